Background: an optimization exercise with open tools, aiming at small area, a short achievable clock period and few clock cycles. Do not read the settings as production practice. RTL that was checked went through simulation tests only; none was proved equivalent to the original. Order is by start time. A run may have started before the one above it ended, and the first run may already hold edits. Not every run is shown, and edits may drop behaviour that the tests do not exercise. No functional check of the RTL was part of runs 2 and 3. Power is estimated from default activity; no workload was simulated.

<file path="config.mk">
export PLATFORM = sky130hd
export DESIGN_NAME = Two_D_Conv_with_S_and_P
export DESIGN_NICKNAME = Two_D_Conv_with_S_and_P
export VERILOG_FILES = /design/flow/design.v
export SDC_FILE = /design/flow/constraint.sdc
export NUM_CORES = 8
export LEC_CHECK = 0
export CAP_MARGIN = 20
export CORE_MARGIN = 2
export CORE_UTILIZATION = 40
export SLEW_MARGIN = 20
</file>
<file path="constraint.sdc">
create_clock -name core_clock -period 15.0 [get_ports {CLK}]
set_input_delay 3.0000 -clock core_clock [delete_from_list [all_inputs] [get_ports {CLK}]]
set_output_delay 3.0000 -clock core_clock [all_outputs]
set_load 0.01 [all_outputs]
</file>
<file path="design.v">
module Two_D_Conv_with_S_and_P #(parameter Width = 16 )(
 input[Width-1:0] A_in,
 input[Width-1:0] B_in,
 input RST,CLK,
 input[5:0] N1, M1, S1, P1, O1,
   output reg [Width-1:0] FINAL_OUT,
   output  reg Done
    );
 reg signed [Width-1:0] A[63:0];
 reg signed [Width-1:0] B[63:0];
 reg signed [Width-1:0] OUT[63:0];
 reg [3:0] State , nxt_State ;
 reg [Width-1:0] ACC;
 reg [5:0] Out_size ;
 reg [5:0] Count_1, Count_2, Count_3,Count_4,Count_5; 
 reg [5:0] N, M ,S,P,N_padded;
 localparam s0 = 4'b0000,
            s1 = 4'b0001,
            s2 = 4'b0010,
            s3 = 4'b0011,
            s4 = 4'b0100,
            s5 = 4'b0101;
 integer i;
 always@(posedge CLK or posedge RST) begin
 if (RST == 1)
 begin
 State <= s0;
  for (i = 0; i < 64 ; i = i+1)
   begin
    A[i] <= 0;
    B[i] <= 0;
    OUT[i] <= 0;
   end
 end
 else
 begin
 State <= nxt_State;
 case (State)
  s0    : begin              
            Count_1  <= 0;
            Count_2 <= 0;
            Count_3 <=0;
            Count_4 <= 0;
            Count_5 <= 0;
            Done <= 0;
            FINAL_OUT <= 0;
            ACC <= 0;
            Out_size <= (O1)   *  (O1) ;
             N <= N1;
              M <= M1;
              S <= S1;
              P <= P1;
              N_padded <= 2*P1 + N1; 
          end
   s1    : begin       
              Count_1 <= Count_1 + 1'b1;
              if(Count_1 < N*N )
              A[Count_1 + P*(N + 2*P + 1) + Count_3] <= A_in;
              if(Count_1 < M*M )
              B[Count_1] <= B_in;
              if(Count_1 == N*N)
               begin
                Count_1 <= 0;
                Count_2 <= 0;
                Count_3 <= 0;
               end
             else if(Count_2 == N-1 )
               begin
               Count_3 <= Count_3 + 2*P;
               Count_2 <= 0;
               end
             else
                Count_2 <= Count_2 + 1'b1;
          end
   s2   : begin  
             ACC <= (ACC + A[Count_1 + N_padded *Count_2 + Count_3 + N_padded *Count_4 ]*B[Count_1 + M*Count_2 ]);
                   if (Count_1 == M-1)
                         begin 
                         Count_1 <=0;
                         Count_2 <= Count_2 + 1;
                        end
                      else
                        Count_1 <= Count_1 + 1'b1; 
             end 
   s3 :   OUT[ Count_5 ]  <= ACC;
   s4 :  begin
                ACC <= 0;
                Count_1 <= 0; 
                Count_2 <= 0;
                Count_5 <= Count_5 + 1;
                Count_3 <= Count_3 + S;
                             if ( Count_3 == N_padded -M)
                             begin
                             Count_4 <= Count_4 + S;
                             Count_3 <= 0;
                             end
           end
   s5 :    begin
                if (Count_5 > 0) 
                 begin
                FINAL_OUT <= OUT[Out_size- (Count_5 )];
                Count_5 <= Count_5 - 1;
                Done <= 1;
                 end
                else 
                  begin
                   Done <= 0;
                   FINAL_OUT <= 0;
                  end
                end
  endcase 
  end 
 end
 always@(*) begin
 case(State)
 4'b0000 :  begin 
         nxt_State =  4'b0001;
         end
4'b0001 : begin
         if(Count_1 == N*N)
                 nxt_State =  4'b0010;
                 else
                 begin
                 nxt_State =  4'b0001;
                 end
         end
  4'b0010 : begin  
            if (Count_2 == M-1 && Count_1 == M-1)
             nxt_State =  4'b0011;
            else
            nxt_State =  4'b0010; 
          end        
  4'b0011 : nxt_State =   4'b0100;        
  4'b0100: begin
           if (Count_4 == N_padded-M && Count_3 == N_padded-M)
           nxt_State = 4'b0101; 
           else
           nxt_State = 4'b0010;
           end   
  4'b0101 : nxt_State =   4'b0101;
  default : nxt_State =   State;
 endcase
 end
endmodule
</file>
<file path="run.sh">
#!/bin/bash
# synth_recipe.tcl (not shown) runs the flow's synth.tcl, then flattens the netlist and writes it again
# the make line also repeats each setting of config.mk as NAME=value (left out here)
make -C /OpenROAD-flow-scripts/flow DESIGN_CONFIG=/design/flow/config.mk WORK_HOME=/design/flow/orfs CLKGATE_MAP_FILE= SYNTH_SCRIPT=/design/flow/synth_recipe.tcl finish
</file>
==> impl_metrics.tcl, run 1 <==
set metrics [dict create \
    place_hpwl_mm 350 \
    path_class "register to register" \
    row_count 222 \
    synth_area_mm2 0.147 \
    route.top_layer_used "met5" \
    grt_pass1_vias 109373 \
    critPathMaxFanout 37 \
    rsz0062_at_grt "false" \
    syn_to_final_growth_pct 13.6 \
    yosys.area.top_type "dfrtp_1" \
    synthTopCellsByCount "dfrtp_1, mux2_2, nand2_1" \
    antenna_found_initial 26 \
    min_period_ns 13.21 \
    slowest_stage "or4_1" \
    cts_tree "yes" \
    yosys_register_bits 3172 \
    min_path_type "register to register" \
    avgSynthCellArea_um2 12.4 \
    fin_nets 12230 \
    synth_sequential_area_ratio_pct 54.2 \
    drt_iter0_markers 13561 \
    grt_overflow_total 0 \
    die-height_um 611 \
    fmax_mhz 75.7 \
    ys.flop_type "dfrtp_1" \
    max_stage_delay_ns 0.64 \
    ant_nets 0 \
    track_usage_pct 30.3 \
    root_buffer "clkbuf_16" \
    async_reset_ff_share_pct 96.9 \
    met3_length_mm 62.5 \
    cap_violations 0 \
    first_pass_iters 6 \
    coreArea_mm2 0.366 \
    synthTopCellsByArea "dfrtp_1, mux2_2, a22oi_1" \
    wl_per_cell_um 33.9 \
    cts_buffers 352 \
    port_buffers 79 \
    cts_sinks 3172 \
    synth-edff-count 97 \
    place_congestion 0.936 \
    final.setup.tns_ns 0 \
    grt_pass1_wl_mm 818 \
    dieArea_mm2 0.374 \
    yosys.area.top_type_share_pct 52.2 \
    syn-num-nets 12285 \
    cp.arrival_ns 14.06 \
    via_per_inst 6.39 \
    syn_inst 11901 \
    grt_max_degree 195 \
    ctsHoldBuffers 0 \
    h-tree-depth 5 \
    drt-met1-wl_mm 220 \
    start_kind "register" \
    min_period_over_period_pct 88.1 \
    die_width_um 611 \
    clk_pin_slew_worst_paths_ns 0.06 \
    status "timing/DRC/antenna clean" \
    crit_required_ns 15.85 \
    crit_path_frequent_cell "fa_1" \
    wl_mm 574 \
    clkLatencyLatePin_ns 1.01 \
    tightest_slew_ns 1.30 \
    hold_violations 0 \
    post_cts_buffers 0 \
    clock_skew_ns 0.107 \
    maxSlewHeadroom_pct 12.8 \
    wl_met2_mm 252 \
    io_pins 81 \
    initial_core_util_pct 40.3 \
    yosysWarnings 4 \
    synth_most_common_cell "dfrtp_1" \
    slew_violations 0 \
    clockBufferDepth 4 \
    end_kind "register" \
    drive_above_1_share_pct 32.8 \
    vias 108451 \
    ys_types 81 \
    remaining_drc_errors 0 \
    setup-violations-final 0 \
    cts_resized 0 \
]
## worst max-delay path: cells and delay by family (launching register included)
family	cells	cell delay, ns
and+or+nand+nor	9	2.29
DFF	1	0.58
xor gates and xnor gates	3	0.60
AOI/OAI and AO/OA	8	2.72
buffers and inverters	6	0.65
adders and majority gates	14	6.17
## flip-flops by register name (all words and copies together) (netlist names), 16 cells and up
signal and flops:
A 1024, B 1024, ACC 16, FINAL_OUT 16
OUT 1024
## worst paths after layout
| path | endpoint | depth (start not counted) | start | slack [ns] |
|---|---|---|---|---|
| setup / recovery | ACC[15] | 40 | Count_4[0] | 1.79 |
| hold / removal | OUT[53][5] | 2 | OUT[53][5] | 0.48 |
| setup reg to reg | ACC[15] | 40 | Count_4[0] | 1.79 |
| hold reg to reg | OUT[53][5] | 2 | OUT[53][5] | 0.48 |
| max in group asynchronous | B[46][9] | 5 | RST | 8.80 |
| min in group asynchronous | State[1] | 2 | RST | 2.99 |
## cell families after synthesis
| kind of cell | count (synthesis) | synth area share (%) |
|---|---|---|
| AOI/OAI and AO/OA | 2132 | 10.5 |
| xor gates and xnor gates | 181 | 1.19 |
| adders and majority gates | 320 | 3.45 |
| buffers and inverters | 1269 | 3.27 |
| DFF | 3172 | 54.2 |
| muxes | 2756 | 21.0 |
| and+or+nand+nor | 2071 | 6.41 |
## per-layer routing
| layer | track usage [%] | up-vias |
|---|---|---|
| met5 | 0 | - |
| met4 | 16.9 | 20 |
| met3 | 7.57 | 1831 |
| met2 | 46.1 | 6478 |
| met1 | 39.6 | 56705 |
| li1 | - | 43417 |
## area by class of cell
cell class | instances | area, µm²
Antenna cell | 14 | 35.0
Clock buffer | 524 | 10400
Clock inverter | 115 | 1590
Fill cell | 32802 | 199000
Inverter | 283 | 1070
Multi-Input combinational cell | 7460 | 63800
Sequential cell | 3172 | 79900
Tap cell | 4816 | 6030
Timing Repair Buffer | 577 | 4770
## cell usage in the layout, fill, tap and decap left out, types with 171 or more instances in the layout
cell / instances
a22oi_1: 620
dfrtp_1: 3075
o21ai_0: 470
inv_1: 279
buf_4: 460
clkbuf_16: 354
mux2_2: 2703
ha_1: 171
nand2_1: 943
nor2_1: 181
nand3_1: 256
a22o_1: 190
a221oi_1: 210
## metrics by stage
step | setup WS, ns | cell area [µm²] | std cells | hold WS, ns | utilization (%)
floorplan | -36.84 | 147000 | 11901 | 0.450 | -
CTS | 1.94 | 167000 | 16942 | 0.483 | 45.7
global placement | 1.57 | 155000 | 16298 | 0.461 | 42.4
global route | 1.25 | 167000 | 16949 | 0.495 | 45.7
detailed placement | 2.04 | 155000 | 16303 | 0.470 | 42.4
finish | 1.79 | 168000 | 16961 | 0.480 | 45.7
Testbench counts, summed over its fixed seeds: cycles 193,814.
Power of run 1 is left out: the tool's default activity adds up to more than one toggle a clock period on the data nets, which glitch-free logic cannot reach.
==> run 2: changes to the inputs <==
==> design.v (replaced) <==
module Two_D_Conv_with_S_and_P #(parameter Width = 16 )(
  input  [Width-1:0] A_in,
  input  [Width-1:0] B_in,
  input  RST, CLK,
  input  [5:0] N1, M1, S1, P1, O1,
  output reg [Width-1:0] FINAL_OUT,
  output reg Done
);
  localparam L = 5;
  function [2:0] add7;
    input [2:0] a, b;
    reg [3:0] s;
    begin
      s = a + b;
      add7 = (s >= 4'd7) ? s - 4'd7 : s[2:0];
    end
  endfunction
  function [2:0] sub7;
    input [2:0] a, b;
    begin
      sub7 = (a >= b) ? a - b : a + 3'd7 - b;
    end
  endfunction
  function [2:0] mul7;
    input [2:0] a, b;
    reg [5:0] p;
    begin
      p = a * b;
      mul7 = p % 7;
    end
  endfunction
  function [6:0] onehot7;
    input [2:0] a;
    begin
      onehot7 = 7'd1 << a;
    end
  endfunction
  reg [2:0] cN, cM, cS, cO;
  reg [1:0] cP;
  always @(posedge CLK) begin
    cN <= N1[2:0];
    cM <= M1[2:0];
    cS <= S1[2:0];
    cP <= P1[1:0];
    cO <= O1[2:0];
  end
  wire m6 = (cM == 3'd6);
  wire m7 = (cM == 3'd7);
  wire [2:0] N7 = (cN == 3'd7) ? 3'd0 : cN;    
  wire [2:0] S7 = (cS == 3'd7) ? 3'd0 : cS;    
  wire [2:0] M7 = m7 ? 3'd0 : cM;              
  reg [2:0] tm7;
  wire [2:0] tm7_n = (tm7 == 3'd6) ? 3'd0 : tm7 + 3'd1;
  always @(posedge CLK or posedge RST)
    if (RST) tm7 <= 3'd6; else tm7 <= tm7_n;
  reg        go;                
  reg [2:0]  ar, ac;            
  reg        adone;             
  reg [2:0]  kr, kc;            
  reg        kdone;
  wire       awr = go & ~adone;
  wire       kwr = go & ~kdone;
  always @(posedge CLK or posedge RST) begin
    if (RST) begin
      go <= 1'b0;
      ar <= 3'd0; ac <= 3'd0; adone <= 1'b0;
      kr <= 3'd0; kc <= 3'd0; kdone <= 1'b0;
    end else begin
      go <= 1'b1;
      if (awr) begin
        if (ac == cN - 3'd1) begin
          ac <= 3'd0;
          ar <= ar + 3'd1;
          if (ar == cN - 3'd1) adone <= 1'b1;
        end else
          ac <= ac + 3'd1;
      end
      if (kwr) begin
        if (kc == cM - 3'd1) begin
          kc <= 3'd0;
          kr <= kr + 3'd1;
          if (kr == cM - 3'd1) kdone <= 1'b1;
        end else
          kc <= kc + 3'd1;
      end
    end
  end
  reg [Width-1:0] aring [0:6][0:6];
  reg [Width-1:0] kring [0:5][0:6];
  integer ri, si;
  always @(posedge CLK) begin
    for (ri = 0; ri < 7; ri = ri + 1) begin
      for (si = 1; si < 7; si = si + 1)
        aring[ri][si] <= aring[ri][si-1];
      aring[ri][0] <= (awr && ar == ri) ? A_in : aring[ri][6];
    end
    for (ri = 0; ri < 6; ri = ri + 1) begin
      for (si = 1; si < 7; si = si + 1)
        kring[ri][si] <= kring[ri][si-1];
      kring[ri][0] <= (kwr && kc == ri) ? B_in : kring[ri][6];
    end
  end
  wire signed [4:0] sN = $signed({2'b00, cN});
  wire signed [4:0] sM = $signed({2'b00, cM});
  wire signed [4:0] sS = $signed({2'b00, cS});
  function [4:0] lanemask;
    input signed [4:0] x;
    input [2:0] m, n;
    integer q;
    reg signed [5:0] c;
    begin
      for (q = 0; q < 5; q = q + 1) begin
        c = x + q;
        lanemask[q] = (q < m) && (c >= 0) && (c < $signed({3'b000, n}));
      end
    end
  endfunction
  function [2:0] lastcol;
    input signed [4:0] x;
    input [2:0] m, n;
    reg signed [5:0] c;
    begin
      c = x + $signed({3'b000, m}) - 6'sd1;
      if (c >= $signed({3'b000, n})) lastcol = n - 3'd1;
      else if (c < 0) lastcol = 3'd0;
      else lastcol = c[2:0];
    end
  endfunction
  reg [2:0] kN7, kS7, kM7, kSN7, kSM7, kP1;
  reg signed [4:0] k_top0;        
  reg [2:0] k_tN0, k_tM0;         
  reg [2:0] k_last0;              
  reg [4:0] k_lm0;                
  reg [2:0] kOm1, kNm1;           
  reg k_m6, k_m7;
  always @(posedge CLK) begin
    kN7   <= (cN == 3'd7) ? 3'd0 : cN;
    kS7   <= (cS == 3'd7) ? 3'd0 : cS;
    kM7   <= (cM == 3'd7) ? 3'd0 : cM;
    kSN7  <= mul7((cS == 3'd7) ? 3'd0 : cS, (cN == 3'd7) ? 3'd0 : cN);
    kSM7  <= mul7((cS == 3'd7) ? 3'd0 : cS, (cM == 3'd7) ? 3'd0 : cM);
    kP1   <= sub7({1'b0, cP}, 3'd1);
    k_top0 <= -$signed({3'b000, cP});
    k_tN0 <= sub7(3'd0, mul7({1'b0, cP}, (cN == 3'd7) ? 3'd0 : cN));
    k_tM0 <= sub7(3'd0, mul7({1'b0, cP}, (cM == 3'd7) ? 3'd0 : cM));
    k_last0 <= lastcol(-$signed({3'b000, cP}), cM, cN);
    k_lm0 <= lanemask(-$signed({3'b000, cP}), cM, cN);
    kOm1  <= cO - 3'd1;
    kNm1  <= cN - 3'd1;
    k_m6  <= (cM == 3'd6);
    k_m7  <= (cM == 3'd7);
  end
  function [26:0] rowdesc;        
    input signed [4:0] t;
    input [2:0] tn, tm;
    input [2:0] n, m, p1;
    reg signed [5:0] bot;
    reg [2:0] ra_, rb_, ua_, ba_, ka_;
    reg e;
    begin
      bot = t + $signed({3'b000, m}) - 6'sd1;
      ra_ = t[4] ? 3'd0 : t[2:0];
      ua_ = t[4] ? -t[2:0] : 3'd0;
      rb_ = (bot >= $signed({3'b000, n})) ? n - 3'd1 : bot[2:0];
      e   = (t >= $signed({2'b00, n})) || bot[5];
      ba_ = t[4] ? p1 : sub7(p1, tn);         
      ka_ = t[4] ? add7(3'd6, tm) : 3'd6;      
      rowdesc = {e, ka_, ba_, ua_, rb_, ra_, tm, tn, t};
    end
  endfunction
  function [12:0] coldesc;
    input signed [4:0] x;
    input [2:0] m, n;
    begin
      coldesc = {lanemask(x, m, n), lastcol(x, m, n), x};
    end
  endfunction
  reg        go1;               
  reg        run;               
  reg [2:0]  oi, oj;            
  reg [2:0]  ra, rb, ua;        
  reg        empty;             
  reg [2:0]  ba, ka;            
  reg [10:0] nrow;              
  reg [2:0]  n_ra, n_rb, n_ua, n_ba, n_ka;
  reg        n_empty;
  reg signed [4:0] c0;          
  reg [2:0]  cend;              
  reg [4:0]  lmo;               
  reg signed [4:0] n_c0;        
  reg [2:0]  n_cend;
  reg [4:0]  n_lmo;
  reg [2:0]  r, u;              
  reg        sub;               
  reg [2:0]  bb, kb;            
  reg [6:0]  rsel;              
  reg [6:0]  bsel, ksel;        
  reg [4:0]  lmask;             
  wire a_ok  = adone || (r < ar) || (r == ar && cend < ac);
  wire k_ok  = kdone || (u < kr);
  wire avail = empty || (a_ok && k_ok);
  wire last_row  = empty || (r == rb);
  wire more_sub  = k_m6 && !sub && !empty;
  wire step_last = last_row && !more_sub;
  wire issue     = run && !k_m7 && avail;
  wire col_adv   = issue && !more_sub && last_row && (oj != kOm1);
  wire row_adv   = issue && !more_sub && last_row && (oj == kOm1) && (oi != kOm1);
  wire [10:0] rbase = go1 ? nrow : {k_tM0, k_tN0, k_top0};
  wire [26:0] rd_0  = rowdesc(k_top0, k_tN0, k_tM0, cN, cM, kP1);
  wire signed [4:0] t2 = $signed(rbase[4:0]) + sS;
  wire [26:0] rd_2  = rowdesc(t2, add7(rbase[7:5], kSN7), add7(rbase[10:8], kSM7), cN, cM, kP1);
  wire signed [4:0] cbase = col_adv ? n_c0 : k_top0;
  wire [12:0] cd_2  = coldesc(cbase + sS, cM, cN);
  reg        run_x, sub_x, empty_x;
  reg [2:0]  r_x, u_x, bb_x, kb_x, bsub, ksub;
  reg [4:0]  lmask_x;
  always @(*) begin
    run_x = run; sub_x = sub; empty_x = empty;
    r_x = r; u_x = u; bb_x = bb; kb_x = kb;
    lmask_x = lmask;
    if (!go1) begin
      run_x = go; sub_x = 1'b0;
      empty_x = rd_0[26];
      r_x = rd_0[13:11]; u_x = rd_0[19:17];
      bb_x = rd_0[22:20]; kb_x = rd_0[25:23];
      lmask_x = rd_0[26] ? 5'd0 : k_lm0;
    end else if (issue) begin
      if (more_sub) begin
        sub_x = 1'b1;
        lmask_x = {4'd0, (c0 + 5'sd5 < sN)};
      end else begin
        sub_x = 1'b0;
        if (!last_row) begin
          r_x = r + 3'd1; u_x = u + 3'd1;
          bb_x = sub7(bb, kN7); kb_x = sub7(kb, kM7);
          lmask_x = lmo;
        end else if (oj != kOm1) begin
          r_x = ra; u_x = ua;
          bb_x = sub7(ba, kS7); kb_x = ka;
          lmask_x = empty ? 5'd0 : n_lmo;
        end else if (oi != kOm1) begin
          empty_x = n_empty;
          r_x = n_ra; u_x = n_ua;
          bb_x = n_ba; kb_x = n_ka;
          lmask_x = n_empty ? 5'd0 : k_lm0;
        end else
          run_x = 1'b0;
      end
    end
    bsub = sub_x ? sub7(bb_x, 3'd5) : bb_x;
    ksub = sub_x ? sub7(kb_x, 3'd5) : kb_x;
  end
  always @(posedge CLK or posedge RST) begin
    if (RST) begin
      go1 <= 1'b0;
      run <= 1'b0; sub <= 1'b0; empty <= 1'b0;
      oi <= 3'd0; oj <= 3'd0; r <= 3'd0; u <= 3'd0;
      ra <= 3'd0; rb <= 3'd0; ua <= 3'd0; ba <= 3'd0; ka <= 3'd0;
      nrow <= 11'd0; n_ra <= 3'd0; n_rb <= 3'd0; n_ua <= 3'd0; n_ba <= 3'd0; n_ka <= 3'd0;
      n_empty <= 1'b0;
      c0 <= 5'sd0; cend <= 3'd0; lmo <= 5'd0;
      n_c0 <= 5'sd0; n_cend <= 3'd0; n_lmo <= 5'd0;
      bb <= 3'd0; kb <= 3'd0; lmask <= 5'd0;
      rsel <= 7'd0; bsel <= 7'd0; ksel <= 7'd0;
    end else begin
      go1 <= go;
      run <= run_x; sub <= sub_x; empty <= empty_x;
      r <= r_x; u <= u_x; bb <= bb_x; kb <= kb_x; lmask <= lmask_x;
      rsel <= onehot7(r_x);
      bsel <= onehot7(add7(tm7_n, bsub));
      ksel <= onehot7(add7(tm7_n, ksub));
      if (go && !go1) begin
        oi <= 3'd0; oj <= 3'd0;
        {empty, ka, ba, ua, rb, ra} <= rd_0[26:11];
        c0 <= k_top0; cend <= k_last0; lmo <= k_lm0;
        {n_empty, n_ka, n_ba, n_ua, n_rb, n_ra, nrow} <= rd_2;
        {n_lmo, n_cend, n_c0} <= cd_2;
      end else if (col_adv) begin
        oj <= oj + 3'd1;
        c0 <= n_c0; cend <= n_cend; lmo <= n_lmo;
        ba <= sub7(ba, kS7);
        {n_lmo, n_cend, n_c0} <= cd_2;
      end else if (row_adv) begin
        oi <= oi + 3'd1; oj <= 3'd0;
        {empty, ka, ba, ua, rb, ra} <= {n_empty, n_ka, n_ba, n_ua, n_rb, n_ra};
        c0 <= k_top0; cend <= k_last0; lmo <= k_lm0;
        {n_empty, n_ka, n_ba, n_ua, n_rb, n_ra, nrow} <= rd_2;
        {n_lmo, n_cend, n_c0} <= cd_2;
      end
    end
  end
  reg [Width-1:0] rowv [0:6];
  integer rs, rr;
  always @(*) begin
    for (rs = 0; rs < 7; rs = rs + 1) begin
      rowv[rs] = {Width{1'b0}};
      for (rr = 0; rr < 7; rr = rr + 1)
        rowv[rs] = rowv[rs] | ({Width{rsel[rr]}} & aring[rr][rs]);
    end
  end
  function [23:0] booth_enc;
    input [Width-1:0] y;
    integer k;
    reg ym1;
    begin
      for (k = 0; k < 8; k = k + 1) begin
        ym1 = (k == 0) ? 1'b0 : y[2*k-1];
        booth_enc[3*k]   = y[2*k+1];
        booth_enc[3*k+1] = y[2*k] ^ ym1;
        booth_enc[3*k+2] = (y[2*k+1] & ~y[2*k] & ~ym1) | (~y[2*k+1] & y[2*k] & ym1);
      end
    end
  endfunction
  reg [Width-1:0] la [0:L-1];
  reg [23:0]      lk [0:L-1];
  reg v_valid, v_first, v_last;
  reg first_pend;               
  integer l, ss;
  reg [Width-1:0] av, kv;
  always @(posedge CLK) begin
    for (l = 0; l < L; l = l + 1) begin
      av = {Width{1'b0}};
      kv = {Width{1'b0}};
      for (ss = 0; ss < 7; ss = ss + 1) begin
        av = av | ({Width{bsel[(ss + l) % 7]}} & rowv[ss]);
        if (l == 0)
          kv = kv | ({Width{ksel[ss]}} & (sub ? kring[5][ss] : kring[0][ss]));
        else
          kv = kv | ({Width{ksel[(ss + l) % 7]}} & kring[l][ss]);
      end
      if (k_m7) begin
        la[l] <= (l == 0) ? A_in : {Width{1'b0}};
        lk[l] <= booth_enc((l == 0) ? B_in : {Width{1'b0}});
      end else begin
        la[l] <= lmask[l] ? av : {Width{1'b0}};
        lk[l] <= booth_enc(kv);
      end
    end
  end
  always @(posedge CLK or posedge RST) begin
    if (RST) begin
      v_valid <= 1'b0; v_first <= 1'b0; v_last <= 1'b0; first_pend <= 1'b1;
    end else begin
      if (k_m7) begin
        v_valid <= awr;
        v_first <= awr && ar == 3'd0 && ac == 3'd0;
        v_last  <= awr && ar == 3'd6 && ac == 3'd6;
      end else begin
        v_valid <= issue;
        v_first <= issue && first_pend;
        v_last  <= issue && step_last;
        if (issue) first_pend <= step_last;
      end
    end
  end
  function [2*Width-1:0] csa;         
    input [Width-1:0] a, b, c;
    reg [Width-1:0] cy;
    begin
      cy = (a & b) | (a & c) | (b & c);
      csa = {cy[Width-2:0], 1'b0, a ^ b ^ c};
    end
  endfunction
  function [2*Width-1:0] lane_mul;
    input [Width-1:0] x;
    input [23:0] yd;
    reg [Width-1:0] pp [0:8];
    reg [Width-1:0] mag, x2;
    reg neg, one, two;
    reg [2*Width-1:0] t1, t2, t3, t4, t5, t6, t7;
    integer k;
    begin
      x2 = {x[Width-2:0], 1'b0};
      pp[8] = {Width{1'b0}};
      for (k = 0; k < 8; k = k + 1) begin
        neg = yd[3*k];
        one = yd[3*k+1];
        two = yd[3*k+2];
        mag = ({Width{one}} & x) | ({Width{two}} & x2);
        pp[k] = ({Width{neg}} ^ mag) << (2*k);
        pp[8][2*k] = neg;
      end
      t1 = csa(pp[0], pp[1], pp[2]);
      t2 = csa(pp[3], pp[4], pp[5]);
      t3 = csa(pp[6], pp[7], pp[8]);
      t4 = csa(t1[Width-1:0], t1[2*Width-1:Width], t2[Width-1:0]);
      t5 = csa(t2[2*Width-1:Width], t3[Width-1:0], t3[2*Width-1:Width]);
      t6 = csa(t4[Width-1:0], t4[2*Width-1:Width], t5[Width-1:0]);
      t7 = csa(t6[Width-1:0], t6[2*Width-1:Width], t5[2*Width-1:Width]);
      lane_mul = t7;
    end
  endfunction
  reg [2*Width-1:0] pm [0:L-1];
  reg p_valid, p_first, p_last;
  integer lp;
  always @(posedge CLK) begin
    for (lp = 0; lp < L; lp = lp + 1)
      pm[lp] <= lane_mul(la[lp], lk[lp]);
  end
  reg [Width-1:0] acs, acc_c;
  wire [Width-1:0] qs = p_first ? {Width{1'b0}} : acs;
  wire [Width-1:0] qc = p_first ? {Width{1'b0}} : acc_c;
  wire [2*Width-1:0] q1 = csa(pm[0][Width-1:0], pm[0][2*Width-1:Width], pm[1][Width-1:0]);
  wire [2*Width-1:0] q2 = csa(pm[1][2*Width-1:Width], pm[2][Width-1:0], pm[2][2*Width-1:Width]);
  wire [2*Width-1:0] q3 = csa(pm[3][Width-1:0], pm[3][2*Width-1:Width], pm[4][Width-1:0]);
  wire [2*Width-1:0] q4 = csa(pm[4][2*Width-1:Width], qs, qc);
  wire [2*Width-1:0] q5 = csa(q1[Width-1:0], q1[2*Width-1:Width], q2[Width-1:0]);
  wire [2*Width-1:0] q6 = csa(q2[2*Width-1:Width], q3[Width-1:0], q3[2*Width-1:Width]);
  wire [2*Width-1:0] q7 = csa(q4[Width-1:0], q4[2*Width-1:Width], q5[Width-1:0]);
  wire [2*Width-1:0] q8 = csa(q5[2*Width-1:Width], q6[Width-1:0], q6[2*Width-1:Width]);
  wire [2*Width-1:0] q9 = csa(q7[Width-1:0], q7[2*Width-1:Width], q8[Width-1:0]);
  wire [2*Width-1:0] q10 = csa(q9[Width-1:0], q9[2*Width-1:Width], q8[2*Width-1:Width]);
  reg q_last;
  always @(posedge CLK) begin
    if (p_valid) begin
      acs   <= q10[Width-1:0];
      acc_c <= q10[2*Width-1:Width];
    end
  end
  always @(posedge CLK) begin
    if (q_last) FINAL_OUT <= acs + acc_c;
  end
  always @(posedge CLK or posedge RST) begin
    if (RST) begin
      p_valid <= 1'b0; p_first <= 1'b0; p_last <= 1'b0; q_last <= 1'b0;
      Done <= 1'b0;
    end else begin
      p_valid <= v_valid;
      p_first <= v_first;
      p_last  <= v_valid && v_last;
      q_last  <= p_valid && p_last;
      Done    <= q_last;
    end
  end
endmodule
==> impl_metrics.tcl, run 2 <==
set metrics [dict create \
    status "timing/DRC/antenna clean" \
    clkLatencyLatePin_ns 0.87 \
    synth_compound_area_share_pct 15.7 \
    largestRegisters "aring x784, kring x672, pm x140" \
    track_usage_pct 21.0 \
    fin_nets 7964 \
    post_cts_buffers 0 \
    end_kind "register" \
    syn_to_final_growth_pct 12.0 \
    min_period_over_period_pct 41.0 \
    critPathMaxFanout 23 \
    rr_worst_depth 20 \
    path_class "register to register" \
    synth_sequential_area_ratio_pct 50.2 \
    vias 56960 \
    avgSynthCellArea_um2 11.4 \
    remaining_drc_errors 0 \
    ys.flop_type "dfxtp_1" \
    antenna_found_initial 19 \
    synthSimpleGateAreaFrac_pct 5.69 \
    slowest_stage "o41ai_1" \
    crit_path_end "n_cend[1]" \
    yosysWarnings 12 \
    crit_required_ns 15.77 \
    final_cell_mix "dfxtp_1, a22oi_1, inv_1, xnor2_1, ha_1" \
    grt_overflow_total 0 \
    cap_violations 0 \
    via_per_inst 5.60 \
    fmax_mhz 163 \
    syn_inst 7352 \
    clockBufferDepth 3 \
    clk_pin_slew_worst_paths_ns 0.06 \
    root_buffer "clkbuf_16" \
    first_pass_iters 14 \
    path_buf_inv 4 \
    coreArea_mm2 0.207 \
    ctsHoldBuffers 0 \
    regMostFlops "aring" \
    cts_sinks 2039 \
    synthTopCellsByArea "dfxtp_1, fa_1, a22oi_1" \
    synthXorXnorAreaFrac_pct 6.23 \
    syn-num-nets 8113 \
    synth_most_common_cell "dfxtp_1" \
    initial_core_util_pct 40.3 \
    drive_above_1_share_pct 10.4 \
    synthAdderAreaFrac_pct 13.5 \
    final.setup.tns_ns 0 \
    layout_commonest_cell "dfxtp_1" \
    min_path_type "register to register" \
    yosys_register_bits 2039 \
    cts_resized 0 \
    synth_top_family_by_area "compound AO/OA/AOI/OAI gates" \
    yosys.area.top_type "dfxtp_1" \
    rr_endpoint "n_cend[1]" \
    cp.arrival_ns 6.91 \
    largest_reg_flops 784 \
    maxSlewHeadroom_pct 12.3 \
    row_count 167 \
    ys_types 91 \
    crit_family "adder cells" \
    wl_mm 228 \
    ant_nets 0 \
    slew_violations 0 \
    grt_max_degree 88 \
    die-height_um 461 \
    path_depth 20 \
    yosys.area.top_type_share_pct 44.3 \
    synth-edff-count 46 \
    setup-violations-final 0 \
    io_pins 81 \
    cts_buffers 201 \
    port_buffers 64 \
    clock_skew_ns 0.0511 \
    tightest_slew_ns 1.31 \
    synthTopCellsByCount "dfxtp_1, a22oi_1, inv_1" \
    crit_path_frequent_cell "ha_1" \
    grt_pass1_wl_mm 344 \
    start_kind "register" \
    startpoint "ar[2]" \
    rsz0062_at_grt "false" \
    r2r-start "ar[2]" \
    rrSetupSlack_ns 8.86 \
    die_width_um 461 \
    place_congestion 0.877 \
    drt_iter0_markers 6601 \
    path_cells "inv_1, ha_1, a21oi_1, a211oi_1, a221o_1, nor4_4, buf_4, o21ai_0, ha_1, fa_1, inv_1, ha_1, inv_1, ha_1, fa_1, ha_1, nor2b_1, o41ai_1, nand3_1, a31oi_1" \
    async_reset_ff_share_pct 7.01 \
    place_hpwl_mm 155 \
    min_period_ns 6.14 \
    synth_area_mm2 0.0836 \
    dieArea_mm2 0.213 \
    max_stage_delay_ns 0.72 \
    cts_tree "yes" \
    muxShareOfSynthArea_pct 4.36 \
    grt_pass1_vias 57145 \
    wl_per_cell_um 22.4 \
    h-tree-depth 4 \
    hold_violations 0 \
]
-- run 2: cell count changes after synthesis, moves of 261 or more --
cell	change
a22oi_1	+261
clkbuf_1	-437
dfrtp_1	-2935
dfxtp_1	+1850
mux2_2	-2410
nand2_1	-687
o21ai_0	-375
xnor2_1	+282
-- run 2: worst min path at each step --
stage,start,end,slack (ns),depth (start not counted)
after CTS,aring[11][9],aring[12][9],0.33,0
final,kring[4][7],kring[5][7],0.33,0
after detailed placement,kring[38][9],kring[39][9],0.33,0
after global placement,kring[35][11],kring[36][11],0.33,0
after global routing,aring[19][3],aring[20][3],0.33,0
after floorplan,kring[35][10],kring[36][10],0.33,0
-- run 2: worst reg2reg max path: cells and delay by family (launching register included) --
family | cells | cell delay, ns
fa+ha+maj | 7 | 2.55
flops | 1 | 0.41
simple gates | 3 | 0.54
buf+inv | 4 | 0.71
compound gates | 6 | 1.85
-- run 2: cells by family (layout without fill, tap and decap cells) --
kind of cell | Yosys count | count (layout)
muxes | 328 | 328
other | 1 | 12
DFF | 2039 | 2039
buffers and inverters | 966 | 986
xor gates and xnor gates | 591 | 591
adders and majority gates | 698 | 698
AOI/OAI and AO/OA | 1736 | 1736
and+or+nand+nor | 993 | 993
-- run 2: stage by stage --
stage | instance area (µm²) | util, % | setup slack (ns) | std cells | hold WS (ns)
3_3_place_gp | 86500 | 41.7 | 9.05 | 9788 | 0.330
6_report | 93600 | 45.1 | 8.86 | 10171 | 0.326
5_1_grt | 93600 | 45.1 | 8.38 | 10163 | 0.325
4_1_cts | 93600 | 45.1 | 8.88 | 10160 | 0.327
2_1_floorplan | 83600 | - | 8.17 | 7352 | 0.326
3_5_place_dp | 86500 | 41.7 | 8.92 | 9788 | 0.332
-- run 2: metal layers --
layer	global-route usage (%)	wire, µm	vias to the layer above	share of wire (%)
li1	-	-	26064	-
met1	28.0	98300	28358	43
met2	33.7	105000	2091	46
met3	4.10	16300	427	7.2
met4	7.57	7780	20	3.4
met5	0	138	-	0.061
-- run 2: cell type report --
class | count | area, µm²
antenna | 11 | 27.5
clock buffer | 271 | 5760
clock inverter | 101 | 1330
fill | 18918 | 114000
inverter | 479 | 1800
multi-input combinational | 4347 | 38000
sequential | 2039 | 42100
tap | 2788 | 3490
timing repair buffer | 135 | 1170
Power of run 2 is not shown: the default activity estimate is doubtful for this run.
==> run 3: changes to the inputs <==
--- a/design.v
+++ b/design.v
@@ -23,10 +23,73 @@
   endfunction
   function [2:0] mul7;
     input [2:0] a, b;
-    reg [5:0] p;
     begin
-      p = a * b;
-      mul7 = p % 7;
+      case ({a, b})
+        6'd0: mul7 = 3'd0;
+        6'd1: mul7 = 3'd0;
+        6'd2: mul7 = 3'd0;
+        6'd3: mul7 = 3'd0;
+        6'd4: mul7 = 3'd0;
+        6'd5: mul7 = 3'd0;
+        6'd6: mul7 = 3'd0;
+        6'd7: mul7 = 3'd0;
+        6'd8: mul7 = 3'd0;
+        6'd9: mul7 = 3'd1;
+        6'd10: mul7 = 3'd2;
+        6'd11: mul7 = 3'd3;
+        6'd12: mul7 = 3'd4;
+        6'd13: mul7 = 3'd5;
+        6'd14: mul7 = 3'd6;
+        6'd15: mul7 = 3'd0;
+        6'd16: mul7 = 3'd0;
+        6'd17: mul7 = 3'd2;
+        6'd18: mul7 = 3'd4;
+        6'd19: mul7 = 3'd6;
+        6'd20: mul7 = 3'd1;
+        6'd21: mul7 = 3'd3;
+        6'd22: mul7 = 3'd5;
+        6'd23: mul7 = 3'd0;
+        6'd24: mul7 = 3'd0;
+        6'd25: mul7 = 3'd3;
+        6'd26: mul7 = 3'd6;
+        6'd27: mul7 = 3'd2;
+        6'd28: mul7 = 3'd5;
+        6'd29: mul7 = 3'd1;
+        6'd30: mul7 = 3'd4;
+        6'd31: mul7 = 3'd0;
+        6'd32: mul7 = 3'd0;
+        6'd33: mul7 = 3'd4;
+        6'd34: mul7 = 3'd1;
+        6'd35: mul7 = 3'd5;
+        6'd36: mul7 = 3'd2;
+        6'd37: mul7 = 3'd6;
+        6'd38: mul7 = 3'd3;
+        6'd39: mul7 = 3'd0;
+        6'd40: mul7 = 3'd0;
+        6'd41: mul7 = 3'd5;
+        6'd42: mul7 = 3'd3;
+        6'd43: mul7 = 3'd1;
+        6'd44: mul7 = 3'd6;
+        6'd45: mul7 = 3'd4;
+        6'd46: mul7 = 3'd2;
+        6'd47: mul7 = 3'd0;
+        6'd48: mul7 = 3'd0;
+        6'd49: mul7 = 3'd6;
+        6'd50: mul7 = 3'd5;
+        6'd51: mul7 = 3'd4;
+        6'd52: mul7 = 3'd3;
+        6'd53: mul7 = 3'd2;
+        6'd54: mul7 = 3'd1;
+        6'd55: mul7 = 3'd0;
+        6'd56: mul7 = 3'd0;
+        6'd57: mul7 = 3'd0;
+        6'd58: mul7 = 3'd0;
+        6'd59: mul7 = 3'd0;
+        6'd60: mul7 = 3'd0;
+        6'd61: mul7 = 3'd0;
+        6'd62: mul7 = 3'd0;
+        6'd63: mul7 = 3'd0;
+      endcase
     end
   endfunction
   function [6:0] onehot7;
@@ -126,73 +189,92 @@
       else lastcol = c[2:0];
     end
   endfunction
-  reg [2:0] kN7, kS7, kM7, kSN7, kSM7, kP1;
+  reg [2:0] kN7, kS7, kM7, kP7, kP1;
   reg signed [4:0] k_top0;        
-  reg [2:0] k_tN0, k_tM0;         
-  reg [2:0] k_last0;              
-  reg [4:0] k_lm0;                
   reg [2:0] kOm1, kNm1;           
   reg k_m6, k_m7;
+  reg signed [4:0] k_bot0;        
+  reg signed [4:0] k_c1, k_cl1;   
+  reg signed [4:0] k_n5;          
   always @(posedge CLK) begin
+    k_bot0 <= $signed({2'b00, cM}) - 5'sd1 - $signed({3'b000, cP});
+    k_c1  <= $signed({2'b00, cS}) - $signed({3'b000, cP});
+    k_cl1 <= $signed({2'b00, cS}) - $signed({3'b000, cP}) + $signed({2'b00, cM}) - 5'sd1;
+    k_n5  <= $signed({2'b00, cN}) - 5'sd5;
     kN7   <= (cN == 3'd7) ? 3'd0 : cN;
     kS7   <= (cS == 3'd7) ? 3'd0 : cS;
     kM7   <= (cM == 3'd7) ? 3'd0 : cM;
-    kSN7  <= mul7((cS == 3'd7) ? 3'd0 : cS, (cN == 3'd7) ? 3'd0 : cN);
-    kSM7  <= mul7((cS == 3'd7) ? 3'd0 : cS, (cM == 3'd7) ? 3'd0 : cM);
-    kP1   <= sub7({1'b0, cP}, 3'd1);
+    kP7   <= {1'b0, cP};
+    kP1   <= (cP == 2'd0) ? 3'd6 : {1'b0, cP} - 3'd1;
     k_top0 <= -$signed({3'b000, cP});
-    k_tN0 <= sub7(3'd0, mul7({1'b0, cP}, (cN == 3'd7) ? 3'd0 : cN));
-    k_tM0 <= sub7(3'd0, mul7({1'b0, cP}, (cM == 3'd7) ? 3'd0 : cM));
-    k_last0 <= lastcol(-$signed({3'b000, cP}), cM, cN);
-    k_lm0 <= lanemask(-$signed({3'b000, cP}), cM, cN);
     kOm1  <= cO - 3'd1;
     kNm1  <= cN - 3'd1;
     k_m6  <= (cM == 3'd6);
     k_m7  <= (cM == 3'd7);
   end
-  function [26:0] rowdesc;        
-    input signed [4:0] t;
-    input [2:0] tn, tm;
-    input [2:0] n, m, p1;
-    reg signed [5:0] bot;
+  reg [2:0] kSN7, kSM7;
+  reg [2:0] k_bN0, k_kM0;         
+  reg [2:0] k_last0;              
+  reg [4:0] k_lm0;                
+  reg       k_lms0, k_lms1;       
+  always @(posedge CLK) begin
+    kSN7  <= mul7(kS7, kN7);
+    kSM7  <= mul7(kS7, kM7);
+    k_bN0 <= add7(kP1, mul7(kP7, kN7));
+    k_kM0 <= sub7(3'd6, mul7(kP7, kM7));
+    k_last0 <= clipcol(k_bot0, cN);
+    k_lm0 <= lanemask(k_top0, cM, cN);
+    k_lms0 <= (k_top0 + 5'sd5 < $signed({2'b00, cN}));
+    k_lms1 <= (k_top0 + $signed({2'b00, cS}) + 5'sd5 < $signed({2'b00, cN}));
+  end
+  function [2:0] clipcol;
+    input signed [4:0] xl;
+    input [2:0] n;
+    begin
+      if (xl >= $signed({2'b00, n})) clipcol = n - 3'd1;
+      else if (xl < 0) clipcol = 3'd0;
+      else clipcol = xl[2:0];
+    end
+  endfunction
+  function [31:0] rowdesc;
+    input signed [4:0] t, b;
+    input [2:0] bN, kM;
+    input [2:0] n, p1;
     reg [2:0] ra_, rb_, ua_, ba_, ka_;
     reg e;
     begin
-      bot = t + $signed({3'b000, m}) - 6'sd1;
       ra_ = t[4] ? 3'd0 : t[2:0];
       ua_ = t[4] ? -t[2:0] : 3'd0;
-      rb_ = (bot >= $signed({3'b000, n})) ? n - 3'd1 : bot[2:0];
-      e   = (t >= $signed({2'b00, n})) || bot[5];
-      ba_ = t[4] ? p1 : sub7(p1, tn);         
-      ka_ = t[4] ? add7(3'd6, tm) : 3'd6;      
-      rowdesc = {e, ka_, ba_, ua_, rb_, ra_, tm, tn, t};
+      rb_ = (b >= $signed({2'b00, n})) ? n - 3'd1 : b[2:0];
+      e   = (t >= $signed({2'b00, n})) || b[4];
+      ba_ = t[4] ? p1 : bN;                     
+      ka_ = t[4] ? kM : 3'd6;                   
+      rowdesc = {e, ka_, ba_, ua_, rb_, ra_, kM, bN, b, t};
     end
   endfunction
-  function [12:0] coldesc;
-    input signed [4:0] x;
+  function [17:0] coldesc;
+    input signed [4:0] x, xl;
     input [2:0] m, n;
     begin
-      coldesc = {lanemask(x, m, n), lastcol(x, m, n), x};
+      coldesc = {lanemask(x, m, n), clipcol(xl, n), x, xl};
     end
   endfunction
-  reg        go1;               
+  reg        go0, go1;          
   reg        run;               
   reg [2:0]  oi, oj;            
   reg [2:0]  ra, rb, ua;        
   reg        empty;             
-  reg [2:0]  ba, ka;            
-  reg [10:0] nrow;              
-  reg [2:0]  n_ra, n_rb, n_ua, n_ba, n_ka;
+  reg [15:0] nrow;              
+  reg [2:0]  n_ra, n_rb, n_ua;
   reg        n_empty;
   reg signed [4:0] c0;          
   reg [2:0]  cend;              
   reg [4:0]  lmo;               
-  reg signed [4:0] n_c0;        
+  reg signed [4:0] n_c0, n_cl;  
   reg [2:0]  n_cend;
   reg [4:0]  n_lmo;
   reg [2:0]  r, u;              
   reg        sub;               
-  reg [2:0]  bb, kb;            
   reg [6:0]  rsel;              
   reg [6:0]  bsel, ksel;        
   reg [4:0]  lmask;             
@@ -205,87 +287,140 @@
   wire issue     = run && !k_m7 && avail;
   wire col_adv   = issue && !more_sub && last_row && (oj != kOm1);
   wire row_adv   = issue && !more_sub && last_row && (oj == kOm1) && (oi != kOm1);
-  wire [10:0] rbase = go1 ? nrow : {k_tM0, k_tN0, k_top0};
-  wire [26:0] rd_0  = rowdesc(k_top0, k_tN0, k_tM0, cN, cM, kP1);
-  wire signed [4:0] t2 = $signed(rbase[4:0]) + sS;
-  wire [26:0] rd_2  = rowdesc(t2, add7(rbase[7:5], kSN7), add7(rbase[10:8], kSM7), cN, cM, kP1);
-  wire signed [4:0] cbase = col_adv ? n_c0 : k_top0;
-  wire [12:0] cd_2  = coldesc(cbase + sS, cM, cN);
-  reg        run_x, sub_x, empty_x;
-  reg [2:0]  r_x, u_x, bb_x, kb_x, bsub, ksub;
-  reg [4:0]  lmask_x;
-  always @(*) begin
-    run_x = run; sub_x = sub; empty_x = empty;
-    r_x = r; u_x = u; bb_x = bb; kb_x = kb;
-    lmask_x = lmask;
-    if (!go1) begin
-      run_x = go; sub_x = 1'b0;
-      empty_x = rd_0[26];
-      r_x = rd_0[13:11]; u_x = rd_0[19:17];
-      bb_x = rd_0[22:20]; kb_x = rd_0[25:23];
-      lmask_x = rd_0[26] ? 5'd0 : k_lm0;
-    end else if (issue) begin
-      if (more_sub) begin
-        sub_x = 1'b1;
-        lmask_x = {4'd0, (c0 + 5'sd5 < sN)};
-      end else begin
-        sub_x = 1'b0;
-        if (!last_row) begin
-          r_x = r + 3'd1; u_x = u + 3'd1;
-          bb_x = sub7(bb, kN7); kb_x = sub7(kb, kM7);
-          lmask_x = lmo;
-        end else if (oj != kOm1) begin
-          r_x = ra; u_x = ua;
-          bb_x = sub7(ba, kS7); kb_x = ka;
-          lmask_x = empty ? 5'd0 : n_lmo;
-        end else if (oi != kOm1) begin
-          empty_x = n_empty;
-          r_x = n_ra; u_x = n_ua;
-          bb_x = n_ba; kb_x = n_ka;
-          lmask_x = n_empty ? 5'd0 : k_lm0;
-        end else
-          run_x = 1'b0;
+  wire [15:0] rbase = go1 ? nrow : {k_kM0, k_bN0, k_bot0, k_top0};
+  reg  [31:0] rd_0;             
+  always @(posedge CLK) rd_0 <= rowdesc(k_top0, k_bot0, kP1, sub7(3'd6, mul7(kP7, kM7)), cN, kP1);
+  wire [31:0] rd_2  = rowdesc($signed(rbase[4:0]) + sS, $signed(rbase[9:5]) + sS,
+                              sub7(rbase[12:10], kSN7), add7(rbase[15:13], kSM7), cN, kP1);
+  wire [17:0] cd_n2 = coldesc(n_c0 + sS, n_cl + sS, cM, cN);    
+  reg  [17:0] cd_1;              
+  always @(posedge CLK) cd_1 <= coldesc(k_c1, k_cl1, cM, cN);
+  reg         lm_sub;                                      
+  reg         n_lm_sub;
+  wire c_init = !go1;
+  wire c_sub  = go1 && issue && more_sub;
+  wire c_radv = go1 && issue && !more_sub && !last_row;
+  wire c_cadv = go1 && col_adv;
+  wire c_oadv = go1 && row_adv;
+  wire c_stay = !(c_init || c_sub || c_radv || c_cadv || c_oadv);
+  function [6:0] rotl;              
+    input [6:0] x;
+    input integer a;
+    integer i;
+    begin
+      for (i = 0; i < 7; i = i + 1) rotl[i] = x[(i + 7 - a) % 7];
+    end
+  endfunction
+  function [6:0] rotk;              
+    input [6:0] x, c;
+    integer i, k;
+    begin
+      for (i = 0; i < 7; i = i + 1) begin
+        rotk[i] = 1'b0;
+        for (k = 0; k < 7; k = k + 1)
+          rotk[i] = rotk[i] | (c[k] & x[(i + 7 - k) % 7]);
       end
     end
-    bsub = sub_x ? sub7(bb_x, 3'd5) : bb_x;
-    ksub = sub_x ? sub7(kb_x, 3'd5) : kb_x;
-  end
+  endfunction
+  reg [6:0] rN1, rM1, rS1;          
+  always @(posedge CLK) begin
+    rN1 <= onehot7(sub7(3'd1, kN7));
+    rM1 <= onehot7(sub7(3'd1, kM7));
+    rS1 <= onehot7(sub7(3'd1, kS7));
+  end
+  reg [6:0] Bh, Ah, NAh, Kh, KAh, NKAh;
+  wire [2:0] tn = tm7_n;
+  wire [6:0] b_init  = onehot7(add7(tn, rd_0[27:25]));
+  wire [6:0] k_init  = onehot7(add7(tn, rd_0[30:28]));
+  reg [2:0] n_ba, n_ka;
+  reg       n_ld;
+  wire [6:0] nb_new  = onehot7(add7(tn, n_ba));
+  wire [6:0] nk_new  = onehot7(add7(tn, n_ka));
+  wire [6:0] b_radv  = rotk(Bh, rN1);
+  wire [6:0] k_radv  = rotk(Kh, rM1);
+  wire [6:0] a_cadv  = rotk(Ah, rS1);
+  wire [6:0] Bh_x = ({7{c_init}} & b_init) | ({7{c_radv}} & b_radv) | ({7{c_cadv}} & a_cadv)
+                  | ({7{c_oadv}} & rotl(NAh, 1)) | ({7{c_stay | c_sub}} & rotl(Bh, 1));
+  wire [6:0] Kh_x = ({7{c_init}} & k_init) | ({7{c_radv}} & k_radv) | ({7{c_cadv}} & rotl(KAh, 1))
+                  | ({7{c_oadv}} & rotl(NKAh, 1)) | ({7{c_stay | c_sub}} & rotl(Kh, 1));
   always @(posedge CLK or posedge RST) begin
     if (RST) begin
-      go1 <= 1'b0;
+      go0 <= 1'b0; go1 <= 1'b0;
       run <= 1'b0; sub <= 1'b0; empty <= 1'b0;
       oi <= 3'd0; oj <= 3'd0; r <= 3'd0; u <= 3'd0;
-      ra <= 3'd0; rb <= 3'd0; ua <= 3'd0; ba <= 3'd0; ka <= 3'd0;
-      nrow <= 11'd0; n_ra <= 3'd0; n_rb <= 3'd0; n_ua <= 3'd0; n_ba <= 3'd0; n_ka <= 3'd0;
+      ra <= 3'd0; rb <= 3'd0; ua <= 3'd0;
+      nrow <= 16'd0; n_ra <= 3'd0; n_rb <= 3'd0; n_ua <= 3'd0;
       n_empty <= 1'b0;
-      c0 <= 5'sd0; cend <= 3'd0; lmo <= 5'd0;
-      n_c0 <= 5'sd0; n_cend <= 3'd0; n_lmo <= 5'd0;
-      bb <= 3'd0; kb <= 3'd0; lmask <= 5'd0;
+      c0 <= 5'sd0; cend <= 3'd0; lmo <= 5'd0; lm_sub <= 1'b0;
+      n_c0 <= 5'sd0; n_cl <= 5'sd0; n_cend <= 3'd0; n_lmo <= 5'd0; n_lm_sub <= 1'b0;
+      lmask <= 5'd0;
       rsel <= 7'd0; bsel <= 7'd0; ksel <= 7'd0;
+      Bh <= 7'd0; Ah <= 7'd0; NAh <= 7'd0; Kh <= 7'd0; KAh <= 7'd0; NKAh <= 7'd0;
+      n_ba <= 3'd0; n_ka <= 3'd0; n_ld <= 1'b0;
     end else begin
-      go1 <= go;
-      run <= run_x; sub <= sub_x; empty <= empty_x;
-      r <= r_x; u <= u_x; bb <= bb_x; kb <= kb_x; lmask <= lmask_x;
-      rsel <= onehot7(r_x);
-      bsel <= onehot7(add7(tm7_n, bsub));
-      ksel <= onehot7(add7(tm7_n, ksub));
-      if (go && !go1) begin
+      go0 <= go; go1 <= go0;
+      Bh <= Bh_x; Kh <= Kh_x;
+      Ah <= c_init ? b_init : c_cadv ? a_cadv : c_oadv ? rotl(NAh, 1) : rotl(Ah, 1);
+      KAh <= c_init ? k_init : c_oadv ? rotl(NKAh, 1) : rotl(KAh, 1);
+      n_ld <= c_init || c_oadv;
+      if (c_init || c_oadv) begin
+        n_ba <= rd_2[27:25];
+        n_ka <= rd_2[30:28];
+      end
+      NAh <= n_ld ? nb_new : rotl(NAh, 1);
+      NKAh <= n_ld ? nk_new : rotl(NKAh, 1);
+      bsel <= c_sub ? rotl(Bh, 3) : (c_stay ? rotl(bsel, 1) : Bh_x);
+      ksel <= c_sub ? rotl(Kh, 3) : (c_stay ? rotl(ksel, 1) : Kh_x);
+      if (c_init) begin
+        run <= go0; sub <= 1'b0;
+        empty <= rd_0[31];
+        r <= rd_0[18:16]; u <= rd_0[24:22]; rsel <= onehot7(rd_0[18:16]);
+        lmask <= rd_0[31] ? 5'd0 : k_lm0;
         oi <= 3'd0; oj <= 3'd0;
-        {empty, ka, ba, ua, rb, ra} <= rd_0[26:11];
+        {ua, rb, ra} <= rd_0[24:16];
         c0 <= k_top0; cend <= k_last0; lmo <= k_lm0;
-        {n_empty, n_ka, n_ba, n_ua, n_rb, n_ra, nrow} <= rd_2;
-        {n_lmo, n_cend, n_c0} <= cd_2;
-      end else if (col_adv) begin
+        lm_sub <= k_lms0;
+        {n_empty, n_ua, n_rb, n_ra, nrow} <= {rd_2[31], rd_2[24:0]};
+        {n_lmo, n_cend, n_c0, n_cl} <= cd_1;
+        n_lm_sub <= k_lms1;
+      end
+      if (c_sub) begin
+        sub <= 1'b1;
+        lmask <= {4'd0, lm_sub};
+      end
+      if (c_radv) begin
+        sub <= 1'b0;
+        r <= r + 3'd1; u <= u + 3'd1; rsel <= {rsel[5:0], rsel[6]};
+        lmask <= lmo;
+      end
+      if (c_cadv) begin
+        sub <= 1'b0;
+        r <= ra; u <= ua; rsel <= onehot7(ra);
+        lmask <= empty ? 5'd0 : n_lmo;
         oj <= oj + 3'd1;
-        c0 <= n_c0; cend <= n_cend; lmo <= n_lmo;
-        ba <= sub7(ba, kS7);
-        {n_lmo, n_cend, n_c0} <= cd_2;
-      end else if (row_adv) begin
+        c0 <= n_c0; cend <= n_cend; lmo <= n_lmo; lm_sub <= n_lm_sub;
+        {n_lmo, n_cend, n_c0, n_cl} <= cd_n2;
+        n_lm_sub <= (n_c0 + sS < k_n5);
+      end
+      if (c_oadv) begin
+        sub <= 1'b0;
+        empty <= n_empty;
+        r <= n_ra; u <= n_ua; rsel <= onehot7(n_ra);
+        lmask <= n_empty ? 5'd0 : k_lm0;
         oi <= oi + 3'd1; oj <= 3'd0;
-        {empty, ka, ba, ua, rb, ra} <= {n_empty, n_ka, n_ba, n_ua, n_rb, n_ra};
+        {ua, rb, ra} <= {n_ua, n_rb, n_ra};
         c0 <= k_top0; cend <= k_last0; lmo <= k_lm0;
-        {n_empty, n_ka, n_ba, n_ua, n_rb, n_ra, nrow} <= rd_2;
-        {n_lmo, n_cend, n_c0} <= cd_2;
+        lm_sub <= k_lms0;
+        {n_empty, n_ua, n_rb, n_ra, nrow} <= {rd_2[31], rd_2[24:0]};
+        {n_lmo, n_cend, n_c0, n_cl} <= cd_1;
+        n_lm_sub <= k_lms1;
+      end
+      if (go1 && issue && !more_sub && last_row && oj == kOm1 && oi == kOm1)
+        run <= 1'b0;
+      if (k_m7) begin
+        rsel <= onehot7(ar);
+        bsel <= 7'd1;
+        lmask <= 5'd1;
       end
     end
   end
@@ -311,6 +446,9 @@
       end
     end
   endfunction
+  reg [Width-1:0] bin_r;        
+  always @(posedge CLK) bin_r <= B_in;
+  reg m7v, m7f, m7l;            
   reg [Width-1:0] la [0:L-1];
   reg [23:0]      lk [0:L-1];
   reg v_valid, v_first, v_last;
@@ -328,29 +466,22 @@
         else
           kv = kv | ({Width{ksel[(ss + l) % 7]}} & kring[l][ss]);
       end
-      if (k_m7) begin
-        la[l] <= (l == 0) ? A_in : {Width{1'b0}};
-        lk[l] <= booth_enc((l == 0) ? B_in : {Width{1'b0}});
-      end else begin
-        la[l] <= lmask[l] ? av : {Width{1'b0}};
-        lk[l] <= booth_enc(kv);
-      end
+      la[l] <= lmask[l] ? av : {Width{1'b0}};
+      lk[l] <= booth_enc((l == 0 && k_m7) ? bin_r : kv);
     end
   end
   always @(posedge CLK or posedge RST) begin
     if (RST) begin
       v_valid <= 1'b0; v_first <= 1'b0; v_last <= 1'b0; first_pend <= 1'b1;
+      m7v <= 1'b0; m7f <= 1'b0; m7l <= 1'b0;
     end else begin
-      if (k_m7) begin
-        v_valid <= awr;
-        v_first <= awr && ar == 3'd0 && ac == 3'd0;
-        v_last  <= awr && ar == 3'd6 && ac == 3'd6;
-      end else begin
-        v_valid <= issue;
-        v_first <= issue && first_pend;
-        v_last  <= issue && step_last;
-        if (issue) first_pend <= step_last;
-      end
+      m7v <= k_m7 && awr;
+      m7f <= ar == 3'd0 && ac == 3'd0;
+      m7l <= ar == 3'd6 && ac == 3'd6;
+      v_valid <= issue || m7v;
+      v_first <= (issue && first_pend) || (m7v && m7f);
+      v_last  <= (issue && step_last) || (m7v && m7l);
+      if (issue) first_pend <= step_last;
     end
   end
   function [2*Width-1:0] csa;         
@@ -418,18 +549,17 @@
     end
   end
   always @(posedge CLK) begin
-    if (q_last) FINAL_OUT <= acs + acc_c;
+    FINAL_OUT <= acs + acc_c;
+    Done <= q_last;
   end
   always @(posedge CLK or posedge RST) begin
     if (RST) begin
       p_valid <= 1'b0; p_first <= 1'b0; p_last <= 1'b0; q_last <= 1'b0;
-      Done <= 1'b0;
     end else begin
       p_valid <= v_valid;
       p_first <= v_first;
       p_last  <= v_valid && v_last;
       q_last  <= p_valid && p_last;
-      Done    <= q_last;
     end
   end
 endmodule
==> flow/run.sh (new file) <==
#!/bin/bash
# Layout flow: the standard ORFS flow, with timing repair asked to leave
# setup slack beyond what the 15 ns clock needs (the clock, constraints and
# every other step stay as the standard flow has them).
set -euo pipefail
bash standard.sh SETUP_SLACK_MARGIN=11 finish > flow_make.log 2>&1
==> standard.sh (new file) <==
#!/bin/bash
# synth_recipe.tcl (not shown) runs the flow's synth.tcl, then flattens the netlist and writes it again
# the make line also repeats each setting of config.mk as NAME=value (left out here)
make -C /OpenROAD-flow-scripts/flow DESIGN_CONFIG=/design/flow/config.mk WORK_HOME=/design/flow/orfs CLKGATE_MAP_FILE= SYNTH_SCRIPT=/design/flow/synth_recipe.tcl "${@:-finish}"
removed: run.sh
==> impl_metrics.tcl, run 3 <==
set metrics [dict create \
    synth_most_common_cell "dfxtp_1" \
    drive_above_1_share_pct 11.4 \
    clkLatencyLatePin_ns 0.89 \
    wl_per_cell_um 22.6 \
    ys.flop_type "dfxtp_1" \
    yosys_register_bits 2172 \
    largestRegisters "aring x784, kring x672, pm x140" \
    remaining_drc_errors 0 \
    io_pins 81 \
    placedCellCount 10025 \
    via_per_inst 5.66 \
    crit_required_ns 12.00 \
    yosys.area.top_type "dfxtp_1" \
    path_class "register to primary output" \
    r2r-start "la[4][8]" \
    synth_sequential_area_ratio_pct 51.5 \
    die_width_um 470 \
    fmax_mhz 232 \
    track_usage_pct 20.8 \
    min-delay-start "kring[39][4]" \
    cts_tree "yes" \
    crit_family "flip-flops" \
    drt_iter0_markers 6904 \
    tightest_slew_ns 1.16 \
    ctsHoldBuffers 0 \
    wl_mm 236 \
    first_pass_iters 12 \
    avgSynthCellArea_um2 11.5 \
    end_kind "primary output" \
    ys_types 89 \
    place_congestion 0.879 \
    grt_max_degree 88 \
    start_kind "register" \
    rrSetupSlack_ns 11.14 \
    max_stage_delay_ns 0.30 \
    rr_worst_depth 11 \
    ant_nets 0 \
    critPathMaxFanout 1 \
    cts_sinks 2172 \
    min_period_ns 4.30 \
    synthTopCellsByArea "dfxtp_1, a22oi_1, fa_1" \
    hold_path_depth 0 \
    fin_nets 8125 \
    maxSlewHeadroom_pct 22.1 \
    yosysWarnings 12 \
    clk_pin_slew_worst_paths_ns 0.06 \
    antenna_found_initial 20 \
    slew_violations 0 \
    regMostFlops "aring" \
    layout_commonest_cell "dfxtp_1" \
    vias 59077 \
    place_hpwl_mm 160 \
    grt_pass1_wl_mm 360 \
    yosys.area.top_type_share_pct 45.2 \
    rr_endpoint "pm[4][15]" \
    die-height_um 470 \
    path_buf_inv 1 \
    synth-edff-count 30 \
    synthTopCellsByCount "dfxtp_1, a22oi_1, inv_1" \
    coreArea_mm2 0.215 \
    clockBufferDepth 3 \
    min_path_type "register to register" \
    final_cell_mix "dfxtp_1, a22oi_1, inv_1, xnor2_1, ha_1" \
    port_buffers 64 \
    root_buffer "clkbuf_16" \
    dieArea_mm2 0.221 \
    finalNonFillerCells 10442 \
    h-tree-depth 4 \
    hold_violations 0 \
    grt_pass1_vias 59709 \
    status "timing/DRC/antenna clean" \
    path_cells "buf_2" \
    final.setup.tns_ns 0 \
    cts_buffers 215 \
    largest_reg_flops 784 \
    slowest_stage "dfxtp_1" \
    cp.arrival_ns 1.30 \
    setup-violations-final 0 \
    async_reset_ff_share_pct 8.47 \
    synth_area_mm2 0.0868 \
    row_count 170 \
    grt_overflow_total 0 \
    min_period_over_period_pct 28.7 \
    cap_violations 0 \
    initial_core_util_pct 40.3 \
    rsz0062_at_grt "true" \
    syn-num-nets 8275 \
    whs_endpoint "kring[40][4]" \
    syn_inst 7555 \
    syn_to_final_growth_pct 12.3 \
    clock_skew_ns 0.0977 \
]
run 3: worst max path at each step:
stage | from | endpoint | slack (ns) | cells after the start
floorplan | RST | Ah[0] | 9.64 | 1
global placement | RST | ksel[3] | 9.61 | 4
detailed placement | RST | ksel[0] | 9.57 | 4
CTS | Done | Done | 10.62 | 1
global route | Done | Done | 10.62 | 1
finish | Done | Done | 10.70 | 1
run 3: layout make-up:
| cell class | instances | area (µm²) |
|---|---|---|
| Fill cell | 19595 | 118000 |
| Sequential cell | 2172 | 44800 |
| Multi-Input combinational cell | 4402 | 38400 |
| Clock buffer | 292 | 6250 |
| Tap cell | 2838 | 3550 |
| Inverter | 478 | 1800 |
| Clock inverter | 113 | 1480 |
| Timing Repair Buffer | 136 | 1150 |
| Antenna cell | 11 | 27.5 |
run 3: routing by layer:
layer / vias to the layer above / global-route usage (%) / wire length (µm)
li1: 26971 / - / -
met2: 2359 / 34.2 / 111000
met4: 2 / 7.80 / 8190
met3: 465 / 3.51 / 16000
met1: 29280 / 27.4 / 101000
met5: - / 0 / 11
run 3: logic make-up (layout without fill, tap and decap cells):
logic type / count (synthesis) / count (layout) / share of synthesized area [%]
flip-flops: 2172 / 2172 / 51.5
AO/OA/AOI/OAI: 1853 / 1853 / 16.1
buffers and inverters: 981 / 1019 / 4.27
AND/OR/NAND/NOR: 945 / 945 / 5.18
adder cells (fa/ha/maj): 659 / 659 / 12.3
XOR/XNOR: 566 / 566 / 5.72
multiplexers: 377 / 377 / 4.84
other: 2 / 13 / 0.00866
run 3: timing repair:
item | in CTS | in global routing
buffers inserted | 1 | 0
hold endpoints to repair | 0 | 0
pin swaps | 1 | 0
resized for setup | 75 | 15
endpoints found under the setup margin | 149 | 112
run 3: stage by stage:
step	utilization, %	instance area (µm²)	hold slack [ns]	worst slack (ns)
floorplan	-	86800	0.324	9.64
global placement	41.7	89700	0.328	9.61
detailed placement	41.7	89700	0.332	9.57
CTS	45.3	97400	0.254	10.62
global route	45.3	97400	0.270	10.62
finish	45.3	97500	0.266	10.70
Power of run 3 is not shown: the default activity estimate is doubtful for this run.
==> run 4: changes to the inputs <==
--- a/design.v
+++ b/design.v
@@ -149,7 +149,7 @@
     end
   end
   reg [Width-1:0] aring [0:6][0:6];
-  reg [Width-1:0] kring [0:5][0:6];
+  reg [Width-1:0] kring [0:4][0:6];
   integer ri, si;
   always @(posedge CLK) begin
     for (ri = 0; ri < 7; ri = ri + 1) begin
@@ -157,38 +157,29 @@
         aring[ri][si] <= aring[ri][si-1];
       aring[ri][0] <= (awr && ar == ri) ? A_in : aring[ri][6];
     end
-    for (ri = 0; ri < 6; ri = ri + 1) begin
+    for (ri = 0; ri < 5; ri = ri + 1) begin
       for (si = 1; si < 7; si = si + 1)
         kring[ri][si] <= kring[ri][si-1];
-      kring[ri][0] <= (kwr && kc == ri) ? B_in : kring[ri][6];
+      kring[ri][0] <= (kwr && (kc == ri || (kc == 3'd5 && kr == 4 - ri))) ? B_in : kring[ri][6];
     end
   end
-  wire signed [4:0] sN = $signed({2'b00, cN});
-  wire signed [4:0] sM = $signed({2'b00, cM});
-  wire signed [4:0] sS = $signed({2'b00, cS});
+  wire signed [4:0] sN = {2'b00, cN};
+  wire signed [4:0] sM = {2'b00, cM};
+  wire signed [4:0] sS = {2'b00, cS};
+  wire signed [4:0] sP = {3'b000, cP};
   function [4:0] lanemask;
     input signed [4:0] x;
     input [2:0] m, n;
     integer q;
-    reg signed [5:0] c;
+    reg signed [5:0] c, nn;
     begin
+      nn = {3'b000, n};
       for (q = 0; q < 5; q = q + 1) begin
         c = x + q;
-        lanemask[q] = (q < m) && (c >= 0) && (c < $signed({3'b000, n}));
+        lanemask[q] = (q < m) && (c >= 0) && (c < nn);
       end
     end
   endfunction
-  function [2:0] lastcol;
-    input signed [4:0] x;
-    input [2:0] m, n;
-    reg signed [5:0] c;
-    begin
-      c = x + $signed({3'b000, m}) - 6'sd1;
-      if (c >= $signed({3'b000, n})) lastcol = n - 3'd1;
-      else if (c < 0) lastcol = 3'd0;
-      else lastcol = c[2:0];
-    end
-  endfunction
   reg [2:0] kN7, kS7, kM7, kP7, kP1;
   reg signed [4:0] k_top0;        
   reg [2:0] kOm1, kNm1;           
@@ -197,16 +188,16 @@
   reg signed [4:0] k_c1, k_cl1;   
   reg signed [4:0] k_n5;          
   always @(posedge CLK) begin
-    k_bot0 <= $signed({2'b00, cM}) - 5'sd1 - $signed({3'b000, cP});
-    k_c1  <= $signed({2'b00, cS}) - $signed({3'b000, cP});
-    k_cl1 <= $signed({2'b00, cS}) - $signed({3'b000, cP}) + $signed({2'b00, cM}) - 5'sd1;
-    k_n5  <= $signed({2'b00, cN}) - 5'sd5;
+    k_bot0 <= sM - 5'sd1 - sP;
+    k_c1  <= sS - sP;
+    k_cl1 <= sS - sP + sM - 5'sd1;
+    k_n5  <= sN - 5'sd5;
     kN7   <= (cN == 3'd7) ? 3'd0 : cN;
     kS7   <= (cS == 3'd7) ? 3'd0 : cS;
     kM7   <= (cM == 3'd7) ? 3'd0 : cM;
     kP7   <= {1'b0, cP};
     kP1   <= (cP == 2'd0) ? 3'd6 : {1'b0, cP} - 3'd1;
-    k_top0 <= -$signed({3'b000, cP});
+    k_top0 <= -sP;
     kOm1  <= cO - 3'd1;
     kNm1  <= cN - 3'd1;
     k_m6  <= (cM == 3'd6);
@@ -224,14 +215,16 @@
     k_kM0 <= sub7(3'd6, mul7(kP7, kM7));
     k_last0 <= clipcol(k_bot0, cN);
     k_lm0 <= lanemask(k_top0, cM, cN);
-    k_lms0 <= (k_top0 + 5'sd5 < $signed({2'b00, cN}));
-    k_lms1 <= (k_top0 + $signed({2'b00, cS}) + 5'sd5 < $signed({2'b00, cN}));
+    k_lms0 <= (k_top0 + 5'sd5 < sN);
+    k_lms1 <= (k_top0 + sS + 5'sd5 < sN);
   end
   function [2:0] clipcol;
     input signed [4:0] xl;
     input [2:0] n;
+    reg signed [4:0] nn;
     begin
-      if (xl >= $signed({2'b00, n})) clipcol = n - 3'd1;
+      nn = {2'b00, n};
+      if (xl >= nn) clipcol = n - 3'd1;
       else if (xl < 0) clipcol = 3'd0;
       else clipcol = xl[2:0];
     end
@@ -242,11 +235,13 @@
     input [2:0] n, p1;
     reg [2:0] ra_, rb_, ua_, ba_, ka_;
     reg e;
+    reg signed [4:0] nn;
     begin
+      nn = {2'b00, n};
       ra_ = t[4] ? 3'd0 : t[2:0];
       ua_ = t[4] ? -t[2:0] : 3'd0;
-      rb_ = (b >= $signed({2'b00, n})) ? n - 3'd1 : b[2:0];
-      e   = (t >= $signed({2'b00, n})) || b[4];
+      rb_ = (b >= nn) ? n - 3'd1 : b[2:0];
+      e   = (t >= nn) || b[4];
       ba_ = t[4] ? p1 : bN;                     
       ka_ = t[4] ? kM : 3'd6;                   
       rowdesc = {e, ka_, ba_, ua_, rb_, ra_, kM, bN, b, t};
@@ -278,7 +273,9 @@
   reg [6:0]  rsel;              
   reg [6:0]  bsel, ksel;        
   reg [4:0]  lmask;             
-  wire a_ok  = adone || (r < ar) || (r == ar && cend < ac);
+  wire a_now = adone || (r < ar) || (r == ar && cend < ac);
+  wire a_byp = awr && (r == ar) && (cend == ac) && !k_m6;
+  wire a_ok  = a_now || a_byp;
   wire k_ok  = kdone || (u < kr);
   wire avail = empty || (a_ok && k_ok);
   wire last_row  = empty || (r == rb);
@@ -290,7 +287,9 @@
   wire [15:0] rbase = go1 ? nrow : {k_kM0, k_bN0, k_bot0, k_top0};
   reg  [31:0] rd_0;             
   always @(posedge CLK) rd_0 <= rowdesc(k_top0, k_bot0, kP1, sub7(3'd6, mul7(kP7, kM7)), cN, kP1);
-  wire [31:0] rd_2  = rowdesc($signed(rbase[4:0]) + sS, $signed(rbase[9:5]) + sS,
+  wire signed [4:0] rbase_t = rbase[4:0];
+  wire signed [4:0] rbase_b = rbase[9:5];
+  wire [31:0] rd_2  = rowdesc(rbase_t + sS, rbase_b + sS,
                               sub7(rbase[12:10], kSN7), add7(rbase[15:13], kSM7), cN, kP1);
   wire [17:0] cd_n2 = coldesc(n_c0 + sS, n_cl + sS, cM, cN);    
   reg  [17:0] cd_1;              
@@ -339,6 +338,11 @@
   wire [6:0] b_radv  = rotk(Bh, rN1);
   wire [6:0] k_radv  = rotk(Kh, rM1);
   wire [6:0] a_cadv  = rotk(Ah, rS1);
+  wire [6:0] sub_bsel = rotk(Bh, (u == 3'd5) ? 7'b0001000 : onehot7(sub7(3'd0, u)));
+  wire [6:0] sub_ksel = onehot7(add7(tn, 3'd5));
+  wire [4:0] sub_lane = (u == 3'd5) ? 5'b00001 : (5'b10000 >> u);
+  reg        kbin;                  
+  reg        first_pend;            
   wire [6:0] Bh_x = ({7{c_init}} & b_init) | ({7{c_radv}} & b_radv) | ({7{c_cadv}} & a_cadv)
                   | ({7{c_oadv}} & rotl(NAh, 1)) | ({7{c_stay | c_sub}} & rotl(Bh, 1));
   wire [6:0] Kh_x = ({7{c_init}} & k_init) | ({7{c_radv}} & k_radv) | ({7{c_cadv}} & rotl(KAh, 1))
@@ -346,19 +350,16 @@
   always @(posedge CLK or posedge RST) begin
     if (RST) begin
       go0 <= 1'b0; go1 <= 1'b0;
-      run <= 1'b0; sub <= 1'b0; empty <= 1'b0;
-      oi <= 3'd0; oj <= 3'd0; r <= 3'd0; u <= 3'd0;
-      ra <= 3'd0; rb <= 3'd0; ua <= 3'd0;
-      nrow <= 16'd0; n_ra <= 3'd0; n_rb <= 3'd0; n_ua <= 3'd0;
-      n_empty <= 1'b0;
-      c0 <= 5'sd0; cend <= 3'd0; lmo <= 5'd0; lm_sub <= 1'b0;
-      n_c0 <= 5'sd0; n_cl <= 5'sd0; n_cend <= 3'd0; n_lmo <= 5'd0; n_lm_sub <= 1'b0;
-      lmask <= 5'd0;
-      rsel <= 7'd0; bsel <= 7'd0; ksel <= 7'd0;
-      Bh <= 7'd0; Ah <= 7'd0; NAh <= 7'd0; Kh <= 7'd0; KAh <= 7'd0; NKAh <= 7'd0;
-      n_ba <= 3'd0; n_ka <= 3'd0; n_ld <= 1'b0;
+      run <= 1'b0;
     end else begin
       go0 <= go; go1 <= go0;
+      if (c_init) run <= go0;
+      if (go1 && issue && !more_sub && last_row && oj == kOm1 && oi == kOm1)
+        run <= 1'b0;
+    end
+  end
+  always @(posedge CLK) begin
+    begin
       Bh <= Bh_x; Kh <= Kh_x;
       Ah <= c_init ? b_init : c_cadv ? a_cadv : c_oadv ? rotl(NAh, 1) : rotl(Ah, 1);
       KAh <= c_init ? k_init : c_oadv ? rotl(NKAh, 1) : rotl(KAh, 1);
@@ -369,10 +370,11 @@
       end
       NAh <= n_ld ? nb_new : rotl(NAh, 1);
       NKAh <= n_ld ? nk_new : rotl(NKAh, 1);
-      bsel <= c_sub ? rotl(Bh, 3) : (c_stay ? rotl(bsel, 1) : Bh_x);
-      ksel <= c_sub ? rotl(Kh, 3) : (c_stay ? rotl(ksel, 1) : Kh_x);
+      bsel <= c_sub ? sub_bsel : (c_stay ? rotl(bsel, 1) : Bh_x);
+      ksel <= c_sub ? sub_ksel : (c_stay ? rotl(ksel, 1) : Kh_x);
+      kbin <= k_m7 || (c_sub && u == 3'd5) || (c_stay && kbin);
       if (c_init) begin
-        run <= go0; sub <= 1'b0;
+        sub <= 1'b0; first_pend <= 1'b1;
         empty <= rd_0[31];
         r <= rd_0[18:16]; u <= rd_0[24:22]; rsel <= onehot7(rd_0[18:16]);
         lmask <= rd_0[31] ? 5'd0 : k_lm0;
@@ -386,7 +388,7 @@
       end
       if (c_sub) begin
         sub <= 1'b1;
-        lmask <= {4'd0, lm_sub};
+        lmask <= lm_sub ? sub_lane : 5'd0;
       end
       if (c_radv) begin
         sub <= 1'b0;
@@ -415,8 +417,7 @@
         {n_lmo, n_cend, n_c0, n_cl} <= cd_1;
         n_lm_sub <= k_lms1;
       end
-      if (go1 && issue && !more_sub && last_row && oj == kOm1 && oi == kOm1)
-        run <= 1'b0;
+      if (issue) first_pend <= step_last;
       if (k_m7) begin
         rsel <= onehot7(ar);
         bsel <= 7'd1;
@@ -447,12 +448,13 @@
     end
   endfunction
   reg [Width-1:0] bin_r;        
-  always @(posedge CLK) bin_r <= B_in;
+  always @(posedge CLK)
+    if (!k_m6 || (kwr && kr == 3'd5 && kc == 3'd5)) bin_r <= B_in;
   reg m7v, m7f, m7l;            
   reg [Width-1:0] la [0:L-1];
   reg [23:0]      lk [0:L-1];
   reg v_valid, v_first, v_last;
-  reg first_pend;               
+  wire [4:0] ltop = lmask & ~{1'b0, lmask[4:1]};    
   integer l, ss;
   reg [Width-1:0] av, kv;
   always @(posedge CLK) begin
@@ -461,27 +463,24 @@
       kv = {Width{1'b0}};
       for (ss = 0; ss < 7; ss = ss + 1) begin
         av = av | ({Width{bsel[(ss + l) % 7]}} & rowv[ss]);
-        if (l == 0)
-          kv = kv | ({Width{ksel[ss]}} & (sub ? kring[5][ss] : kring[0][ss]));
-        else
-          kv = kv | ({Width{ksel[(ss + l) % 7]}} & kring[l][ss]);
+        kv = kv | ({Width{ksel[(ss + l) % 7]}} & kring[l][ss]);
       end
-      la[l] <= lmask[l] ? av : {Width{1'b0}};
-      lk[l] <= booth_enc((l == 0 && k_m7) ? bin_r : kv);
+      la[l] <= (!a_now && !k_m7 && ltop[l]) ? A_in : lmask[l] ? av : {Width{1'b0}};
+      lk[l] <= booth_enc((l == 0 && kbin) ? bin_r : kv);
     end
   end
+  always @(posedge CLK) begin
+    m7v <= k_m7 && awr;
+    m7f <= ar == 3'd0 && ac == 3'd0;
+    m7l <= ar == 3'd6 && ac == 3'd6;
+    v_first <= (issue && first_pend) || (m7v && m7f);
+  end
   always @(posedge CLK or posedge RST) begin
     if (RST) begin
-      v_valid <= 1'b0; v_first <= 1'b0; v_last <= 1'b0; first_pend <= 1'b1;
-      m7v <= 1'b0; m7f <= 1'b0; m7l <= 1'b0;
+      v_valid <= 1'b0; v_last <= 1'b0;
     end else begin
-      m7v <= k_m7 && awr;
-      m7f <= ar == 3'd0 && ac == 3'd0;
-      m7l <= ar == 3'd6 && ac == 3'd6;
       v_valid <= issue || m7v;
-      v_first <= (issue && first_pend) || (m7v && m7f);
       v_last  <= (issue && step_last) || (m7v && m7l);
-      if (issue) first_pend <= step_last;
     end
   end
   function [2*Width-1:0] csa;         
@@ -552,12 +551,12 @@
     FINAL_OUT <= acs + acc_c;
     Done <= q_last;
   end
+  always @(posedge CLK) p_first <= v_first;
   always @(posedge CLK or posedge RST) begin
     if (RST) begin
-      p_valid <= 1'b0; p_first <= 1'b0; p_last <= 1'b0; q_last <= 1'b0;
+      p_valid <= 1'b0; p_last <= 1'b0; q_last <= 1'b0;
     end else begin
       p_valid <= v_valid;
-      p_first <= v_first;
       p_last  <= v_valid && v_last;
       q_last  <= p_valid && p_last;
     end
--- a/config.mk
+++ b/config.mk
@@ -7,5 +7,5 @@
 export LEC_CHECK = 0
 export CAP_MARGIN = 20
 export CORE_MARGIN = 2
-export CORE_UTILIZATION = 40
+export CORE_UTILIZATION = 60
 export SLEW_MARGIN = 20
==> impl_metrics.tcl, run 4 <==
set metrics [dict create \
    dp_slack_ns 10.63 \
    layout_commonest_cell "dfxtp_1" \
    rsz0062_at_grt "true" \
    drive_above_1_share_pct 9.90 \
    wl_per_cell_um 24.5 \
    cap_violations 0 \
    synthTopCellsByCount "dfxtp_1, a22oi_1, inv_1" \
    cts_tree "yes" \
    cp.arrival_ns 1.25 \
    syn-num-nets 8057 \
    yosys.area.top_type "dfxtp_1" \
    row_count 136 \
    maxSlewHeadroom_pct 25.5 \
    tightest_slew_ns 1.12 \
    start_kind "register" \
    syn_to_final_growth_pct 10.3 \
    synth_most_common_cell "dfxtp_1" \
    synthTopCellsByArea "dfxtp_1, a22oi_1, fa_1" \
    end_kind "primary output" \
    via_per_inst 6.23 \
    grt_max_degree 114 \
    syn_inst 7315 \
    io_pins 81 \
    port_buffers 64 \
    grt_pass1_wl_mm 343 \
    place_congestion 0.910 \
    clock_skew_ns 0.0656 \
    path_class "register to primary output" \
    h-tree-depth 4 \
    coreArea_mm2 0.138 \
    die_width_um 377 \
    critPathMaxFanout 1 \
    slew_violations 0 \
    antenna_found_initial 6 \
    fin_nets 7913 \
    n_fill_cell 10495 \
    async_reset_ff_share_pct 1.26 \
    die-height_um 377 \
    path_buf_inv 1 \
    grt_overflow_total 0 \
    track_usage_pct 31.3 \
    ant_nets 0 \
    yosys_register_bits 2061 \
    final_cell_mix "dfxtp_1, a22oi_1, inv_1, xnor2_1, ha_1" \
    status "timing/DRC/antenna clean" \
    synth-edff-count 133 \
    dieArea_mm2 0.142 \
    root_buffer "clkbuf_16" \
    clk_pin_slew_worst_paths_ns 0.06 \
    largestRegisters "aring x784, kring x560, pm x140" \
    fmax_mhz 236 \
    ys.flop_type "dfxtp_1" \
    yosys.area.top_type_share_pct 45.5 \
    synth_sequential_area_ratio_pct 51.1 \
    cts_sinks 2061 \
    clockBufferDepth 3 \
    first_pass_iters 11 \
    setup-violations-final 0 \
    vias 56912 \
    remaining_drc_errors 0 \
    ys_types 85 \
    avgSynthCellArea_um2 11.4 \
    slowest_stage "dfxtp_2" \
    cts_buffers 199 \
    min_period_over_period_pct 28.3 \
    crit_family "flip-flops" \
    max_stage_delay_ns 0.32 \
    clkLatencyLatePin_ns 0.84 \
    yosysWarnings 12 \
    hold_violations 0 \
    largest_reg_flops 784 \
    holdWs_ns 0.302 \
    setup_ws_ns 10.75 \
    diodes 0 \
    min_path_type "register to register" \
    min_period_ns 4.25 \
    place_hpwl_mm 153 \
    regMostFlops "aring" \
    initial_core_util_pct 60.7 \
    grt_pass1_vias 57255 \
    drt_iter0_markers 7119 \
    final.setup.tns_ns 0 \
    synth_area_mm2 0.0836 \
    crit_required_ns 12.00 \
    wl_mm 224 \
    path_cells "buf_6" \
]
[run 4: cell types whose count changed in the layout (fill, tap and decap cells not counted), moves of 38 or more]
cell / change
a21oi_1: -38
a22o_1: +71
a221oi_1: -38
nand3_1: +86
dfxtp_1: -73
a31oi_1: -97
dfrtp_1: -135
mux2_2: -97
edfxtp_1: +103
[run 4: kinds of logic (layout without fill, tap and decap cells)]
| group | after synthesis | after routing | share of synthesized area, % |
|---|---|---|---|
| flops | 2061 | 2061 | 51.1 |
| compound gates | 1759 | 1759 | 16.2 |
| simple gates | 998 | 998 | 5.70 |
| buf+inv | 986 | 1006 | 4.48 |
| fa+ha+maj | 678 | 678 | 13.1 |
| xor+xnor | 568 | 568 | 5.95 |
| mux | 263 | 263 | 3.48 |
| other cells | 2 | 2 | 0.00898 |
[run 4: cell type report]
type / count / area (µm²) / share of cell area, %
Sequential cell: 2061 / 42800 / 46.4
Multi-Input combinational cell: 4268 / 37300 / 40.4
Clock buffer: 279 / 5770 / 6.25
Tap cell: 1794 / 2240 / 2.43
Inverter: 494 / 1860 / 2.02
Timing Repair Buffer: 147 / 1250 / 1.36
Clock inverter: 86 / 1050 / 1.14
[run 4: path summary, 6_finish.rpt]
path / startpoint / endpoint / slack, ns / cells past startpoint
max: Done / Done / 10.75 / 1
min reg2reg: aring[19][2] / aring[20][2] / 0.30 / 0
max in group asynchronous: RST / q_last / 12.07 / 3
max reg2reg: la[4][8] / pm[4][15] / 11.12 / 11
min in group asynchronous: RST / kr[2] / 2.56 / 3
min: aring[19][2] / aring[20][2] / 0.30 / 0
[run 4: stage by stage]
stage | util (%) | std cells | cell area [µm²]
global placement | 61.9 | 8761 | 85300
finish | 66.9 | 9129 | 92200
floorplan | - | 7315 | 83600
detailed placement | 61.9 | 8761 | 85300
global route | 66.9 | 9129 | 92200
CTS | 66.8 | 9126 | 92100
[run 4: worst reg2reg max path, cell delays in order, from the launching register on]
cell     delay [ns]
dfxtp_1        0.93
a22oi_1        0.24
xor2_1         0.21
fa_1           0.52
fa_1           0.56
inv_1          0.06
fa_1           0.37
xor2_1         0.18
xnor2_1        0.19
xnor2_1        0.16
xnor2_1        0.17
xnor2_1        0.17
[run 4: metal layers]
layer	global-route usage [%]	vias up	wire, µm
met5	0	-	25
met4	11.7	4	7990
met3	5.55	452	16600
met2	50.6	2350	104000
met1	42.1	28060	94700
li1	-	26046	-
[run 4: timing repair]
action                                  in CTS  in global routing
hold buffers                                 0                  0
gates resized for setup                     76                 28
buffers inserted                             0                  3
pin swaps                                    0                  1
endpoints found under the setup margin     120                124
Testbench counts for the RTL of run 4, summed over its fixed seeds: cycles 52,651.
Power of run 4 is not shown: the default activity estimate is doubtful for this run.
==> run 5: changes to the inputs <==
--- a/config.mk
+++ b/config.mk
@@ -8,4 +8,6 @@
 export CAP_MARGIN = 20
 export CORE_MARGIN = 2
 export CORE_UTILIZATION = 60
+export CTS_CLUSTER_DIAMETER = 120
+export CTS_CLUSTER_SIZE = 20
 export SLEW_MARGIN = 20
==> impl_metrics.tcl, run 5 <==
set metrics [dict create \
    status "timing/DRC/antenna clean" \
    synth-edff-count 133 \
    synthTopCellsByCount "dfxtp_1, a22oi_1, inv_1" \
    syn-num-nets 8057 \
    startpoint "Done" \
    dieArea_mm2 0.142 \
    diodes 0 \
    avgSynthCellArea_um2 11.4 \
    grt_pass1_vias 55851 \
    ctsHoldBuffers 0 \
    cap_violations 0 \
    slowest_stage "dfxtp_2" \
    rrSetupSlack_ns 11.15 \
    root_buffer "clkbuf_16" \
    placedCellCount 8761 \
    yosys.area.top_type "dfxtp_1" \
    met3_length_mm 15.7 \
    slew_violations 0 \
    grt_pass1_wl_mm 338 \
    crit_family "flip-flops" \
    row_count 136 \
    syn_inst 7315 \
    remaining_drc_errors 0 \
    clkLatencyLatePin_ns 0.80 \
    path_buf_inv 1 \
    min_path_type "register to register" \
    maxSlewHeadroom_pct 26.9 \
    die_width_um 377 \
    rsz0062_at_grt "true" \
    rr_worst_depth 11 \
    min_period_ns 4.23 \
    fin_nets 7825 \
    syn_to_final_growth_pct 5.93 \
    cts_sinks 2061 \
    path_depth 1 \
    synthTopCellsByArea "dfxtp_1, a22oi_1, fa_1" \
    die-height_um 377 \
    critPathMaxFanout 1 \
    min-delay-start "kring[12][10]" \
    cts_buffers 113 \
    initial_core_util_pct 60.7 \
    drt_iter0_markers 7258 \
    drt-met1-wl_mm 94.8 \
    r2r-start "la[2][3]" \
    largest_reg_flops 784 \
    vias 56090 \
    place_congestion 0.910 \
    yosys.area.top_type_share_pct 45.5 \
    max_stage_delay_ns 0.33 \
    largestRegisters "aring x784, kring x560, pm x140" \
    clock_skew_ns 0.0754 \
    coreArea_mm2 0.138 \
    ys.flop_type "dfxtp_1" \
    h-tree-depth 3 \
    crit_required_ns 12.00 \
    async_reset_ff_share_pct 1.26 \
    first_pass_iters 12 \
    fmax_mhz 236 \
    via_per_inst 6.29 \
    wl_per_cell_um 24.8 \
    cts_tree "yes" \
    final.setup.tns_ns 0 \
    path_class "register to primary output" \
    grt_overflow_total 0 \
    io_pins 81 \
    cp.arrival_ns 1.23 \
    place_hpwl_mm 153 \
    regMostFlops "aring" \
    setup-violations-final 0 \
    wl_mm 222 \
    route.top_layer_used "met5" \
    track_usage_pct 30.9 \
    wl_met2_mm 103 \
    hold_violations 0 \
    synth_area_mm2 0.0836 \
    yosys_register_bits 2061 \
    rr_endpoint "pm[2][15]" \
    drive_above_1_share_pct 7.31 \
    yosysWarnings 12 \
    synth_sequential_area_ratio_pct 51.1 \
    fin_util_pct 64.3 \
    port_buffers 64 \
    ys_types 85 \
    final_cell_mix "dfxtp_1, a22oi_1, inv_1, xnor2_1, ha_1" \
    crit_path_end "Done" \
    ant_nets 0 \
    tightest_slew_ns 1.10 \
    min_period_over_period_pct 28.2 \
    clockBufferDepth 3 \
    antenna_found_initial 6 \
    layout_commonest_cell "dfxtp_1" \
    path_cells "buf_6" \
    finalNonFillerCells 8921 \
    clk_pin_slew_worst_paths_ns 0.08 \
    holdWs_ns 0.304 \
    start_kind "register" \
    grt_max_degree 114 \
    synth_most_common_cell "dfxtp_1" \
    end_kind "primary output" \
    hold_path_depth 0 \
]
-- run 5: routing by layer --
| layer | vias to the layer above | GRT usage [%] |
|---|---|---|
| li1 | 25742 | - |
| met1 | 27725 | 42.2 |
| met2 | 2234 | 50.2 |
| met3 | 385 | 4.39 |
| met4 | 4 | 10.8 |
| met5 | - | 0 |
-- run 5: area by class of cell --
type                    instances  area (µm²)
clock inverters                 7         183
well taps                    1794        2240
flip-flops and latches       2061       42800
fillers                     10859       49200
repair buffers                144        1230
clock buffers                 152        3020
inverters                     494        1860
multi-input cells            4269       37300
-- run 5: what timing repair did --
| action | 4_1_cts | 5_1_grt |
|---|---|---|
| buffers inserted | 0 | 0 |
| pin swaps | 0 | 2 |
| cloned | 0 | 1 |
| resized for setup | 77 | 27 |
| endpoints found under the setup margin | 122 | 125 |
-- run 5: worst min-delay path by stage --
stage	slack, ns	endpoint
detailed placement	0.34	aring[44][9]
finish	0.30	kring[13][10]
floorplan	0.31	p_first
CTS	0.31	kring[20][10]
global route	0.32	kring[20][10]
global placement	0.33	kring[3][9]
-- run 5: cells by family (layout without fill, tap and decap cells) --
group,after synthesis,count (layout),synth area share [%]
other,2,2,0.00898
muxes,263,263,3.48
buffers and inverters,986,797,4.48
DFF,2061,2061,51.1
adders and majority gates,678,678,13.1
AOI/OAI and AO/OA,1759,1759,16.2
and+or+nand+nor,998,999,5.70
xor gates and xnor gates,568,568,5.95
-- run 5: per-stage QoR --
| step | setup WS, ns | instance area, µm² |
|---|---|---|
| 2_1_floorplan | 11.04 | 83600 |
| 3_3_place_gp | 10.62 | 85300 |
| 3_5_place_dp | 10.63 | 85300 |
| 4_1_cts | 10.71 | 88500 |
| 5_1_grt | 10.74 | 88600 |
| 6_report | 10.77 | 88600 |
Power of run 5 is not shown: the default activity estimate is doubtful for this run.
==> run 6: changes to the inputs <==
--- a/design.v
+++ b/design.v
@@ -185,12 +185,9 @@
   reg [2:0] kOm1, kNm1;           
   reg k_m6, k_m7;
   reg signed [4:0] k_bot0;        
-  reg signed [4:0] k_c1, k_cl1;   
   reg signed [4:0] k_n5;          
   always @(posedge CLK) begin
     k_bot0 <= sM - 5'sd1 - sP;
-    k_c1  <= sS - sP;
-    k_cl1 <= sS - sP + sM - 5'sd1;
     k_n5  <= sN - 5'sd5;
     kN7   <= (cN == 3'd7) ? 3'd0 : cN;
     kS7   <= (cS == 3'd7) ? 3'd0 : cS;
@@ -207,7 +204,7 @@
   reg [2:0] k_bN0, k_kM0;         
   reg [2:0] k_last0;              
   reg [4:0] k_lm0;                
-  reg       k_lms0, k_lms1;       
+  reg       k_lms0;               
   always @(posedge CLK) begin
     kSN7  <= mul7(kS7, kN7);
     kSM7  <= mul7(kS7, kM7);
@@ -216,7 +213,6 @@
     k_last0 <= clipcol(k_bot0, cN);
     k_lm0 <= lanemask(k_top0, cM, cN);
     k_lms0 <= (k_top0 + 5'sd5 < sN);
-    k_lms1 <= (k_top0 + sS + 5'sd5 < sN);
   end
   function [2:0] clipcol;
     input signed [4:0] xl;
@@ -247,13 +243,6 @@
       rowdesc = {e, ka_, ba_, ua_, rb_, ra_, kM, bN, b, t};
     end
   endfunction
-  function [17:0] coldesc;
-    input signed [4:0] x, xl;
-    input [2:0] m, n;
-    begin
-      coldesc = {lanemask(x, m, n), clipcol(xl, n), x, xl};
-    end
-  endfunction
   reg        go0, go1;          
   reg        run;               
   reg [2:0]  oi, oj;            
@@ -265,9 +254,7 @@
   reg signed [4:0] c0;          
   reg [2:0]  cend;              
   reg [4:0]  lmo;               
-  reg signed [4:0] n_c0, n_cl;  
-  reg [2:0]  n_cend;
-  reg [4:0]  n_lmo;
+  reg signed [4:0] cl;          
   reg [2:0]  r, u;              
   reg        sub;               
   reg [6:0]  rsel;              
@@ -291,11 +278,10 @@
   wire signed [4:0] rbase_b = rbase[9:5];
   wire [31:0] rd_2  = rowdesc(rbase_t + sS, rbase_b + sS,
                               sub7(rbase[12:10], kSN7), add7(rbase[15:13], kSM7), cN, kP1);
-  wire [17:0] cd_n2 = coldesc(n_c0 + sS, n_cl + sS, cM, cN);    
-  reg  [17:0] cd_1;              
-  always @(posedge CLK) cd_1 <= coldesc(k_c1, k_cl1, cM, cN);
+  wire signed [4:0] c0_n = c0 + sS;
+  wire signed [4:0] cl_n = cl + sS;
+  wire [4:0] lm_n = lanemask(c0_n, cM, cN);
   reg         lm_sub;                                      
-  reg         n_lm_sub;
   wire c_init = !go1;
   wire c_sub  = go1 && issue && more_sub;
   wire c_radv = go1 && issue && !more_sub && !last_row;
@@ -380,11 +366,9 @@
         lmask <= rd_0[31] ? 5'd0 : k_lm0;
         oi <= 3'd0; oj <= 3'd0;
         {ua, rb, ra} <= rd_0[24:16];
-        c0 <= k_top0; cend <= k_last0; lmo <= k_lm0;
+        c0 <= k_top0; cl <= k_bot0; cend <= k_last0; lmo <= k_lm0;
         lm_sub <= k_lms0;
         {n_empty, n_ua, n_rb, n_ra, nrow} <= {rd_2[31], rd_2[24:0]};
-        {n_lmo, n_cend, n_c0, n_cl} <= cd_1;
-        n_lm_sub <= k_lms1;
       end
       if (c_sub) begin
         sub <= 1'b1;
@@ -398,11 +382,10 @@
       if (c_cadv) begin
         sub <= 1'b0;
         r <= ra; u <= ua; rsel <= onehot7(ra);
-        lmask <= empty ? 5'd0 : n_lmo;
+        lmask <= empty ? 5'd0 : lm_n;
         oj <= oj + 3'd1;
-        c0 <= n_c0; cend <= n_cend; lmo <= n_lmo; lm_sub <= n_lm_sub;
-        {n_lmo, n_cend, n_c0, n_cl} <= cd_n2;
-        n_lm_sub <= (n_c0 + sS < k_n5);
+        c0 <= c0_n; cl <= cl_n; cend <= clipcol(cl_n, cN); lmo <= lm_n;
+        lm_sub <= (c0_n < k_n5);
       end
       if (c_oadv) begin
         sub <= 1'b0;
@@ -411,11 +394,9 @@
         lmask <= n_empty ? 5'd0 : k_lm0;
         oi <= oi + 3'd1; oj <= 3'd0;
         {ua, rb, ra} <= {n_ua, n_rb, n_ra};
-        c0 <= k_top0; cend <= k_last0; lmo <= k_lm0;
+        c0 <= k_top0; cl <= k_bot0; cend <= k_last0; lmo <= k_lm0;
         lm_sub <= k_lms0;
         {n_empty, n_ua, n_rb, n_ra, nrow} <= {rd_2[31], rd_2[24:0]};
-        {n_lmo, n_cend, n_c0, n_cl} <= cd_1;
-        n_lm_sub <= k_lms1;
       end
       if (issue) first_pend <= step_last;
       if (k_m7) begin
@@ -463,7 +444,7 @@
       kv = {Width{1'b0}};
       for (ss = 0; ss < 7; ss = ss + 1) begin
         av = av | ({Width{bsel[(ss + l) % 7]}} & rowv[ss]);
-        kv = kv | ({Width{ksel[(ss + l) % 7]}} & kring[l][ss]);
+        kv = kv | ({Width{ksel[(ss + l) % 7] & lmask[l]}} & kring[l][ss]);
       end
       la[l] <= (!a_now && !k_m7 && ltop[l]) ? A_in : lmask[l] ? av : {Width{1'b0}};
       lk[l] <= booth_enc((l == 0 && kbin) ? bin_r : kv);
--- a/config.mk
+++ b/config.mk
@@ -7,7 +7,7 @@
 export LEC_CHECK = 0
 export CAP_MARGIN = 20
 export CORE_MARGIN = 2
-export CORE_UTILIZATION = 60
+export CORE_UTILIZATION = 70
 export CTS_CLUSTER_DIAMETER = 120
 export CTS_CLUSTER_SIZE = 20
 export SLEW_MARGIN = 20
==> impl_metrics.tcl, run 6 <==
set metrics [dict create \
    grt_pass1_vias 56514 \
    min_period_over_period_pct 28.0 \
    slowest_stage "dfxtp_1" \
    finalNonFillerCells 8664 \
    yosys_register_bits 2025 \
    grt_pass1_wl_mm 329 \
    largest_reg_flops 784 \
    maxSlewHeadroom_pct 16.1 \
    layout_commonest_cell "dfxtp_1" \
    drive_above_1_share_pct 6.92 \
    start_kind "register" \
    ys.flop_type "dfxtp_1" \
    ctsHoldBuffers 0 \
    fmax_mhz 238 \
    async_reset_ff_share_pct 1.28 \
    cts_buffers 111 \
    cts_tree "yes" \
    cap_violations 0 \
    path_class "register to primary output" \
    crit_family "flip-flops" \
    syn_inst 7344 \
    wl_mm 215 \
    path_cells "buf_2" \
    first_pass_iters 11 \
    port_buffers 64 \
    largestRegisters "aring x784, kring x560, pm x140" \
    row_count 126 \
    syn-num-nets 8046 \
    fin_nets 7796 \
    crit_required_ns 12.00 \
    io_pins 81 \
    drt_iter0_markers 7846 \
    end_kind "primary output" \
    remaining_drc_errors 0 \
    grt_overflow_total 0 \
    min_path_type "register to register" \
    initial_core_util_pct 70.4 \
    final.setup.tns_ns 0 \
    clk_pin_slew_worst_paths_ns 0.09 \
    yosys.area.top_type "dfxtp_1" \
    final_cell_mix "dfxtp_1, a22oi_1, inv_1, xnor2_1, nand2_1" \
    hold_violations 0 \
    cts_sinks 2025 \
    antenna_found_initial 1 \
    slew_violations 0 \
    clockBufferDepth 3 \
    clkLatencyLatePin_ns 0.75 \
    yosysWarnings 12 \
    clock_skew_ns 0.0615 \
    vias 57057 \
    coreArea_mm2 0.118 \
    n_fill_cell 8197 \
    track_usage_pct 35.1 \
    grt_max_degree 82 \
    min_period_ns 4.20 \
    wl_per_cell_um 24.8 \
    synth_most_common_cell "dfxtp_1" \
    avgSynthCellArea_um2 11.3 \
    synthTopCellsByArea "dfxtp_1, a22oi_1, fa_1" \
    die-height_um 348 \
    placedCellCount 8513 \
    die_width_um 348 \
    yosys.area.top_type_share_pct 45.2 \
    setup-violations-final 0 \
    synth-edff-count 124 \
    cp.arrival_ns 1.20 \
    place_hpwl_mm 152 \
    regMostFlops "aring" \
    synth_area_mm2 0.0830 \
    critPathMaxFanout 1 \
    via_per_inst 6.59 \
    ant_nets 0 \
    rrSetupSlack_ns 11.07 \
    syn_to_final_growth_pct 5.19 \
    synth_sequential_area_ratio_pct 50.5 \
    rsz0062_at_grt "true" \
    synthTopCellsByCount "dfxtp_1, a22oi_1, inv_1" \
    path_buf_inv 1 \
    status "timing/DRC/antenna clean" \
    dieArea_mm2 0.121 \
    place_congestion 0.950 \
    tightest_slew_ns 1.24 \
    ys_types 95 \
    root_buffer "clkbuf_16" \
    max_stage_delay_ns 0.32 \
    h-tree-depth 3 \
]
==> run 6: changes by cell type after synthesis, sizes merged, moves of 16 or more <==
| cell | previous run | this run |
|---|---|---|
| or3 | 5 | 21 |
| a222oi | 299 | 225 |
| a22oi | 909 | 968 |
| clkbuf | 421 | 448 |
| xnor2 | 355 | 387 |
| and2 | 15 | 50 |
| nand4 | 8 | 27 |
| dfxtp | 1902 | 1875 |
| nor2 | 157 | 138 |
| xor2 | 213 | 177 |
| and4 | 1 | 42 |
| nand3 | 322 | 274 |
| nand2 | 308 | 356 |
| ha | 351 | 314 |
==> run 6: routing by layer <==
layer,vias to the layer above,routed length (µm),track usage (%)
met5,-,0,0
met4,0,11800,17.2
met3,508,16700,4.47
met2,2729,98700,56.0
met1,28048,87700,47.4
li1,25772,-,-
==> run 6: repair_timing <==
action | in CTS | in global routing
buffers inserted | 0 | 4
pin swaps | 0 | 1
resized for setup | 72 | 19
endpoints found under the setup margin | 30 | 81
==> run 6: kinds of logic after synthesis <==
logic type,Yosys count,synth area share (%)
simple gates,1096,6.57
flops,2025,50.5
buf+inv,998,4.59
fa+ha+maj,638,12.6
mux,253,3.37
compound gates,1768,16.4
other cells,2,0.00905
xor+xnor,564,5.95
==> run 6: stage by stage <==
| step | util, % | hold slack [ns] | cell area, µm² | setup WS, ns |
|---|---|---|---|---|
| after floorplan | - | 0.310 | 83000 | 11.18 |
| after global placement | 71.5 | 0.315 | 84200 | 10.57 |
| after detailed placement | 71.5 | 0.315 | 84200 | 10.57 |
| after CTS | 74.0 | 0.303 | 87100 | 10.76 |
| after global routing | 74.1 | 0.310 | 87300 | 10.77 |
| final | 74.1 | 0.302 | 87300 | 10.80 |
==> run 6: path summary, 6_finish.rpt <==
check,start,end,depth (start not counted)
setup / recovery,FINAL_OUT[3],FINAL_OUT[3],1
hold / removal,aring[10][11],aring[11][11],0
setup reg to reg,la[3][4],pm[3][15],11
min in group asynchronous,RST,go0,3
max in group asynchronous,RST,tm7[1],3
hold reg to reg,aring[10][11],aring[11][11],0
==> run 6: layout make-up <==
cell class | instances | area, µm² | area share (%)
clock inverters | 6 | 135 | 0.155
well taps | 1536 | 1920 | 2.20
multi-input cells | 4321 | 37300 | 42.8
diodes | 1 | 2.50 | 0.00287
clock buffers | 140 | 2910 | 3.33
inverters | 492 | 1850 | 2.12
flip-flops and latches | 2025 | 41900 | 48.0
repair buffers | 143 | 1180 | 1.35
Testbench counts for the RTL of run 6, summed over its fixed seeds: cycles 52,651.
Power of run 6 is not shown: the default activity estimate is doubtful for this run.
==> run 7: changes to the inputs <==
--- a/design.v
+++ b/design.v
@@ -200,19 +200,22 @@
     k_m6  <= (cM == 3'd6);
     k_m7  <= (cM == 3'd7);
   end
-  reg [2:0] kSN7, kSM7;
   reg [2:0] k_bN0, k_kM0;         
   reg [2:0] k_last0;              
   reg [4:0] k_lm0;                
   reg       k_lms0;               
   always @(posedge CLK) begin
+    k_bN0 <= add7((cP == 2'd0) ? 3'd6 : {1'b0, cP} - 3'd1,
+                  mul7({1'b0, cP}, (cN == 3'd7) ? 3'd0 : cN));
+    k_kM0 <= sub7(3'd6, mul7({1'b0, cP}, (cM == 3'd7) ? 3'd0 : cM));
+    k_last0 <= clipcol(sM - 5'sd1 - sP, cN);
+    k_lm0 <= lanemask(-sP, cM, cN);
+    k_lms0 <= (5'sd5 - sP < sN);
+  end
+  reg [2:0] kSN7, kSM7;
+  always @(posedge CLK) begin
     kSN7  <= mul7(kS7, kN7);
     kSM7  <= mul7(kS7, kM7);
-    k_bN0 <= add7(kP1, mul7(kP7, kN7));
-    k_kM0 <= sub7(3'd6, mul7(kP7, kM7));
-    k_last0 <= clipcol(k_bot0, cN);
-    k_lm0 <= lanemask(k_top0, cM, cN);
-    k_lms0 <= (k_top0 + 5'sd5 < sN);
   end
   function [2:0] clipcol;
     input signed [4:0] xl;
@@ -243,14 +246,12 @@
       rowdesc = {e, ka_, ba_, ua_, rb_, ra_, kM, bN, b, t};
     end
   endfunction
-  reg        go0, go1;          
+  reg        go0;               
   reg        run;               
   reg [2:0]  oi, oj;            
   reg [2:0]  ra, rb, ua;        
   reg        empty;             
-  reg [15:0] nrow;              
-  reg [2:0]  n_ra, n_rb, n_ua;
-  reg        n_empty;
+  reg [15:0] crow;              
   reg signed [4:0] c0;          
   reg [2:0]  cend;              
   reg [4:0]  lmo;               
@@ -271,22 +272,19 @@
   wire issue     = run && !k_m7 && avail;
   wire col_adv   = issue && !more_sub && last_row && (oj != kOm1);
   wire row_adv   = issue && !more_sub && last_row && (oj == kOm1) && (oi != kOm1);
-  wire [15:0] rbase = go1 ? nrow : {k_kM0, k_bN0, k_bot0, k_top0};
-  reg  [31:0] rd_0;             
-  always @(posedge CLK) rd_0 <= rowdesc(k_top0, k_bot0, kP1, sub7(3'd6, mul7(kP7, kM7)), cN, kP1);
-  wire signed [4:0] rbase_t = rbase[4:0];
-  wire signed [4:0] rbase_b = rbase[9:5];
-  wire [31:0] rd_2  = rowdesc(rbase_t + sS, rbase_b + sS,
-                              sub7(rbase[12:10], kSN7), add7(rbase[15:13], kSM7), cN, kP1);
+  wire signed [4:0] crow_t = crow[4:0];
+  wire signed [4:0] crow_b = crow[9:5];
+  wire [31:0] rd_n  = rowdesc(crow_t + sS, crow_b + sS,
+                              sub7(crow[12:10], kSN7), add7(crow[15:13], kSM7), cN, kP1);
   wire signed [4:0] c0_n = c0 + sS;
   wire signed [4:0] cl_n = cl + sS;
   wire [4:0] lm_n = lanemask(c0_n, cM, cN);
   reg         lm_sub;                                      
-  wire c_init = !go1;
-  wire c_sub  = go1 && issue && more_sub;
-  wire c_radv = go1 && issue && !more_sub && !last_row;
-  wire c_cadv = go1 && col_adv;
-  wire c_oadv = go1 && row_adv;
+  wire c_init = !go0;
+  wire c_sub  = go0 && issue && more_sub;
+  wire c_radv = go0 && issue && !more_sub && !last_row;
+  wire c_cadv = go0 && col_adv;
+  wire c_oadv = go0 && row_adv;
   wire c_stay = !(c_init || c_sub || c_radv || c_cadv || c_oadv);
   function [6:0] rotl;              
     input [6:0] x;
@@ -315,12 +313,8 @@
   end
   reg [6:0] Bh, Ah, NAh, Kh, KAh, NKAh;
   wire [2:0] tn = tm7_n;
-  wire [6:0] b_init  = onehot7(add7(tn, rd_0[27:25]));
-  wire [6:0] k_init  = onehot7(add7(tn, rd_0[30:28]));
-  reg [2:0] n_ba, n_ka;
-  reg       n_ld;
-  wire [6:0] nb_new  = onehot7(add7(tn, n_ba));
-  wire [6:0] nk_new  = onehot7(add7(tn, n_ka));
+  wire [6:0] b_init  = onehot7(add7(tn, kP1));
+  wire [6:0] k_init  = onehot7(add7(tn, k_kM0));
   wire [6:0] b_radv  = rotk(Bh, rN1);
   wire [6:0] k_radv  = rotk(Kh, rM1);
   wire [6:0] a_cadv  = rotk(Ah, rS1);
@@ -335,12 +329,12 @@
                   | ({7{c_oadv}} & rotl(NKAh, 1)) | ({7{c_stay | c_sub}} & rotl(Kh, 1));
   always @(posedge CLK or posedge RST) begin
     if (RST) begin
-      go0 <= 1'b0; go1 <= 1'b0;
+      go0 <= 1'b0;
       run <= 1'b0;
     end else begin
-      go0 <= go; go1 <= go0;
-      if (c_init) run <= go0;
-      if (go1 && issue && !more_sub && last_row && oj == kOm1 && oi == kOm1)
+      go0 <= go;
+      if (c_init) run <= go;
+      if (go0 && issue && !more_sub && last_row && oj == kOm1 && oi == kOm1)
         run <= 1'b0;
     end
   end
@@ -349,26 +343,21 @@
       Bh <= Bh_x; Kh <= Kh_x;
       Ah <= c_init ? b_init : c_cadv ? a_cadv : c_oadv ? rotl(NAh, 1) : rotl(Ah, 1);
       KAh <= c_init ? k_init : c_oadv ? rotl(NKAh, 1) : rotl(KAh, 1);
-      n_ld <= c_init || c_oadv;
-      if (c_init || c_oadv) begin
-        n_ba <= rd_2[27:25];
-        n_ka <= rd_2[30:28];
-      end
-      NAh <= n_ld ? nb_new : rotl(NAh, 1);
-      NKAh <= n_ld ? nk_new : rotl(NKAh, 1);
+      NAh <= onehot7(add7(tn, rd_n[27:25]));
+      NKAh <= onehot7(add7(tn, rd_n[30:28]));
       bsel <= c_sub ? sub_bsel : (c_stay ? rotl(bsel, 1) : Bh_x);
       ksel <= c_sub ? sub_ksel : (c_stay ? rotl(ksel, 1) : Kh_x);
       kbin <= k_m7 || (c_sub && u == 3'd5) || (c_stay && kbin);
       if (c_init) begin
         sub <= 1'b0; first_pend <= 1'b1;
-        empty <= rd_0[31];
-        r <= rd_0[18:16]; u <= rd_0[24:22]; rsel <= onehot7(rd_0[18:16]);
-        lmask <= rd_0[31] ? 5'd0 : k_lm0;
+        empty <= k_bot0[4];
+        r <= 3'd0; u <= kP7; rsel <= 7'd1;
+        lmask <= k_bot0[4] ? 5'd0 : k_lm0;
         oi <= 3'd0; oj <= 3'd0;
-        {ua, rb, ra} <= rd_0[24:16];
+        ra <= 3'd0; rb <= k_last0; ua <= kP7;
+        crow <= {k_kM0, k_bN0, k_bot0, k_top0};
         c0 <= k_top0; cl <= k_bot0; cend <= k_last0; lmo <= k_lm0;
         lm_sub <= k_lms0;
-        {n_empty, n_ua, n_rb, n_ra, nrow} <= {rd_2[31], rd_2[24:0]};
       end
       if (c_sub) begin
         sub <= 1'b1;
@@ -389,14 +378,14 @@
       end
       if (c_oadv) begin
         sub <= 1'b0;
-        empty <= n_empty;
-        r <= n_ra; u <= n_ua; rsel <= onehot7(n_ra);
-        lmask <= n_empty ? 5'd0 : k_lm0;
+        empty <= rd_n[31];
+        r <= rd_n[18:16]; u <= rd_n[24:22]; rsel <= onehot7(rd_n[18:16]);
+        lmask <= rd_n[31] ? 5'd0 : k_lm0;
         oi <= oi + 3'd1; oj <= 3'd0;
-        {ua, rb, ra} <= {n_ua, n_rb, n_ra};
+        {ua, rb, ra} <= rd_n[24:16];
+        crow <= rd_n[15:0];
         c0 <= k_top0; cl <= k_bot0; cend <= k_last0; lmo <= k_lm0;
         lm_sub <= k_lms0;
-        {n_empty, n_ua, n_rb, n_ra, nrow} <= {rd_2[31], rd_2[24:0]};
       end
       if (issue) first_pend <= step_last;
       if (k_m7) begin
==> impl_metrics.tcl, run 7 <==
set metrics [dict create \
    cts_tree "yes" \
    yosys_register_bits 1991 \
    setup-violations-final 0 \
    synthSimpleGateAreaFrac_pct 6.65 \
    die-height_um 345 \
    end_kind "primary output" \
    async_reset_ff_share_pct 1.26 \
    finalNonFillerCells 8533 \
    port_buffers 64 \
    min_period_ns 4.18 \
    synth_top_family_by_area "compound AO/OA/AOI/OAI gates" \
    wl_per_cell_um 24.6 \
    tightest_slew_ns 1.13 \
    n_fill_cell 8103 \
    fin_nets 7672 \
    ys_types 86 \
    yosysWarnings 12 \
    rr_worst_depth 11 \
    cap_violations 0 \
    grt_pass1_vias 55810 \
    grt_pass1_wl_mm 326 \
    dieArea_mm2 0.119 \
    hold_violations 0 \
    first_pass_iters 15 \
    row_count 125 \
    synthXorXnorAreaFrac_pct 5.99 \
    crit_family "flip-flops" \
    maxSlewHeadroom_pct 24.6 \
    cts_sinks 1991 \
    hold_path_depth 0 \
    wl_mm 210 \
    ctsHoldBuffers 0 \
    slowest_stage "dfxtp_1" \
    initial_core_util_pct 70.3 \
    synthAdderAreaFrac_pct 12.7 \
    track_usage_pct 34.9 \
    clkLatencyLatePin_ns 0.76 \
    clk_pin_slew_worst_paths_ns 0.08 \
    largest_reg_flops 784 \
    place_congestion 0.972 \
    h-tree-depth 3 \
    status "timing/DRC/antenna clean" \
    synthTopCellsByCount "dfxtp_1, a22oi_1, inv_1" \
    die_width_um 345 \
    ys.flop_type "dfxtp_1" \
    root_buffer "clkbuf_16" \
    layout_commonest_cell "dfxtp_1" \
    max_stage_delay_ns 0.31 \
    synth_most_common_cell "dfxtp_1" \
    path_class "register to primary output" \
    syn_to_final_growth_pct 5.19 \
    fmax_mhz 239 \
    synth-edff-count 108 \
    clock_skew_ns 0.0656 \
    path_cells "buf_2" \
    min_period_over_period_pct 27.8 \
    muxShareOfSynthArea_pct 3.26 \
    yosys.area.top_type_share_pct 45.7 \
    ff_latch_area_mm2 0.0411 \
    path_buf_inv 1 \
    critPathMaxFanout 1 \
    start_kind "register" \
    path_depth 1 \
    yosys.area.top_type "dfxtp_1" \
    avgSynthCellArea_um2 11.3 \
    regMostFlops "aring" \
    synth_area_mm2 0.0815 \
    via_per_inst 6.61 \
    min_path_type "register to register" \
    slew_violations 0 \
    place_hpwl_mm 147 \
    remaining_drc_errors 0 \
    clockBufferDepth 3 \
    synthTopCellsByArea "dfxtp_1, a22oi_1, fa_1" \
    synth_sequential_area_ratio_pct 50.4 \
    ant_nets 0 \
    cp.arrival_ns 1.18 \
    drive_above_1_share_pct 6.72 \
    syn-num-nets 7939 \
    coreArea_mm2 0.116 \
    largestRegisters "aring x784, kring x560, pm x140" \
    rsz0062_at_grt "true" \
    crit_required_ns 12.00 \
    final_cell_mix "dfxtp_1, a22oi_1, inv_1, xnor2_1, nand2_1" \
    vias 56364 \
    io_pins 81 \
    grt_overflow_total 0 \
    synth_compound_area_share_pct 16.4 \
    multiInputGateArea_mm2 0.0368 \
    final.setup.tns_ns 0 \
    placedCellCount 8381 \
    cts_buffers 109 \
    grt_max_degree 82 \
    syn_inst 7240 \
    drt_iter0_markers 7629 \
    antenna_found_initial 1 \
]
[run 7: cell count changes after synthesis, sizes merged, moves of 8 or more]
cell	previous run	this run
a22oi	968	980
and3	24	10
dfxtp	1875	1858
edfxtp	124	108
inv	483	456
mux2	211	200
nand2	356	371
nor3	42	64
o21ai	128	114
o32ai	1	9
or3	21	13
xnor2	387	379
[run 7: per-layer routing]
| metal | vias to the layer above | track usage (%) | share of wire (%) |
|---|---|---|---|
| met5 | - | 0 | 0 |
| met4 | 0 | 16.5 | 5.1 |
| met3 | 452 | 6.11 | 9.3 |
| met2 | 2984 | 53.1 | 44 |
| met1 | 27564 | 48.7 | 41 |
| li1 | 25364 | - | - |
[run 7: final timing paths]
path | start | end | slack (ns)
max | Done | Done | 10.82
min | aring[40][15] | aring[41][15] | 0.30
max reg2reg | la[4][4] | pm[4][15] | 11.12
min reg2reg | aring[40][15] | aring[41][15] | 0.30
max in group asynchronous | RST | kc[0] | 11.89
min in group asynchronous | RST | ac[2] | 2.65
[run 7: cells by family after synthesis]
group / count (synthesis)
muxes: 240
xor gates and xnor gates: 557
buffers and inverters: 977
other: 1
AOI/OAI and AO/OA: 1741
DFF: 1991
and+or+nand+nor: 1098
adders and majority gates: 635
[run 7: timing repair]
item	4_1_cts	5_1_grt
setup buffers	2	2
pin swaps	1	2
gates cloned	0	1
hold endpoints to repair	0	0
resized for setup	74	25
endpoints found under the setup margin	48	49
[run 7: area by class of cell]
| class | instances | share of cell area (%) |
|---|---|---|
| antenna | 1 | 0.00292 |
| clock buffer | 139 | 3.34 |
| clock inverter | 7 | 0.164 |
| inverter | 466 | 2.04 |
| multi-input combinational | 4273 | 43.0 |
| sequential | 1991 | 47.9 |
| tap | 1524 | 2.22 |
| timing repair buffer | 132 | 1.31 |
[run 7: metrics by stage]
step | instance area, µm² | hold WS (ns) | util [%] | worst slack, ns
floorplan | 81500 | 0.310 | - | 11.32
global placement | 82600 | 0.327 | 71.3 | 10.59
detailed placement | 82600 | 0.331 | 71.3 | 10.55
CTS | 85600 | 0.306 | 73.8 | 10.77
global route | 85700 | 0.324 | 74.0 | 10.77
finish | 85700 | 0.299 | 74.0 | 10.82
Testbench counts for the RTL of run 7, summed over its fixed seeds: cycles 52,448.
Power of run 7 is not shown: the default activity estimate is doubtful for this run.
==> run 8: changes to the inputs <==
--- a/design.v
+++ b/design.v
@@ -123,29 +123,45 @@
   reg        kdone;
   wire       awr = go & ~adone;
   wire       kwr = go & ~kdone;
+  reg [2:0]  ar_x, ac_x, kr_x, kc_x;
+  reg        adone_x, kdone_x;
+  always @(*) begin
+    ar_x = ar; ac_x = ac; adone_x = adone;
+    kr_x = kr; kc_x = kc; kdone_x = kdone;
+    if (awr) begin
+      if (ac == cN - 3'd1) begin
+        ac_x = 3'd0;
+        ar_x = ar + 3'd1;
+        if (ar == cN - 3'd1) adone_x = 1'b1;
+      end else
+        ac_x = ac + 3'd1;
+    end
+    if (kwr) begin
+      if (kc == cM - 3'd1) begin
+        kc_x = 3'd0;
+        kr_x = kr + 3'd1;
+        if (kr == cM - 3'd1) kdone_x = 1'b1;
+      end else
+        kc_x = kc + 3'd1;
+    end
+  end
+  reg [6:0]  wea;
+  reg [4:0]  wek;
+  integer wi;
   always @(posedge CLK or posedge RST) begin
     if (RST) begin
       go <= 1'b0;
       ar <= 3'd0; ac <= 3'd0; adone <= 1'b0;
       kr <= 3'd0; kc <= 3'd0; kdone <= 1'b0;
+      wea <= 7'd0; wek <= 5'd0;
     end else begin
       go <= 1'b1;
-      if (awr) begin
-        if (ac == cN - 3'd1) begin
-          ac <= 3'd0;
-          ar <= ar + 3'd1;
-          if (ar == cN - 3'd1) adone <= 1'b1;
-        end else
-          ac <= ac + 3'd1;
-      end
-      if (kwr) begin
-        if (kc == cM - 3'd1) begin
-          kc <= 3'd0;
-          kr <= kr + 3'd1;
-          if (kr == cM - 3'd1) kdone <= 1'b1;
-        end else
-          kc <= kc + 3'd1;
-      end
+      ar <= ar_x; ac <= ac_x; adone <= adone_x;
+      kr <= kr_x; kc <= kc_x; kdone <= kdone_x;
+      for (wi = 0; wi < 7; wi = wi + 1)
+        wea[wi] <= !adone_x && ar_x == wi;
+      for (wi = 0; wi < 5; wi = wi + 1)
+        wek[wi] <= !kdone_x && (kc_x == wi || (kc_x == 3'd5 && kr_x == 4 - wi));
     end
   end
   reg [Width-1:0] aring [0:6][0:6];
@@ -155,12 +171,12 @@
     for (ri = 0; ri < 7; ri = ri + 1) begin
       for (si = 1; si < 7; si = si + 1)
         aring[ri][si] <= aring[ri][si-1];
-      aring[ri][0] <= (awr && ar == ri) ? A_in : aring[ri][6];
+      aring[ri][0] <= (A_in & {Width{wea[ri]}}) | (aring[ri][6] & {Width{~wea[ri]}});
     end
     for (ri = 0; ri < 5; ri = ri + 1) begin
       for (si = 1; si < 7; si = si + 1)
         kring[ri][si] <= kring[ri][si-1];
-      kring[ri][0] <= (kwr && (kc == ri || (kc == 3'd5 && kr == 4 - ri))) ? B_in : kring[ri][6];
+      kring[ri][0] <= (B_in & {Width{wek[ri]}}) | (kring[ri][6] & {Width{~wek[ri]}});
     end
   end
   wire signed [4:0] sN = {2'b00, cN};
@@ -433,9 +449,10 @@
       kv = {Width{1'b0}};
       for (ss = 0; ss < 7; ss = ss + 1) begin
         av = av | ({Width{bsel[(ss + l) % 7]}} & rowv[ss]);
-        kv = kv | ({Width{ksel[(ss + l) % 7] & lmask[l]}} & kring[l][ss]);
+        kv = kv | ({Width{ksel[(ss + l) % 7] & lmask[l] & (issue | m7v)}} & kring[l][ss]);
       end
-      la[l] <= (!a_now && !k_m7 && ltop[l]) ? A_in : lmask[l] ? av : {Width{1'b0}};
+      la[l] <= (issue && !a_now && ltop[l]) ? A_in
+             : ((issue || m7v) && lmask[l]) ? av : {Width{1'b0}};
       lk[l] <= booth_enc((l == 0 && kbin) ? bin_r : kv);
     end
   end
@@ -490,32 +507,38 @@
       lane_mul = t7;
     end
   endfunction
-  reg [2*Width-1:0] pm [0:L-1];
+  reg [Width-1:0] pm [0:6];
   reg p_valid, p_first, p_last;
+  reg [2*Width-1:0] lm [0:L-1];
+  reg [2*Width-1:0] m1, m2, m3;
   integer lp;
-  always @(posedge CLK) begin
+  always @(*) begin
     for (lp = 0; lp < L; lp = lp + 1)
-      pm[lp] <= lane_mul(la[lp], lk[lp]);
+      lm[lp] = lane_mul(la[lp], lk[lp]);
+    m1 = csa(lm[0][Width-1:0], lm[0][2*Width-1:Width], lm[1][Width-1:0]);
+    m2 = csa(lm[1][2*Width-1:Width], lm[2][Width-1:0], lm[2][2*Width-1:Width]);
+    m3 = csa(lm[3][Width-1:0], lm[3][2*Width-1:Width], lm[4][Width-1:0]);
+  end
+  always @(posedge CLK) begin
+    pm[0] <= m1[Width-1:0]; pm[1] <= m1[2*Width-1:Width];
+    pm[2] <= m2[Width-1:0]; pm[3] <= m2[2*Width-1:Width];
+    pm[4] <= m3[Width-1:0]; pm[5] <= m3[2*Width-1:Width];
+    pm[6] <= lm[4][2*Width-1:Width];
   end
   reg [Width-1:0] acs, acc_c;
   wire [Width-1:0] qs = p_first ? {Width{1'b0}} : acs;
   wire [Width-1:0] qc = p_first ? {Width{1'b0}} : acc_c;
-  wire [2*Width-1:0] q1 = csa(pm[0][Width-1:0], pm[0][2*Width-1:Width], pm[1][Width-1:0]);
-  wire [2*Width-1:0] q2 = csa(pm[1][2*Width-1:Width], pm[2][Width-1:0], pm[2][2*Width-1:Width]);
-  wire [2*Width-1:0] q3 = csa(pm[3][Width-1:0], pm[3][2*Width-1:Width], pm[4][Width-1:0]);
-  wire [2*Width-1:0] q4 = csa(pm[4][2*Width-1:Width], qs, qc);
-  wire [2*Width-1:0] q5 = csa(q1[Width-1:0], q1[2*Width-1:Width], q2[Width-1:0]);
-  wire [2*Width-1:0] q6 = csa(q2[2*Width-1:Width], q3[Width-1:0], q3[2*Width-1:Width]);
-  wire [2*Width-1:0] q7 = csa(q4[Width-1:0], q4[2*Width-1:Width], q5[Width-1:0]);
-  wire [2*Width-1:0] q8 = csa(q5[2*Width-1:Width], q6[Width-1:0], q6[2*Width-1:Width]);
-  wire [2*Width-1:0] q9 = csa(q7[Width-1:0], q7[2*Width-1:Width], q8[Width-1:0]);
-  wire [2*Width-1:0] q10 = csa(q9[Width-1:0], q9[2*Width-1:Width], q8[2*Width-1:Width]);
+  wire [2*Width-1:0] q1 = csa(pm[0], pm[1], pm[2]);
+  wire [2*Width-1:0] q2 = csa(pm[3], pm[4], pm[5]);
+  wire [2*Width-1:0] q3 = csa(pm[6], qs, qc);
+  wire [2*Width-1:0] q4 = csa(q1[Width-1:0], q1[2*Width-1:Width], q2[Width-1:0]);
+  wire [2*Width-1:0] q5 = csa(q2[2*Width-1:Width], q3[Width-1:0], q3[2*Width-1:Width]);
+  wire [2*Width-1:0] q6 = csa(q4[Width-1:0], q4[2*Width-1:Width], q5[Width-1:0]);
+  wire [2*Width-1:0] q10 = csa(q6[Width-1:0], q6[2*Width-1:Width], q5[2*Width-1:Width]);
   reg q_last;
   always @(posedge CLK) begin
-    if (p_valid) begin
-      acs   <= q10[Width-1:0];
-      acc_c <= q10[2*Width-1:Width];
-    end
+    acs   <= q10[Width-1:0];
+    acc_c <= q10[2*Width-1:Width];
   end
   always @(posedge CLK) begin
     FINAL_OUT <= acs + acc_c;
==> impl_metrics.tcl, run 8 <==
set metrics [dict create \
    clkLatencyLatePin_ns 0.75 \
    cts_sinks 1964 \
    wl_per_cell_um 24.7 \
    tightest_slew_ns 1.23 \
    clockBufferDepth 3 \
    p_per_area_mw_per_mm2 218 \
    yosysWarnings 13 \
    drive_above_1_share_pct 9.84 \
    root_buffer "clkbuf_16" \
    ys.flop_type "dfxtp_1" \
    ys_types 89 \
    ir_worst_vdd_uv 169 \
    placed_area_mm2 0.0817 \
    synth_sequential_area_ratio_pct 50.0 \
    antenna_found_initial 4 \
    avgSynthCellArea_um2 11.3 \
    cap_violations 0 \
    startpoint "FINAL_OUT[15]" \
    fin_area_mm2 0.0852 \
    layout_commonest_cell "dfxtp_1" \
    grt_pass1_vias 54785 \
    port_buffers 64 \
    initial_core_util_pct 70.6 \
    synthTopCellsByArea "dfxtp_1, a22oi_1, fa_1" \
    clock_skew_ns 0.0492 \
    end_kind "primary output" \
    status "timing/DRC/antenna clean" \
    leakagePower_nw 33.7 \
    fin_nets 7581 \
    slew_violations 0 \
    crit_family "flip-flops" \
    maxSlewHeadroom_pct 18.2 \
    crit_required_ns 12.00 \
    min_path_type "register to register" \
    r2r-start "lk[0][7]" \
    start_kind "register" \
    dieArea_mm2 0.118 \
    largestRegisters "aring x784, kring x560, lk x120" \
    synth-edff-count 78 \
    min_period_over_period_pct 28.0 \
    syn-num-nets 7835 \
    row_count 124 \
    first_pass_iters 14 \
    final_cell_mix "dfxtp_1, a22oi_1, inv_1, xnor2_1, nand2_1" \
    fmax_mhz 238 \
    critPathMaxFanout 1 \
    cp.arrival_ns 1.20 \
    io_pins 81 \
    h-tree-depth 3 \
    wl_mm 208 \
    path_class "register to primary output" \
    via_per_inst 6.62 \
    setup_ws_ns 10.80 \
    yosys.area.top_type_share_pct 45.9 \
    largest_reg_flops 784 \
    syn_inst 7144 \
    die-height_um 343 \
    rsz0062_at_grt "true" \
    clk_pin_slew_worst_paths_ns 0.09 \
    remaining_drc_errors 0 \
    cts_tree "yes" \
    path_buf_inv 1 \
    vias 55888 \
    yosys.area.top_type "dfxtp_1" \
    cts_buffers 108 \
    synthTopCellsByCount "dfxtp_1, a22oi_1, inv_1" \
    yosys_register_bits 1964 \
    path_cells "buf_6" \
    synth_area_mm2 0.0806 \
    slowest_stage "dfxtp_2" \
    synth_most_common_cell "dfxtp_1" \
    final.setup.tns_ns 0 \
    ant_nets 0 \
    min_period_ns 4.20 \
    die_width_um 343 \
    grt_pass1_wl_mm 322 \
    min-delay-start "aring[9][15]" \
    hold_violations 0 \
    track_usage_pct 35.2 \
    grt_max_degree 78 \
    place_hpwl_mm 143 \
    dp_slack_ns 10.50 \
    coreArea_mm2 0.114 \
    regMostFlops "aring" \
    drt_iter0_markers 8628 \
    setup-violations-final 0 \
    syn_to_final_growth_pct 5.78 \
    place_congestion 0.945 \
    grt_overflow_total 0 \
    max_stage_delay_ns 0.34 \
    async_reset_ff_share_pct 1.88 \
]
run 8: cell count changes after synthesis, moves of 31 or more:
cell	before	now
a22oi_1	980	901
a222oi_1	224	298
nand3_1	277	206
a22o_1	100	39
a31oi_1	23	74
a31o_2	5	46
nand2_1	371	331
and4_1	40	1
and2_1	45	12
a21oi_1	75	106
run 8: layer usage:
| layer | global-route usage (%) | part of all wire (%) | routed length [µm] |
|---|---|---|---|
| met1 | 49.5 | 41 | 86100 |
| met4 | 16.6 | 5.4 | 11200 |
| met5 | 0 | 0 | 0 |
| met2 | 53.8 | 44 | 92200 |
| met3 | 5.17 | 9.0 | 18700 |
run 8: logic make-up (layout without fill, tap and decap cells):
logic type               after synthesis  count (layout)  share of synthesized area, %
flip-flops                          1964            1964                          50.0
AO/OA/AOI/OAI                       1881            1881                          18.0
buffers and inverters                964             741                          4.57
AND/OR/NAND/NOR                      908             908                          5.36
adder cells (fa/ha/maj)              627             627                          12.8
XOR/XNOR                             563             563                          6.12
multiplexers                         236             236                          3.24
other                                  1               6                       0.00465
run 8: worst paths after layout:
path	endpoint	slack, ns	depth (start not counted)
max in group asynchronous	wek[4]	11.92	3
min in group asynchronous	ac[2]	2.67	3
worst max register to register	pm[0][15]	11.05	14
worst min register to register	aring[10][15]	0.32	0
worst min-delay path	aring[10][15]	0.32	0
worst max-delay path	FINAL_OUT[15]	10.80	1
run 8: where the power goes:
part	total [W]	internal [W]	switching [W]
combinational	0.00653	0.00283	0.00370
clock	0.00299	0.00132	0.00167
sequential	0.00910	0.00739	0.00171
run 8: final cells by class:
type | count | area [µm²]
flip-flops and latches | 1964 | 40500
multi-input cells | 4216 | 36900
fillers | 7852 | 29000
clock buffers | 132 | 2790
well taps | 1512 | 1890
inverters | 450 | 1700
repair buffers | 150 | 1250
clock inverters | 9 | 156
diodes | 5 | 12.5
run 8: per-stage QoR:
stage,hold slack [ns],util [%],std cells,total power [W]
after floorplan,0.310,-,7144,0.0133
after global placement,0.329,71.5,8272,0.0152
after detailed placement,0.329,71.5,8272,0.0155
after CTS,0.307,74.4,8422,0.0185
after global routing,0.316,74.6,8438,0.0198
final,0.318,74.6,8438,0.0186
run 8: repair_timing:
| action | 4_1_cts | 5_1_grt |
|---|---|---|
| gates cloned | 0 | 0 |
| resized for setup | 210 | 72 |
| hold buffers | 0 | 0 |
| pin swaps | 17 | 17 |
| endpoints found under the setup margin | 79 | 82 |
| setup buffers | 9 | 10 |
Testbench counts for the RTL of run 8, summed over its fixed seeds: cycles 52,448.
==> run 9: changes to the inputs <==
--- a/design.v
+++ b/design.v
@@ -107,11 +107,6 @@
     cP <= P1[1:0];
     cO <= O1[2:0];
   end
-  wire m6 = (cM == 3'd6);
-  wire m7 = (cM == 3'd7);
-  wire [2:0] N7 = (cN == 3'd7) ? 3'd0 : cN;    
-  wire [2:0] S7 = (cS == 3'd7) ? 3'd0 : cS;    
-  wire [2:0] M7 = m7 ? 3'd0 : cM;              
   reg [2:0] tm7;
   wire [2:0] tm7_n = (tm7 == 3'd6) ? 3'd0 : tm7 + 3'd1;
   always @(posedge CLK or posedge RST)
@@ -198,7 +193,7 @@
   endfunction
   reg [2:0] kN7, kS7, kM7, kP7, kP1;
   reg signed [4:0] k_top0;        
-  reg [2:0] kOm1, kNm1;           
+  reg [2:0] kOm1;                 
   reg k_m6, k_m7;
   reg signed [4:0] k_bot0;        
   reg signed [4:0] k_n5;          
@@ -212,7 +207,6 @@
     kP1   <= (cP == 2'd0) ? 3'd6 : {1'b0, cP} - 3'd1;
     k_top0 <= -sP;
     kOm1  <= cO - 3'd1;
-    kNm1  <= cN - 3'd1;
     k_m6  <= (cM == 3'd6);
     k_m7  <= (cM == 3'd7);
   end
==> impl_metrics.tcl, run 9 <==
set metrics [dict create \
    largestRegisters "aring x784, kring x560, lk x120" \
    grt_pass1_vias 55106 \
    synth_sequential_area_ratio_pct 50.2 \
    die_width_um 343 \
    clk_pin_slew_worst_paths_ns 0.08 \
    tightest_slew_ns 1.14 \
    clockBufferDepth 3 \
    end_kind "primary output" \
    synth_most_common_cell "dfxtp_1" \
    fmax_mhz 240 \
    synth_area_mm2 0.0803 \
    cap_violations 0 \
    slew_violations 0 \
    cts_sinks 1964 \
    gr-max-usage-layer "met2" \
    crit_required_ns 12.00 \
    fin_util_pct 74.5 \
    maxSlewHeadroom_pct 24.1 \
    yosys.area.top_type_share_pct 46.1 \
    hold_path_depth 0 \
    placedCellCount 8175 \
    h-tree-depth 3 \
    p_per_area_mw_per_mm2 240 \
    start_kind "register" \
    via_per_inst 6.68 \
    async_reset_ff_share_pct 1.88 \
    hold_violations 0 \
    clkLatencyLatePin_ns 0.75 \
    grt_overflow_total 0 \
    yosys_register_bits 1964 \
    dieArea_mm2 0.117 \
    setup_ws_ns 10.83 \
    path_depth 1 \
    path_cells "buf_6" \
    cts_tree "yes" \
    crit_family "flip-flops" \
    ir_worst_vdd_uv 178 \
    wl_per_cell_um 25.2 \
    leakagePower_nw 34.0 \
    critPathMaxFanout 1 \
    startpoint "FINAL_OUT[12]" \
    first_pass_iters 12 \
    cts_buffers 108 \
    syn-num-nets 7724 \
    finalNonFillerCells 8336 \
    grt_pass1_wl_mm 320 \
    cp.arrival_ns 1.17 \
    met3_usage_pct 6.37 \
    use_met1_pct 47.2 \
    ys.flop_type "dfxtp_1" \
    ctsHoldBuffers 0 \
    min_period_ns 4.17 \
    track_usage_pct 35.1 \
    max_stage_delay_ns 0.33 \
    remaining_drc_errors 0 \
    final.setup.tns_ns 0 \
    min_path_type "register to register" \
    rrSetupSlack_ns 11.08 \
    root_buffer "clkbuf_16" \
    path_buf_inv 1 \
    grt_max_degree 81 \
    regMostFlops "aring" \
    min_period_over_period_pct 27.8 \
    row_count 124 \
    antenna_found_initial 10 \
    coreArea_mm2 0.114 \
    synthTopCellsByArea "dfxtp_1, a22oi_1, fa_1" \
    status "timing/DRC/antenna clean" \
    avgSynthCellArea_um2 11.4 \
    syn_inst 7032 \
    r2r-start "la[0][6]" \
    grt_use_met2_pct 56.5 \
    drive_above_1_share_pct 10.1 \
    fin_nets 7488 \
    dp_slack_ns 10.55 \
    ys_types 92 \
    layout_commonest_cell "dfxtp_1" \
    largest_reg_flops 784 \
    clock_skew_ns 0.0515 \
    ant_nets 0 \
    setup-violations-final 0 \
    rr_worst_depth 14 \
    yosysWarnings 13 \
    place_hpwl_mm 145 \
    vias 55644 \
    io_pins 81 \
    rsz0062_at_grt "true" \
    synthTopCellsByCount "dfxtp_1, a22oi_1, inv_1" \
    crit_path_end "FINAL_OUT[12]" \
    holdWs_ns 0.325 \
    wl_mm 210 \
    slowest_stage "dfxtp_2" \
    initial_core_util_pct 70.4 \
    drt_iter0_markers 7506 \
    path_class "register to primary output" \
    place_congestion 0.935 \
    yosys.area.top_type "dfxtp_1" \
    port_buffers 64 \
    die-height_um 343 \
    final_cell_mix "dfxtp_1, a22oi_1, inv_1, xnor2_1, fa_1" \
    syn_to_final_growth_pct 5.82 \
    rr_endpoint "pm[0][15]" \
    synth-edff-count 78 \
]
[run 9: final cells by class]
type,count,area [µm²]
diodes,2,5.00
clock buffers,131,2870
clock inverters,5,105
fillers,7827,29100
inverters,467,1760
multi-input cells,4107,36600
flip-flops and latches,1964,40600
well taps,1512,1890
repair buffers,148,1190
[run 9: worst min path at each step]
stage / startpoint / to / slack (ns)
floorplan: v_first / p_first / 0.31
global placement: kring[30][5] / kring[31][5] / 0.33
detailed placement: aring[45][0] / aring[46][0] / 0.34
CTS: aring[46][0] / aring[47][0] / 0.33
global route: aring[30][8] / aring[31][8] / 0.33
finish: aring[46][0] / aring[47][0] / 0.33
[run 9: metrics by stage]
| stage | area [µm²] | power (W) |
|---|---|---|
| 3_5_place_dp | 81400 | 0.0172 |
| 5_1_grt | 84900 | 0.0217 |
| 4_1_cts | 84500 | 0.0202 |
| 6_report | 84900 | 0.0204 |
| 2_1_floorplan | 80300 | 0.0144 |
| 3_3_place_gp | 81400 | 0.0169 |
[run 9: routing by layer]
layer,part of all wire (%),up-vias,wire length [µm]
met5,0.018,-,38
met4,4.4,6,9150
met3,9.1,541,19100
met2,46,2689,97200
met1,40,27489,84300
li1,-,24919,-
[run 9: timing repair]
item | 4_1_cts | 5_1_grt
buffers inserted | 4 | 18
resized for setup | 160 | 98
gates cloned | 0 | 1
pin swaps | 4 | 24
endpoints found under the setup margin | 77 | 74
[run 9: worst register-to-register path: cells and delay by family, from the launching register on]
family                   cells  cell delay (ns)
AO/OA/AOI/OAI                1             0.26
XOR/XNOR                     8             1.28
adder cells (fa/ha/maj)      4             1.85
buffers and inverters        1             0.05
flip-flops                   1             0.41
[run 9: cell families after synthesis]
group	share of synthesized area [%]
DFF	50.2
AOI/OAI and AO/OA	17.7
buffers and inverters	4.55
and+or+nand+nor	5.29
adders and majority gates	12.8
xor gates and xnor gates	6.17
muxes	3.24
other	0.00467
[run 9: power by group]
group | switching, W | internal, W | total, W
combinational | 0.00461 | 0.00346 | 0.00807
sequential | 0.00183 | 0.00749 | 0.00931
clock | 0.00166 | 0.00135 | 0.00301
total | 0.00810 | 0.0123 | 0.0204
Testbench counts for the RTL of run 9, summed over its fixed seeds: cycles 52,448.

==> afterwards: timing with drivers on the ports <==
The flow's constraints put no driver on any port. The routed layouts listed below were extracted and timed again, unchanged, in two steps.
Step 1 (the two cells are an assumption about what drives the block):
set clk [get_ports {CLK}]
set_driving_cell -lib_cell sky130_fd_sc_hd__clkbuf_16 $clk
set_driving_cell -lib_cell sky130_fd_sc_hd__buf_2 [delete_from_list [all_inputs] $clk]
Step 2, shift: input delay + t, output delay - t, t = (earliest + latest rising clock arrival at the registers) / 2. This alone moves slack from input paths to output paths.
a / b / c = no drivers / after step 1 / after step 2; a / b = the first two.
run	t, ns	setup WS [ns]	worst setup path after step 2	clock arrival spread, ns
run 1	1.073	1.791 / 1.791 / 1.791	register to register	0.123 / 0.122
run 2	0.935	8.857 / 8.857 / 8.857	register to register	0.059 / 0.059
run 3	0.931	10.698 / 10.605 / 10.349	input, reset recovery	0.106 / 0.106
run 4	0.887	10.755 / 10.678 / 10.593	input to register	0.065 / 0.065
run 5	0.837	10.771 / 10.691 / 10.604	input to register	0.079 / 0.079
run 6	0.792	10.804 / 10.732 / 10.577	input to register	0.064 / 0.064
run 7	0.793	10.823 / 10.751 / 10.549	input to register	0.068 / 0.069
run 8	0.799	10.803 / 10.730 / 10.526	input to register	0.052 / 0.052
run 9	0.804	10.829 / 10.750 / 10.456	input to register	0.054 / 0.053
After both steps setup and hold are still met in every run listed. For run 9, which loses most, drivers alone change the setup slack by -0.079 ns; drivers and shift together by -0.373 ns. The worst setup slack also covers recovery checks on asynchronous resets.
